Context: an optimization exercise on an open-source flow, tuned for small area, a short achievable clock period and few clock cycles per item. The choices shown serve that exercise and are no tape-out recipe.
Where RTL was checked, it was by simulation tests only, not by an equivalence proof against the original.
Runs are listed by start time; runs that overlapped did not see each other's results, and the first one shown may already differ from the original design.
Some runs may be left out. An edit can pass the tests and still lose a function that they never use.
The RTL of run 3 was laid out without a check of its function.
Power and IR drop assume default switching activity.

**design.v**
```verilog
module ALU(
    input [2:0] op,
    input [31:0] a,
    input [31:0] b,
    output reg [31:0] x,  
    output reg zero  
);
parameter ALU_CODE_AND = 3'b000;
parameter ALU_CODE_OR = 3'b001;
parameter ALU_CODE_ADD = 3'b010;
parameter ALU_CODE_SUB = 3'b110;
parameter ALU_CODE_SUB_N = 3'b101;  
parameter ALU_CODE_SLT = 3'b111;
always @* begin
    case(op)
        ALU_CODE_AND: begin
            x = a & b;
            zero = 1'bx;
        end
        ALU_CODE_OR: begin
            x = a | b;
            zero = 1'bx;
        end
        ALU_CODE_ADD: begin
            x = a + b;
            zero = 1'bx;
        end
        ALU_CODE_SUB: begin
            x = a - b;
            zero = (a == b);
        end
        ALU_CODE_SUB_N: begin
            x = a - b;
            zero = !(a == b);
        end
        ALU_CODE_SLT: begin
            zero = 1'bx;
            if(a < b) begin
                x = 31'b1;
            end
            else begin
                x = 31'b0;
            end
        end
        default: begin
            x = 3'bx;
            zero = 1'bx;
        end
    endcase
end
endmodule
module ALUCTRL(
    input [2:0] alu_op,  
    input [5:0] func,  
    output reg [2:0] alu_code  
);
parameter ALU_OP_MEM = 3'b000;  
parameter ALU_OP_BEQ = 3'b001;  
parameter ALU_OP_ARITHMETIC = 3'b010;  
parameter ALU_OP_SLTI = 3'b011;  
parameter ALU_OP_BNE = 3'b100;  
parameter ALU_CODE_AND = 3'b000;
parameter ALU_CODE_OR = 3'b001;
parameter ALU_CODE_ADD = 3'b010;
parameter ALU_CODE_SUB = 3'b110;
parameter ALU_CODE_SUB_N = 3'b101;  
parameter ALU_CODE_SLT = 3'b111;
parameter FUNC_AND = 6'b100100;
parameter FUNC_OR =  6'b100101;
parameter FUNC_ADD = 6'b100000;
parameter FUNC_ADDU = 6'b100001;  
parameter FUNC_JR = 6'b001000;  
parameter FUNC_SUB = 6'b100010;
parameter FUNC_SLT = 6'b101010;
always @* begin
    case(alu_op)
        ALU_OP_MEM: alu_code = ALU_CODE_ADD;
        ALU_OP_BEQ: alu_code = ALU_CODE_SUB;
        ALU_OP_SLTI: alu_code = ALU_CODE_SLT;
        ALU_OP_BNE: alu_code = ALU_CODE_SUB_N;
        ALU_OP_ARITHMETIC: begin
            case(func)
                FUNC_AND: alu_code = ALU_CODE_AND;
                FUNC_OR:  alu_code = ALU_CODE_OR;
                FUNC_ADD: alu_code = ALU_CODE_ADD;
                FUNC_ADDU: alu_code = ALU_CODE_ADD;  
                FUNC_JR: alu_code = ALU_CODE_ADD;  
                FUNC_SUB: alu_code = ALU_CODE_SUB;
                FUNC_SLT: alu_code = ALU_CODE_SLT;
                default : alu_code = ALU_CODE_ADD;
            endcase
        end
        default: alu_code = 2'bx;
    endcase
end
endmodule
module DECODER(
    input [5:0] ins_op,
    input [5:0] func_code,
    output reg reg_write,
    output reg reg_dst,
    output reg alu_src,
    output reg [2:0] alu_op,
    output reg mem_read,
    output reg mem_write,
    output reg mem_to_reg,
    output reg branch,
    output reg jmp,
    output reg pc_to_reg,
    output reg pc_src_alu
);
always @* begin
    case(ins_op)
        0: begin  
        if(func_code == 6'b001000) begin
                reg_dst = 1'b1;
                alu_src = 1'b0;
                mem_to_reg = 1'b0;
                reg_write = 1'b0;
                mem_read = 1'b0;
                mem_write = 1'b0;
                branch = 1'b1;
                jmp = 1'b1;
                alu_op = 3'b001;
                pc_to_reg = 1'b0;
                pc_src_alu = 1'b1;
            end
            else begin
                reg_dst = 1'b1;
                alu_src = 1'b0;
                mem_to_reg = 1'b0;
                reg_write = 1'b1;
                mem_read = 1'b0;
                mem_write = 1'b0;
                branch = 1'b0;
                jmp = 1'b0;
                alu_op = 3'b010;
                pc_to_reg = 1'b0;
                pc_src_alu = 1'b0;
            end
        end
        2: begin  
            reg_dst = 1'b1;
            alu_src = 1'b0;
            mem_to_reg = 1'b0;
            reg_write = 1'b0;
            mem_read = 1'b0;
            mem_write = 1'b0;
            branch = 1'b1;
            jmp = 1'b1;
            alu_op = 3'b001;
            pc_to_reg = 1'b0;
            pc_src_alu = 1'b0;
        end
        3:begin  
            reg_dst = 1'b1;
            alu_src = 1'b0;
            mem_to_reg = 1'b0;
            reg_write = 1'b0;
            mem_read = 1'b0;
            mem_write = 1'b0;
            branch = 1'b1;
            jmp = 1'b1;
            alu_op = 3'b001;
            pc_to_reg = 1'b1;
            pc_src_alu = 1'b0;
        end
        4: begin  
            reg_dst = 1'bx;
            alu_src = 1'b0;
            mem_to_reg = 1'bx;
            reg_write = 1'b0;
            mem_read = 1'b0;
            mem_write = 1'b0;
            branch = 1'b1;
            jmp = 1'b0;
            alu_op = 3'b001;
            pc_to_reg = 1'b0;
            pc_src_alu = 1'b0;
        end
        5: begin  
            reg_dst = 1'bx;
            alu_src = 1'b0;
            mem_to_reg = 1'bx;
            reg_write = 1'b0;
            mem_read = 1'b0;
            mem_write = 1'b0;
            branch = 1'b1;
            jmp = 1'b0;
            alu_op = 3'b100;
            pc_to_reg = 1'b0;
            pc_src_alu = 1'b0;
        end
        8: begin  
            reg_dst = 1'b0;
            alu_src = 1'b1;
            mem_to_reg = 1'b0;
            reg_write = 1'b1;
            mem_read = 1'b0;
            mem_write = 1'b0;
            branch = 1'b0;
            jmp = 1'b0;
            alu_op = 3'b000;
            pc_to_reg = 1'b0;
            pc_src_alu = 1'b0;
        end
        9: begin  
            reg_dst = 1'b0;
            alu_src = 1'b1;
            mem_to_reg = 1'b0;
            reg_write = 1'b1;
            mem_read = 1'b0;
            mem_write = 1'b0;
            branch = 1'b0;
            jmp = 1'b0;
            alu_op = 3'b000;
            pc_to_reg = 1'b0;
            pc_src_alu = 1'b0;
        end
        10:begin  
            reg_dst = 1'b0;
            alu_src = 1'b1;
            mem_to_reg = 1'b0;
            reg_write = 1'b1;
            mem_read = 1'b0;
            mem_write = 1'b0;
            branch = 1'b0;
            jmp = 1'b0;
            alu_op = 3'b011;
            pc_to_reg = 1'b0;
            pc_src_alu = 1'b0;
        end
        35: begin  
            reg_dst = 1'b0;
            alu_src = 1'b1;
            mem_to_reg = 1'b1;
            reg_write = 1'b1;
            mem_read = 1'b1;
            mem_write = 1'b0;
            branch = 1'b0;
            jmp = 1'b0;
            alu_op = 3'b000;
            pc_to_reg = 1'b0;
            pc_src_alu = 1'b0;
        end
        43: begin  
            reg_dst = 1'bx;
            alu_src = 1'b1;
            mem_to_reg = 1'bx;
            reg_write = 1'b0;
            mem_read = 1'b0;
            mem_write = 1'b1;
            branch = 1'b0;
            jmp = 1'b0;
            alu_op = 3'b000;
            pc_to_reg = 1'b0;
            pc_src_alu = 1'b0;
        end
        default: begin
            reg_dst = 1'bx;
            alu_src = 1'bx;
            mem_to_reg = 1'bx;
            reg_write = 1'bx;
            mem_read = 1'bx;
            mem_write = 1'bx;
            branch = 1'bx;
            jmp = 1'bx;
            alu_op = 3'bxxx;
            pc_to_reg = 1'bx;
            pc_src_alu = 1'b0;
        end
    endcase
end
endmodule
module REGISTER_32(
    input reset_n,
    input clk,
    input write,
    input [31:0] in_data,
    output reg [31:0] data
);
always @(posedge clk) begin
    if(!reset_n) begin
        data <= 32'b0;
    end
    else begin
        if(write) begin
            data <= in_data;
        end
    end
end
endmodule
module REGFILE(
    input reset_n,
    input clk,
    input reg_write,  
    input reg_write_ra,
    input [4:0] r_reg0,  
    input [4:0] r_reg1,
    input [4:0] w_reg0,  
    input [31:0] w_data,  
    input [31:0] w_ra_data,
    output [31:0] reg0,  
    output [31:0] reg1
);
wire [31:0] _write_sel;
wire [31:0] _r_data[31:0];
wire [31:0] _r0_data;
wire [31:0] _r1_data;
wire [31:0] _r2_data;
wire [31:0] _r3_data;
wire [31:0] _r4_data;
wire [31:0] _r5_data;
wire [31:0] _r6_data;
wire [31:0] _r7_data;
wire [31:0] _r8_data;
wire [31:0] _r9_data;
wire [31:0] _r10_data;
wire [31:0] _r11_data;
wire [31:0] _r12_data;
wire [31:0] _r13_data;
wire [31:0] _r14_data;
wire [31:0] _r15_data;
wire [31:0] _r16_data;
wire [31:0] _r17_data;
wire [31:0] _r18_data;
wire [31:0] _r19_data;
wire [31:0] _r20_data;
wire [31:0] _r21_data;
wire [31:0] _r22_data;
wire [31:0] _r23_data;
wire [31:0] _r24_data;
wire [31:0] _r25_data;
wire [31:0] _r26_data;
wire [31:0] _r27_data;
wire [31:0] _r28_data;
wire [31:0] _r29_data;
wire [31:0] _r30_data;
wire [31:0] _r31_data;
wire [1023:0] regs;
wire [31:0] _r31_w_data;
assign regs = {
    _r31_data,
    _r30_data,
    _r29_data,
    _r28_data,
    _r27_data,
    _r26_data,
    _r25_data,
    _r24_data,
    _r23_data,
    _r22_data,
    _r21_data,
    _r20_data,
    _r19_data,
    _r18_data,
    _r17_data,
    _r16_data,
    _r15_data,
    _r14_data,
    _r13_data,
    _r12_data,
    _r11_data,
    _r10_data,
    _r9_data,
    _r8_data,
    _r7_data,
    _r6_data,
    _r5_data,
    _r4_data,
    _r3_data,
    _r2_data,
    _r1_data,
    _r0_data
};
assign _write_sel = (reg_write == 0) ? 32'b0 : (32'b1 << w_reg0);
assign reg0 = mux_reg(r_reg0, regs);
assign reg1 = mux_reg(r_reg1, regs);
REGISTER_32 r0(reset_n, clk, _write_sel[0], 32'h0, _r0_data);  
REGISTER_32 r1(reset_n, clk, _write_sel[1], w_data, _r1_data);  
REGISTER_32 r2(reset_n, clk, _write_sel[2], w_data, _r2_data);  
REGISTER_32 r3(reset_n, clk, _write_sel[3], w_data, _r3_data);  
REGISTER_32 r4(reset_n, clk, _write_sel[4], w_data, _r4_data);  
REGISTER_32 r5(reset_n, clk, _write_sel[5], w_data, _r5_data);  
REGISTER_32 r6(reset_n, clk, _write_sel[6], w_data, _r6_data);  
REGISTER_32 r7(reset_n, clk, _write_sel[7], w_data, _r7_data);  
REGISTER_32 r8(reset_n, clk, _write_sel[8], w_data, _r8_data);  
REGISTER_32 r9(reset_n, clk, _write_sel[9], w_data, _r9_data);  
REGISTER_32 r10(reset_n, clk, _write_sel[10], w_data, _r10_data);  
REGISTER_32 r11(reset_n, clk, _write_sel[11], w_data, _r11_data);  
REGISTER_32 r12(reset_n, clk, _write_sel[12], w_data, _r12_data);  
REGISTER_32 r13(reset_n, clk, _write_sel[13], w_data, _r13_data);  
REGISTER_32 r14(reset_n, clk, _write_sel[14], w_data, _r14_data);  
REGISTER_32 r15(reset_n, clk, _write_sel[15], w_data, _r15_data);  
REGISTER_32 r16(reset_n, clk, _write_sel[16], w_data, _r16_data);  
REGISTER_32 r17(reset_n, clk, _write_sel[17], w_data, _r17_data);  
REGISTER_32 r18(reset_n, clk, _write_sel[18], w_data, _r18_data);  
REGISTER_32 r19(reset_n, clk, _write_sel[19], w_data, _r19_data);  
REGISTER_32 r20(reset_n, clk, _write_sel[20], w_data, _r20_data);  
REGISTER_32 r21(reset_n, clk, _write_sel[21], w_data, _r21_data);  
REGISTER_32 r22(reset_n, clk, _write_sel[22], w_data, _r22_data);  
REGISTER_32 r23(reset_n, clk, _write_sel[23], w_data, _r23_data);  
REGISTER_32 r24(reset_n, clk, _write_sel[24], w_data, _r24_data);  
REGISTER_32 r25(reset_n, clk, _write_sel[25], w_data, _r25_data);  
REGISTER_32 r26(reset_n, clk, _write_sel[26], w_data, _r26_data);  
REGISTER_32 r27(reset_n, clk, _write_sel[27], w_data, _r27_data);  
REGISTER_32 r28(reset_n, clk, _write_sel[28], w_data, _r28_data);  
REGISTER_32 r29(reset_n, clk, _write_sel[29], w_data, _r29_data);  
REGISTER_32 r30(reset_n, clk, _write_sel[30], w_data, _r30_data);  
REGISTER_32 r31(reset_n, clk, (_write_sel[31] | reg_write_ra), _r31_w_data, _r31_data);  
assign _r31_w_data = (reg_write_ra == 0) ? (w_data) : (w_ra_data);
function [31:0] mux_reg;
    input [4:0] sel;
    input [1023:0] regs;
    begin
        case(sel)
            0: mux_reg = regs[(32*1)-1:32*0];
            1: mux_reg = regs[(32*2)-1:32*1];
            2: mux_reg = regs[(32*3)-1:32*2];
            3: mux_reg = regs[(32*4)-1:32*3];
            4: mux_reg = regs[(32*5)-1:32*4];
            5: mux_reg = regs[(32*6)-1:32*5];
            6: mux_reg = regs[(32*7)-1:32*6];
            7: mux_reg = regs[(32*8)-1:32*7];
            8: mux_reg = regs[(32*9)-1:32*8];
            9: mux_reg = regs[(32*10)-1:32*9];
            10: mux_reg = regs[(32*11)-1:32*10];
            11: mux_reg = regs[(32*12)-1:32*11];
            12: mux_reg = regs[(32*13)-1:32*12];
            13: mux_reg = regs[(32*14)-1:32*13];
            14: mux_reg = regs[(32*15)-1:32*14];
            15: mux_reg = regs[(32*16)-1:32*15];
            16: mux_reg = regs[(32*17)-1:32*16];
            17: mux_reg = regs[(32*18)-1:32*17];
            18: mux_reg = regs[(32*19)-1:32*18];
            19: mux_reg = regs[(32*20)-1:32*19];
            20: mux_reg = regs[(32*21)-1:32*20];
            21: mux_reg = regs[(32*22)-1:32*21];
            22: mux_reg = regs[(32*23)-1:32*22];
            23: mux_reg = regs[(32*24)-1:32*23];
            24: mux_reg = regs[(32*25)-1:32*24];
            25: mux_reg = regs[(32*26)-1:32*25];
            26: mux_reg = regs[(32*27)-1:32*26];
            27: mux_reg = regs[(32*28)-1:32*27];
            28: mux_reg = regs[(32*29)-1:32*28];
            29: mux_reg = regs[(32*30)-1:32*29];
            30: mux_reg = regs[(32*31)-1:32*30];
            31: mux_reg = regs[(32*32)-1:32*31];
        endcase
    end
endfunction
endmodule
module SIGNEXTEND_16_32(
    input [15:0] a,
    output [31:0] x
);
assign x = {
    {16{a[15]}},
    a
};
endmodule
module MIPS(
    input reset_n,
    input clk,
    output [31:0] imem_addr,
    input [31:0] imem_rdata,
    output [31:0] dmem_addr,
    output [31:0] dmem_wdata,
    output dmem_we,
    input [31:0] dmem_rdata
);
parameter ALU_CODE_ADD = 3'b010;
wire [2:0] alu_code;
wire [31:0] alu_result;
wire [4:0] reg_read_sel0;
wire [4:0] reg_read_sel1;
wire [4:0] reg_write_sel0;
wire [31:0] reg_write_data0;
wire [31:0] reg_data0;
wire [31:0] reg_data1;
wire [31:0] ins_data;
wire [31:0] ins_imm;
wire [31:0] alu_in_b;
wire [31:0] pc_data;
wire [31:0] pc_next;
wire [31:0] jmp_to;
wire [31:0] pc_branch_candidate0;
wire [31:0] pc_branch_candidate1;
wire [31:0] mem_data;
wire reg_write;
wire reg_dst;
wire alu_src;
wire [2:0] alu_op;
wire mem_read;
wire mem_write;
wire mem_to_reg;
wire branch;
wire jmp;
wire pc_to_reg;
wire pc_src_alu;
wire alu_zero;
DECODER dec(
    .ins_op(ins_data[31:26]),
    .func_code(ins_data[5:0]),
    .reg_write(reg_write),
    .reg_dst(reg_dst),
    .alu_src(alu_src),
    .alu_op(alu_op),
    .mem_read(mem_read),
    .mem_write(mem_write),
    .mem_to_reg(mem_to_reg),
    .branch(branch),
    .jmp(jmp),
    .pc_to_reg(pc_to_reg),
    .pc_src_alu(pc_src_alu)
);
assign dmem_addr = alu_result;
assign dmem_wdata = reg_data1;
assign dmem_we = mem_write;
assign mem_data = dmem_rdata;
assign reg_write_data0 = (mem_to_reg == 0) ? (alu_result) : (mem_data);
assign imem_addr = pc_data;
assign ins_data = imem_rdata;
assign reg_write_sel0 = (reg_dst == 0) ? (ins_data[20:16]) : (ins_data[15:11]);
assign alu_in_b = (alu_src == 0) ? (reg_data1) : (ins_imm);
SIGNEXTEND_16_32 signextend1(
    .a(ins_data[15:0]),
    .x(ins_imm)
);
REGFILE regfile(
    .reset_n(reset_n),
    .clk(clk),
    .reg_write(reg_write),
    .r_reg0(ins_data[25:21]),
    .r_reg1(ins_data[20:16]),
    .w_reg0(reg_write_sel0),
    .w_data(reg_write_data0),
    .reg0(reg_data0),
    .reg1(reg_data1),
    .w_ra_data(pc_branch_candidate0),
    .reg_write_ra(pc_to_reg)
);
ALUCTRL aluctrl(
    .alu_op(alu_op),
    .func(ins_data[5:0]),
    .alu_code(alu_code)
);
ALU alu(
    .op(alu_code),
    .a(reg_data0),
    .b(alu_in_b),
    .x(alu_result),
    .zero(alu_zero)
);
REGISTER_32 pc(
    .reset_n(reset_n),
    .clk(clk),
    .write(1'b1),
    .in_data((pc_src_alu == 0) ? (pc_next) : (alu_result)),
    .data(pc_data)
);
ALU pc_inc(
    .op(ALU_CODE_ADD),
    .a(pc_data),
    .b(32'h4),
    .x(pc_branch_candidate0)
);
ALU pc_branch(
    .op(ALU_CODE_ADD),
    .a(pc_branch_candidate0),
    .b({ins_imm[29:0], 2'b00}),
    .x(pc_branch_candidate1)
);
wire pc_src;
wire [31:0] branch_to;
assign pc_src = (branch & alu_zero);
assign branch_to = (pc_src == 0) ? (pc_branch_candidate0) : (pc_branch_candidate1);
assign jmp_to = {pc_branch_candidate0[31:28], {ins_imm[25:0], 2'b00}};
assign pc_next = (jmp == 0) ? (branch_to) : (jmp_to);
endmodule
```
**run.sh**
```bash
#!/bin/bash
# synth_recipe.tcl (not shown) runs the flow's synth.tcl, then flattens the netlist and writes it again
# the make line also repeats each setting of config.mk as NAME=value (left out here)
make -C /OpenROAD-flow-scripts/flow DESIGN_CONFIG=/design/flow/config.mk WORK_HOME=/design/flow/orfs CLKGATE_MAP_FILE= SYNTH_SCRIPT=/design/flow/synth_recipe.tcl finish
```
**config.mk**
```make
export PLATFORM = sky130hd
export DESIGN_NAME = MIPS
export DESIGN_NICKNAME = MIPS
export VERILOG_FILES = /design/flow/design.v
export SDC_FILE = /design/flow/constraint.sdc
export NUM_CORES = 4
export LEC_CHECK = 0
export CAP_MARGIN = 20
export CORE_MARGIN = 2
export CORE_UTILIZATION = 35
export PLACE_DENSITY = 0.55
export SLEW_MARGIN = 20
```
**constraint.sdc**
```tcl
create_clock -name core_clock -period 14.0 [get_ports {clk}]
set_input_delay 2.8000 -clock core_clock [delete_from_list [all_inputs] [get_ports {clk}]]
set_output_delay 2.8000 -clock core_clock [all_outputs]
set_load 0.01 [all_outputs]
```
==> results of run 1 <==
## stage by stage
| stage | setup slack [ns] | power (mW) |
|---|---|---|
| after global routing | 0.564 | 7.07 |
| final | 0.725 | 6.95 |
| after CTS | 1.05 | 6.91 |
| after detailed placement | 1.04 | 3.76 |
| after global placement | 1.05 | 3.76 |
| after floorplan | 3.69 | 3.39 |
## Yosys cell counts, types with 26 or more instances
library cell     n  share of area, %
nor3_1          41              0.38
nand4_1         96               1.1
nor2_1         654               4.5
buf_2           42              0.39
nor4_1          45              0.52
a211oi_1        36              0.50
or4_1           32              0.44
nand2_1        606               4.2
a22o_1         135               2.2
o221ai_1        83               1.3
xor2_1          26              0.42
inv_1          127              0.88
a22oi_1        645               8.9
xnor2_1         35              0.57
o21ai_0        600               5.5
a221oi_1       144               2.3
a21oi_1        518               4.8
and2_1          45              0.52
a21o_1          27              0.37
o21a_1          59              0.82
dfxtp_1       1024                38
ha_1           126               2.9
a222oi_1        64               1.2
nand3_1        760               7.0
clkbuf_1       604               4.2
## final cells by class
cell class / count / area (µm²) / share of cell area (%)
Antenna cell: 16 / 40.0 / 0.0639
Timing Repair Buffer: 417 / 3680 / 5.88
Clock buffer: 167 / 3240 / 5.18
Tap cell: 2044 / 2560 / 4.08
Sequential cell: 1024 / 20500 / 32.7
Inverter: 127 / 484 / 0.773
Multi-Input combinational cell: 5158 / 31500 / 50.2
Clock inverter: 51 / 674 / 1.08
## cell families after synthesis
group	count (synthesis)	synth area share, %
simple gates	2418	20.5
mux	39	0.753
compound gates	2511	31.0
flops	1024	37.9
fa+ha+maj	129	3.02
buf+inv	808	5.85
xor+xnor	61	0.987
## layer usage
layer / vias to the layer above / track usage (%)
met5: - / 0
met4: 24 / 24.5
met3: 1527 / 16.6
met2: 5219 / 59.7
met1: 29900 / 51.0
li1: 25800 / -
## final timing paths
path	start	to	cells past startpoint
max	imem_rdata[17]	dmem_addr[24]	20
min	regfile.r23.data[14]	regfile.r23.data[14]	2
max reg2reg	regfile.r5.data[0]	regfile.r31.data[10]	18
min reg2reg	regfile.r23.data[14]	regfile.r23.data[14]	2
## report_power, final
part | total (mW) | internal (mW) | switching (mW)
logic | 0.763 | 0.188 | 0.575
registers | 2.98 | 2.94 | 0.0380
clock network | 3.21 | 1.82 | 1.39
total | 6.95 | 4.95 | 2.00
## worst max-delay path: cells and delay by family
family | cells | cell delay, ns
buf+inv | 4 | 2.04
fa+ha+maj | 2 | 0.46
simple gates | 7 | 2.82
compound gates | 6 | 2.02
mux | 1 | 0.30
==> impl_metrics.ini, run 1 <==
[critical_path]
worstPathRequired_ns = 11.20
r2r_slack_ns = 7.41
worstSetupStartpointType = input port
max_stage_delay_ns = 1.02
cp_cell_sequence = clkdlybuf4s50_1 -> inv_1 -> or3_1 -> nor2_4 -> buf_4 -> a222oi_1 -> nand4_1 -> or3_1 -> mux2_2 -> ha_1 -> fa_1 -> or2_2 -> a221oi_1 -> o311a_1 -> o311ai_1 -> nand3_1 -> nand3_1 -> a221oi_1 -> o221ai_1 -> clkdlybuf4s50_1
critPathKind = in2out
cp_max_fo = 19
crit_path_top_delay_cell = nor2_4
cp-end-kind = output pin
cp.arrival_ns = 10.48

[placed_design]
portBuffers = 162
place_inst = 8769
gp_congestion = 1.01
hpwl_um = 225000
dpl_cell_area_mm2 = 0.0586

[global_routing]
grt_pass1_wl_um = 462000
antenna_found_initial = 29
grt_util_all_layers_pct = 41.2
grt_pass1_vias = 57600
grt_start_max_net_pins = 159
grt_overflow_total = 0

[routing]
wl_per_cell_um = 37.8
drcViolationCount = 0
first_pass_iters = 12
via_per_inst = 6.93
dr_total_vias = 62400
drt_iter0_drc = 11900
wl_um = 340000
wl_met1_um = 128000
ant_nets = 0
wl_met3_um = 48700
top_layer = met5
dr_wl_met2_um = 138000

[synthesis]
synth_flop_cell = dfxtp_1
synth_area_mm2 = 0.0542
synth_seq_area_share_pct = 37.9
ys_ff_latch = 1024
syn_inst = 6990
async_flop_share_pct = 0
synth_enable_flop_cells = 0
yosys_warnings = 5
synth_cell_type_count = 84
syn-mean-instance-area_um2 = 7.75

[clocking]
post-cts-setup-buffers = 0
cts-root-buf = clkbuf_16
clk_latency_ns = 0.79
holdBufCountCts = 0
clock_sinks = 1024
cts_tree = done
cts.clk_slew.worst_paths_ns = 0.06
cts_resized = 0
htree_num_levels = 3
cts_buffers = 115
cts_max_path_buffers = 3

[timing]
maxSlewHeadroom_pct = 11.1
whs_ns = 0.472
timing.setup.tns_ns = 0
post-route-period-util_pct = 94.8
max_freq_mhz = 75.3
fin_crit_ns = 13.28
finalMaxSlewViolations = 0
worst_pin_slew_ns = 1.33
hold_viol = 0
finalClockSkew_ns = 0.0417
finalSetupViolCount = 0
rsz0062_at_grt = false

[finish]
fin_area_mm2 = 0.0627
final_common_cell = dfxtp_1
fillerInstances = 15700
fin_util_pct = 40.7
nets = 7038
fin_cells = 9004
area.growth.synth_to_final_pct = 15.7
layout-drive-gt1-share_pct = 9.19
mostFrequentLayoutCells = dfxtp_1, nand3_1, a22oi_1

[floorplanning]
io_pins = 163
dieArea_mm2 = 0.158
start_util_pct = 35.2
rows = 144
die_h_um = 397
coreArea_mm2 = 0.154
fp.dieW_um = 397

[worst_hold_path]
hold_path.class = reg2reg

[power_and_ir_drop]
power_density_mw_per_mm2 = 111
power_leakage_nw = 21.9
peakVddDrop_v = 0.000100

[run_status]
outcome = timing/DRC/antenna clean

[flow_run]
maxCapViolCount = 0
Testbench counts, summed over its fixed seeds: cycles 32,772, insns 32,772.
==> run 2: changes to the inputs <==
==> design.v (replaced) <==
module MIPS(
    input reset_n,
    input clk,
    output [31:0] imem_addr,
    input [31:0] imem_rdata,
    output [31:0] dmem_addr,
    output [31:0] dmem_wdata,
    output dmem_we,
    input [31:0] dmem_rdata
);
reg [29:0] pc;           
reg [31:0] ir;           
reg        xv;           
reg [29:0] xpc1;         
reg [31:0] m_res;        
reg [31:0] m_wd;         
reg        m_we;         
reg        m_ld;         
reg [4:0]  m_rd;         
reg [31:0] rf [1:31];
wire [29:0] pc1 = pc + 30'd1;
assign imem_addr = {pc, 2'b00};
wire f_jmp = (imem_rdata[31:27] == 5'b00001);       
wire [5:0] op = ir[31:26];
wire [5:0] fn = ir[5:0];
wire [4:0] rs = ir[25:21];
wire [4:0] rt = ir[20:16];
wire [4:0] rd = ir[15:11];
wire is_mem  = op[5];                                    
wire is_sw   = op[5] & op[3];
wire is_lw   = op[5] & ~op[3];
wire is_imm  = ~op[5] & op[3];                           
wire is_slti = is_imm & op[1];
wire is_br   = ~op[5] & ~op[3] & op[2];                  
wire is_jj   = ~op[5] & ~op[3] & ~op[2] & op[1];         
wire is_jal  = is_jj & op[0];
wire is_r    = ~op[5] & ~op[3] & ~op[2] & ~op[1];
wire is_jr   = is_r & (fn == 6'b001000);
wire r_log   = fn[2];                                    
wire r_slt   = fn[3];
wire r_sub   = fn[1] & ~fn[3];
wire uses_rt = is_r | is_br | is_sw;
wire uses_rs = ~is_jj;
reg [31:0] rfa, rfb;
integer i;
always @* begin
    rfa = 32'd0;
    rfb = 32'd0;
    for (i = 1; i < 32; i = i + 1) begin
        rfa = rfa | ({32{rs == i}} & rf[i]);
        rfb = rfb | ({32{rt == i}} & rf[i]);
    end
end
wire fwd_a = (m_rd == rs) & (m_rd != 5'd0);
wire fwd_b = (m_rd == rt) & (m_rd != 5'd0);
wire [31:0] a = fwd_a ? m_res : rfa;
wire [31:0] b = fwd_b ? m_res : rfb;
wire [31:0] imm = {{16{ir[15]}}, ir[15:0]};
wire [31:0] opb = (is_imm | is_mem) ? imm : b;
wire sub = is_slti | (is_r & (r_slt | r_sub | is_jr));
wire [32:0] sum = {1'b0, a} + {1'b0, sub ? ~opb : opb} + {32'd0, sub};
wire lt = ~sum[32];
reg [31:0] res;
always @* begin
    if (is_jal)
        res = {xpc1, 2'b00};
    else if (is_slti | (is_r & r_slt))
        res = {31'd0, lt};
    else if (is_r & r_log)
        res = fn[0] ? (a | b) : (a & b);
    else
        res = sum[31:0];
end
reg [4:0] dst;
always @* begin
    if (is_r & ~is_jr) dst = rd;
    else if (is_imm | is_lw) dst = rt;
    else if (is_jal) dst = 5'd31;
    else dst = 5'd0;
end
wire eq = (a == b);
wire taken = xv & ((is_br & (eq ^ op[0])) | is_jr);
wire [29:0] btarget = xpc1 + imm[29:0];
wire [29:0] target = is_jr ? sum[31:2] : btarget;
wire ld_hz = xv & m_ld & (m_rd != 5'd0) &
             ((uses_rs & (rs == m_rd)) | (uses_rt & (rt == m_rd)));
assign dmem_addr  = m_res;
assign dmem_wdata = m_wd;
assign dmem_we    = m_we;
wire [31:0] wb = m_ld ? dmem_rdata : m_res;
always @(posedge clk) begin
    if (!reset_n) begin
        pc   <= 30'd0;
        xv   <= 1'b0;
        m_we <= 1'b0;
        m_ld <= 1'b0;
        m_rd <= 5'd0;
    end else if (ld_hz) begin
        m_we <= 1'b0;
        m_ld <= 1'b0;
        m_rd <= 5'd0;
    end else begin
        m_we <= xv & is_sw;
        m_ld <= xv & is_lw;
        m_rd <= xv ? dst : 5'd0;
        xv   <= ~taken;
        pc   <= taken ? target : (f_jmp ? {pc1[29:26], imem_rdata[25:0]} : pc1);
    end
end
always @(posedge clk) begin
    if (!ld_hz) begin
        ir    <= imem_rdata;
        xpc1  <= pc1;
        m_res <= res;
        m_wd  <= b;
    end
end
genvar g;
generate
    for (g = 1; g < 32; g = g + 1) begin : regs
        always @(posedge clk) begin
            if (!reset_n || (m_rd == g))
                rf[g] <= reset_n ? wb : 32'd0;
        end
    end
endgenerate
endmodule
--- a/config.mk
+++ b/config.mk
@@ -6,4 +6,5 @@
 export NUM_CORES = 4
 export LEC_CHECK = 0
+export ABC_CLOCK_PERIOD_IN_PS = 4000
 export CAP_MARGIN = 20
 export CORE_MARGIN = 2
==> run 2 against run 1 <==
Still clean on timing, DRC and antenna. Worst setup slack improved by 5.4 ns. Combinational power increased to 2.5 times the previous value. Final cell count decreased by 28%. Total power increased by 51%. Synthesized cell count decreased by 40%. Clock power increased by 5%. Global-route usage decreased by 8.5 points.
==> impl_metrics.ini, run 2 <==
[run_status]
outcome = timing/DRC/antenna clean

[critical_path]
r2r_slack_ns = 6.09
worstSetupStartpointType = flip-flop
rr_endpoint = pc[29]
startpoint = ir[22]
cp-endpoint = pc[29]
critPathKind = reg2reg
r2r_cells = 21
cp.arrival_ns = 8.60
worstReg2RegStart = ir[22]
cp-end-kind = flip-flop
cp_max_fo = 32
worstPathRequired_ns = 14.69

[timing]
finalMaxSlewViolations = 0
whs_ns = 0.511
rsz0062_at_grt = false
finalSetupViolCount = 0
max_freq_mhz = 126
finalClockSkew_ns = 0.0649
timing.setup.tns_ns = 0
maxSlewHeadroom_pct = 13.1
hold_viol = 0
post-route-period-util_pct = 56.5
worst_pin_slew_ns = 1.30
fin_crit_ns = 7.91

[global_routing]
grt_overflow_total = 0
grt_pass1_wl_um = 359000
grt_start_max_net_pins = 83
antenna_found_initial = 10
grt_util_all_layers_pct = 32.7
grt_pass1_vias = 43300

[placed_design]
portBuffers = 160
gp_congestion = 0.981
hpwl_um = 157000

[floorplanning]
die_h_um = 400
coreArea_mm2 = 0.156
start_util_pct = 35.1
rows = 145
io_pins = 163
fp.dieW_um = 400
dieArea_mm2 = 0.160

[power_and_ir_drop]
p_comb_share_pct = 18.1
cell_internal_pwr_mw = 7.21
clkPwrFrac_pct = 32.2
power_leakage_nw = 22.3
p_seq_share_pct = 49.7
sw_frac_of_total_pct = 31.4
peakVddDrop_v = 0.000125
power.switching_mw = 3.30
power_density_mw_per_mm2 = 164

[routing]
dr_total_vias = 46300
wl_um = 269000
drt_iter0_drc = 10900
via_per_inst = 7.14
top_layer = met5
wl_per_cell_um = 41.4
ant_nets = 0
dr_wl_met2_um = 109000
wl_met1_um = 98700
drcViolationCount = 0
wl_met3_um = 42100
first_pass_iters = 11

[clocking]
cts-root-buf = clkbuf_16
cts_resized = 0
cts_buffers = 118
post-cts-setup-buffers = 0
holdBufCountCts = 0
cts_tree = done
clk_latency_ns = 0.80
clock_sinks = 1155
htree_num_levels = 3
cts.clk_slew.worst_paths_ns = 0.07
cts_max_path_buffers = 3

[flow_run]
maxCapViolCount = 0

[worst_hold_path]
hold_path.class = reg2reg

[finish]
area.growth.synth_to_final_pct = 16.9
largestRegisters = rf (992), m_res (32), m_wd (32)
nets = 4526
mostFrequentLayoutCells = edfxtp_1, a22oi_1, a221oi_1
largest_reg_flops = 992
top_register = rf
layout-drive-gt1-share_pct = 11.3
final_common_cell = edfxtp_1
fillerInstances = 14400

[synthesis]
synth_enable_flop_cells = 1117
synth_cell_type_count = 91
ys_ff_latch = 1155
synth_most_common_cell = edfxtp_1
synth_top_area_share_pct = 61.3
yosys_warnings = 2
ys_top_cells_by_area = edfxtp_1, a22oi_1, a221oi_1
yosysTopAreaCell = edfxtp_1
synth_seq_area_share_pct = 62.7
synth_flop_cell = edfxtp_1
synth_area_mm2 = 0.0548
synth_common_cells = edfxtp_1, a22oi_1, nor2_1, a221oi_1, a22o_1
syn_inst = 4183
syn-mean-instance-area_um2 = 13.1
async_flop_share_pct = 0
run 2: cell count changes in the layout (fill, tap and decap cells not counted), moves of 108 or more:
cell | before | now
edfxtp_1 | 0 | 1117
a21oi_1 | 516 | 173
nand3_1 | 756 | 111
a221oi_1 | 144 | 252
o21ai_0 | 597 | 93
nor2_1 | 591 | 184
a22oi_1 | 644 | 381
a22o_1 | 135 | 251
nand2_1 | 579 | 125
dfxtp_1 | 1024 | 37
run 2: power groups by stage:
stage | Clock, mW | Sequential (mW) | Combinational [mW]
5_1_grt | 3.52 | 5.23 | 2.00
4_1_cts | 3.39 | 5.18 | 1.83
3_5_place_dp | 0 | 5.24 | 1.82
3_3_place_gp | 0 | 5.26 | 1.83
2_1_floorplan | 0 | 5.00 | 0.937
6_report | 3.38 | 5.22 | 1.91
run 2: routing by layer:
| metal | global-route usage [%] | vias to the layer above |
|---|---|---|
| met1 | 43.7 | 22900 |
| met4 | 17.4 | 6 |
| met5 | 0 | - |
| met3 | 11.8 | 1152 |
| li1 | - | 17500 |
| met2 | 46.0 | 4747 |
run 2: worst min path at each step:
stage | slack, ns | endpoint | from | cells past startpoint
floorplan | 0.49 | pc[28] | pc[28] | 2
global placement | 0.50 | pc[4] | pc[4] | 2
detailed placement | 0.50 | pc[28] | pc[28] | 2
CTS | 0.51 | pc[28] | pc[28] | 2
global route | 0.52 | pc[28] | pc[28] | 2
finish | 0.51 | pc[1] | pc[1] | 2
run 2: worst max-delay path, stage by stage (launching register included):
cell and delay (ns):
edfxtp_1 0.80, nand2b_1 0.85, nor2_4 0.28, buf_4 0.43, a22o_1 0.31, a221oi_1 0.22
nand4_1 0.16, nor3_1 0.99, nand2_1 0.14, o21a_1 0.19, ha_1 0.34, nor4_1 0.29
nand4_1 0.32, nor2_1 0.28, xnor2_1 0.11, nor3_1 0.20, o21ai_2 0.08, buf_4 0.27
nor2_1 0.66, nand2_1 0.34, o41a_1 0.46, o31ai_1 0.06
run 2: stage by stage:
stage          area, µm²  setup WS (ns)  cells  utilization [%]  power (mW)
2_1_floorplan      54800           8.06   4184                -        5.93
3_3_place_gp       59800           6.64   6265             38.4        7.09
3_5_place_dp       59800           6.58   6266             38.4        7.06
4_1_cts            64000           6.60   6490             41.0        10.4
5_1_grt            64000           5.95   6491             41.1        10.7
6_report           64000           6.09   6494             41.1        10.5
run 2: area by class of cell:
type | count | area [µm²] | share of cell area [%]
Clock buffer | 143 | 3090 | 4.82
Tap cell | 2058 | 2570 | 4.02
Sequential cell | 1155 | 34300 | 53.6
Timing Repair Buffer | 314 | 2780 | 4.34
Inverter | 96 | 365 | 0.571
Clock inverter | 81 | 1030 | 1.62
Multi-Input combinational cell | 2644 | 19900 | 31.0
Antenna cell | 3 | 7.51 | 0.0117
run 2: cell families (layout without fill, tap and decap cells):
family | after synthesis | after routing | synth area share [%]
multiplexers | 72 | 72 | 1.35
AND/OR/NAND/NOR | 862 | 862 | 7.91
AO/OA/AOI/OAI | 1456 | 1456 | 20.4
flip-flops | 1155 | 1155 | 62.7
XOR/XNOR | 121 | 121 | 1.94
other | 1 | 5 | 0.00685
buffers and inverters | 385 | 634 | 2.74
adder cells (fa/ha/maj) | 131 | 131 | 3.02
Testbench counts for the RTL of run 2, summed over its fixed seeds: cycles 36,985, insns 32,772.
==> run 3: changes to the inputs <==
--- a/design.v
+++ b/design.v
@@ -112,7 +112,9 @@
         ir    <= imem_rdata;
         xpc1  <= pc1;
-        m_res <= res;
-        m_wd  <= b;
     end
+end
+always @(posedge clk) begin
+    m_res <= res;
+    m_wd  <= b;
 end
 genvar g;
==> flow/run.sh (new file) <==
#!/bin/bash
set -o pipefail
bash standard.sh SETUP_SLACK_MARGIN=9.5 TNS_END_PERCENT=100 finish > make_finish.log 2>&1
==> standard.sh (new file) <==
#!/bin/bash
# synth_recipe.tcl (not shown) runs the flow's synth.tcl, then flattens the netlist and writes it again
# the make line also repeats each setting of config.mk as NAME=value (left out here)
make -C /OpenROAD-flow-scripts/flow DESIGN_CONFIG=/design/flow/config.mk WORK_HOME=/design/flow/orfs CLKGATE_MAP_FILE= SYNTH_SCRIPT=/design/flow/synth_recipe.tcl "${@:-finish}"
--- a/config.mk
+++ b/config.mk
@@ -6,5 +6,4 @@
 export NUM_CORES = 4
 export LEC_CHECK = 0
-export ABC_CLOCK_PERIOD_IN_PS = 4000
 export CAP_MARGIN = 20
 export CORE_MARGIN = 2
removed: run.sh
==> run 3 against run 2 <==
Wire length grew 5.3%. Worst setup slack gained 2.1 ns. Final cell count is 5.3% higher. Critical path type unchanged. Clock skew grew 0.012 ns. Worst hold slack lost 0.018 ns. Still clean.
==> impl_metrics.ini, run 3 <==
[clocking]
clk_latency_ns = 0.79
cts.clk_slew.worst_paths_ns = 0.07
cts_tree = done
htree_num_levels = 3
clock_sinks = 1155
cts-root-buf = clkbuf_16
cts_max_path_buffers = 3
cts_buffers = 114

[timing]
fin_crit_ns = 5.82
worst_slack_ns = 8.18
rsz0062_at_grt = true
worst_pin_slew_ns = 1.17
max_freq_mhz = 172
finalSetupViolCount = 0
maxSlewHeadroom_pct = 20.1
finalMaxSlewViolations = 0
post-route-period-util_pct = 41.5
finalClockSkew_ns = 0.0772
hold_viol = 0
timing.setup.tns_ns = 0
whs_ns = 0.494

[critical_path]
cp.arrival_ns = 6.45
worstPathRequired_ns = 14.64
cp_max_fo = 31
critPathKind = reg2reg
cp-end-kind = flip-flop
worstSetupStartpointType = flip-flop

[run_status]
outcome = timing/DRC/antenna clean

[finish]
final_common_cell = edfxtp_1
top_register = rf
fin_area_mm2 = 0.0682
largestRegisters = rf (992), m_res (32), m_wd (32)
area.growth.synth_to_final_pct = 25.9
nets = 4893
fin_cells = 6841
fillerInstances = 14000
fin_util_pct = 44.3
largest_reg_flops = 992
mostFrequentLayoutCells = edfxtp_1, a22oi_1, buf_4
layout-drive-gt1-share_pct = 21.7

[global_routing]
busiest_layer = met2
grtUsageMet2_pct = 47.3
met1_usage_pct = 44.7
grt_pass1_wl_um = 372000
grt_overflow_total = 0
grt_pass1_vias = 44100
grt_util_all_layers_pct = 34.1
grt_start_max_net_pins = 89
antenna_found_initial = 9
use_met3_pct = 12.3

[synthesis]
async_flop_share_pct = 0
synth_area_mm2 = 0.0542
synth_top_area_share_pct = 58.4
synth_enable_flop_cells = 1053
yosys_warnings = 2
ys_top_cells_by_area = edfxtp_1, a22oi_1, dfxtp_1
synth_most_common_cell = edfxtp_1
syn_inst = 4288
synth_flop_cell = edfxtp_1
synth_cell_type_count = 88
synth_common_cells = edfxtp_1, a22oi_1, nor2_1, clkbuf_1, nand2_1
yosysTopAreaCell = edfxtp_1
syn-mean-instance-area_um2 = 12.6
ys_ff_latch = 1155
synth_seq_area_share_pct = 62.1

[floorplanning]
io_pins = 163
start_util_pct = 35.2
die_h_um = 397
fp.dieW_um = 397
coreArea_mm2 = 0.154
rows = 144
dieArea_mm2 = 0.158

[routing]
drcViolationCount = 0
ant_nets = 0
first_pass_iters = 12
drt_iter0_drc = 11200
via_per_inst = 7.09
wl_um = 283000
dr_total_vias = 48500
wl_per_cell_um = 41.4

[power_and_ir_drop]
power_density_mw_per_mm2 = 156
peakVddDrop_v = 0.000114
power_leakage_nw = 24.9
total_power_mw = 10.7

[placed_design]
hpwl_um = 155000
post-place-ws_ns = 6.33
portBuffers = 160
place_inst = 6369
gp_congestion = 0.961
dpl_cell_area_mm2 = 0.0594

[flow_run]
maxCapViolCount = 0

[worst_hold_path]
hold_path.class = reg2reg
==> run 3: per-layer routing <==
| layer | wire [µm] | part of all wire (%) |
|---|---|---|
| met1 | 100000 | 35 |
| met2 | 112000 | 39 |
| met3 | 46100 | 16 |
| met4 | 24700 | 8.7 |
| met5 | 480 | 0.17 |
==> run 3: worst max-delay path, stage by stage, from the launching register on <==
cell and delay, ns:
edfxtp_1 0.42, buf_6 0.16, buf_4 0.14, nand2b_4 0.15, buf_4 0.16, nor2_4 0.04, buf_8 0.23, a22o_1 0.32
a221oi_2 0.22, nand3_1 0.17, nor3_4 0.66, a21oi_4 0.15, a21oi_2 0.19, xnor2_1 0.13, ha_2 0.33, a21o_1 0.18
a21oi_2 0.15, o21ai_1 0.11, a21o_1 0.22, a221o_1 0.42, a31oi_2 0.25, a21oi_2 0.10, a31o_4 0.26, xor2_2 0.15
buf_4 0.14, nor2_4 0.03, a211oi_2 0.18
==> run 3: worst paths after layout <==
| path | end | start | slack, ns | cells after the start |
|---|---|---|---|---|
| worst min register to register | m_res[2] | xpc1[0] | 0.49 | 2 |
| worst min-delay path | m_res[2] | xpc1[0] | 0.49 | 2 |
| worst max-delay path | pc[28] | ir[17] | 8.18 | 26 |
| worst max register to register | pc[28] | ir[17] | 8.18 | 26 |
==> run 3: layout make-up <==
type	count	area [µm²]	share of cell area (%)
antenna	8	20.0	0.0294
sequential	1155	33800	49.5
clock buffer	139	2970	4.35
timing repair buffer	574	5930	8.69
multi-input combinational	2731	21600	31.6
clock inverter	70	913	1.34
tap	2044	2560	3.75
inverter	120	450	0.661
==> run 3: what timing repair did <==
action | 4_1_cts | 5_1_grt
pin swaps | 107 | 117
gates cloned | 3 | 7
buffers inserted | 172 | 72
hold buffers | 0 | 0
setup endpoints to repair | 144 | 61
gates resized for setup | 507 | 211
==> run 3: cell families after synthesis <==
logic type,count (synthesis),synth area share [%]
compound gates,1416,19.3
other cells,1,0.00692
buf+inv,403,2.94
xor+xnor,114,1.84
simple gates,957,8.61
mux,111,2.08
flops,1155,62.1
fa+ha+maj,131,3.05
==> run 3: where the power goes <==
| group | internal (mW) | total [mW] | switching (mW) |
|---|---|---|---|
| Sequential | 4.63 | 5.16 | 0.532 |
| Clock | 1.85 | 3.25 | 1.41 |
| Combinational | 0.792 | 2.25 | 1.46 |
| Total | 7.27 | 10.7 | 3.40 |
==> run 4: changes to the inputs <==
--- a/design.v
+++ b/design.v
@@ -12,5 +12,7 @@
 reg [31:0] ir;           
 reg        xv;           
-reg [29:0] xpc1;         
+reg        xp;           
+reg [31:0] opa, opb_r;   
+reg        fa, fb;       
 reg [31:0] m_res;        
 reg [31:0] m_wd;         
@@ -19,10 +21,37 @@
 reg [4:0]  m_rd;         
 reg [31:0] rf [1:31];
+wire [4:0]  dst;         
+wire        taken;       
+wire [29:0] target;
+wire        ld_hz;       
+wire [31:0] wb;          
 wire [29:0] pc1 = pc + 30'd1;
 assign imem_addr = {pc, 2'b00};
+wire [4:0] f_rs = imem_rdata[25:21];
+wire [4:0] f_rt = imem_rdata[20:16];
 wire f_jmp = (imem_rdata[31:27] == 5'b00001);       
+wire f_jal = f_jmp & imem_rdata[26];
+wire [31:0] f_ir = f_jal ? {imem_rdata[31:26], pc1[25:0]} : imem_rdata;
+wire w31_busy = (xv & (dst == 5'd31)) | (m_rd == 5'd31);
+wire f_jr31 = (imem_rdata[31:26] == 6'd0) & (f_rs == 5'd31) & (f_rt == 5'd0) &
+              (imem_rdata[5:0] == 6'b001000) & ~w31_busy;
+reg [31:0] rfa, rfb;
+integer i;
+always @* begin
+    rfa = 32'd0;
+    rfb = 32'd0;
+    for (i = 1; i < 32; i = i + 1) begin
+        rfa = rfa | ({32{f_rs == i}} & rf[i]);
+        rfb = rfb | ({32{f_rt == i}} & rf[i]);
+    end
+end
+wire fm_a = (m_rd != 5'd0) & (m_rd == f_rs);
+wire fm_b = (m_rd != 5'd0) & (m_rd == f_rt);
+wire fe_a = (dst != 5'd0) & (dst == f_rs);
+wire fe_b = (dst != 5'd0) & (dst == f_rt);
+wire [31:0] f_a = fm_a ? wb : rfa;
+wire [31:0] f_b = fm_b ? wb : rfb;
 wire [5:0] op = ir[31:26];
 wire [5:0] fn = ir[5:0];
-wire [4:0] rs = ir[25:21];
 wire [4:0] rt = ir[20:16];
 wire [4:0] rd = ir[15:11];
@@ -42,18 +71,6 @@
 wire uses_rt = is_r | is_br | is_sw;
 wire uses_rs = ~is_jj;
-reg [31:0] rfa, rfb;
-integer i;
-always @* begin
-    rfa = 32'd0;
-    rfb = 32'd0;
-    for (i = 1; i < 32; i = i + 1) begin
-        rfa = rfa | ({32{rs == i}} & rf[i]);
-        rfb = rfb | ({32{rt == i}} & rf[i]);
-    end
-end
-wire fwd_a = (m_rd == rs) & (m_rd != 5'd0);
-wire fwd_b = (m_rd == rt) & (m_rd != 5'd0);
-wire [31:0] a = fwd_a ? m_res : rfa;
-wire [31:0] b = fwd_b ? m_res : rfb;
+wire [31:0] a = fa ? m_res : opa;
+wire [31:0] b = fb ? m_res : opb_r;
 wire [31:0] imm = {{16{ir[15]}}, ir[15:0]};
 wire [31:0] opb = (is_imm | is_mem) ? imm : b;
@@ -64,5 +81,5 @@
 always @* begin
     if (is_jal)
-        res = {xpc1, 2'b00};
+        res = {pc[29:26], ir[25:0], 2'b00};
     else if (is_slti | (is_r & r_slt))
         res = {31'd0, lt};
@@ -72,21 +89,17 @@
         res = sum[31:0];
 end
-reg [4:0] dst;
-always @* begin
-    if (is_r & ~is_jr) dst = rd;
-    else if (is_imm | is_lw) dst = rt;
-    else if (is_jal) dst = 5'd31;
-    else dst = 5'd0;
-end
+assign dst = ~xv ? 5'd0 :
+             (is_r & ~is_jr) ? rd :
+             (is_imm | is_lw) ? rt :
+             is_jal ? 5'd31 : 5'd0;
 wire eq = (a == b);
-wire taken = xv & ((is_br & (eq ^ op[0])) | is_jr);
-wire [29:0] btarget = xpc1 + imm[29:0];
-wire [29:0] target = is_jr ? sum[31:2] : btarget;
-wire ld_hz = xv & m_ld & (m_rd != 5'd0) &
-             ((uses_rs & (rs == m_rd)) | (uses_rt & (rt == m_rd)));
+assign taken = xv & ((is_br & (eq ^ op[0])) | (is_jr & ~xp));
+wire [29:0] btarget = pc + imm[29:0];
+assign target = is_jr ? sum[31:2] : btarget;
+assign ld_hz = xv & m_ld & ((uses_rs & fa) | (uses_rt & fb));
 assign dmem_addr  = m_res;
 assign dmem_wdata = m_wd;
 assign dmem_we    = m_we;
-wire [31:0] wb = m_ld ? dmem_rdata : m_res;
+assign wb = m_ld ? dmem_rdata : m_res;
 always @(posedge clk) begin
     if (!reset_n) begin
@@ -103,13 +116,24 @@
         m_we <= xv & is_sw;
         m_ld <= xv & is_lw;
-        m_rd <= xv ? dst : 5'd0;
+        m_rd <= dst;
         xv   <= ~taken;
-        pc   <= taken ? target : (f_jmp ? {pc1[29:26], imem_rdata[25:0]} : pc1);
+        pc   <= taken ? target :
+                f_jmp ? {pc1[29:26], imem_rdata[25:0]} :
+                f_jr31 ? rf[31][31:2] : pc1;
     end
 end
 always @(posedge clk) begin
-    if (!ld_hz) begin
-        ir    <= imem_rdata;
-        xpc1  <= pc1;
+    if (ld_hz) begin
+        if (fa) opa <= wb;
+        if (fb) opb_r <= wb;
+        fa <= 1'b0;
+        fb <= 1'b0;
+    end else begin
+        ir    <= f_ir;
+        xp    <= f_jr31;
+        opa   <= f_a;
+        opb_r <= f_b;
+        fa    <= fe_a;
+        fb    <= fe_b;
     end
 end
==> flow/run.sh (replaced) <==
#!/bin/bash
# Standard ORFS layout (standard.sh, standard synthesis unchanged), with:
#  - sizing free to pick any footprint of a cell's function;
#  - port buffers made with buf_2 instead of a delay-buffer cell.
set -o pipefail
bash standard.sh SETUP_SLACK_MARGIN=9.6 TNS_END_PERCENT=100 MATCH_CELL_FOOTPRINT=0 \
    "BUFFER_PORTS_ARGS=-buffer_cell sky130_fd_sc_hd__buf_2" finish > make_finish.log 2>&1
--- a/config.mk
+++ b/config.mk
@@ -8,5 +8,6 @@
 export CAP_MARGIN = 20
 export CORE_MARGIN = 2
-export CORE_UTILIZATION = 35
-export PLACE_DENSITY = 0.55
+export CORE_UTILIZATION = 50
+export CTS_BUF_LIST = sky130_fd_sc_hd__clkbuf_4 sky130_fd_sc_hd__clkbuf_8
+export PLACE_DENSITY = 0.65
 export SLEW_MARGIN = 20
==> run 4 against run 3 <==
Still clean. Clock power hardly changed. Sequential cell count is 37 higher. Synthesized area is 4.0% higher. Critical endpoint is now opa[27].
==> impl_metrics.ini, run 4 <==
[global_routing]
grt_pass1_vias = 47000
antenna_found_initial = 31
grt_start_max_net_pins = 65
grt_util_all_layers_pct = 48.1
grt_overflow_total = 0
grt_pass1_wl_um = 382000

[timing]
timing.setup.tns_ns = 0
fin_crit_ns = 4.58
post-route-period-util_pct = 32.7
max_freq_mhz = 218
finalSetupViolCount = 0
maxSlewHeadroom_pct = 12.8
worst_slack_ns = 9.42
hold_viol = 0
worst_pin_slew_ns = 1.30
rsz0062_at_grt = true
finalClockSkew_ns = 0.0556
finalMaxSlewViolations = 0

[clocking]
holdBufCountCts = 0
clock_sinks = 1192
cts_buffers = 194
cts.clk_slew.worst_paths_ns = 0.07
htree_num_levels = 4
cts_tree = done
cts-root-buf = clkbuf_8
cts_max_path_buffers = 3
clk_latency_ns = 0.94

[synthesis]
synth_seq_area_share_pct = 61.7
yosys_warnings = 2
yosysTopAreaCell = edfxtp_1
synth_area_mm2 = 0.0563
synth_common_cells = edfxtp_1, a22oi_1, clkbuf_1, nor2_1, a22o_1
synth_most_common_cell = edfxtp_1
async_flop_share_pct = 0
ys_ff_latch = 1192
synth_top_area_share_pct = 58.0
synth_enable_flop_cells = 1088
synth_cell_type_count = 86
syn_inst = 4428
syn-mean-instance-area_um2 = 12.7
ys_top_cells_by_area = edfxtp_1, a22oi_1, dfxtp_1
synth_flop_cell = edfxtp_1

[critical_path]
cp_cell_sequence = buf_4 -> nand3b_1 -> buf_12 -> nor2_4 -> buf_4 -> a22oi_1 -> nand4_1 -> nor4_2 -> a21oi_1
cp.arrival_ns = 5.30
cp-end-kind = flip-flop
worstSetupStartpointType = input port
cp_max_fo = 20
crit_path_top_delay_cell = buf_4
cpMostUsedCell = buf_4
max_stage_delay_ns = 0.56
r2r_slack_ns = 9.65
critPathKind = in2reg
worstPathRequired_ns = 14.72

[floorplanning]
rows = 123
coreArea_mm2 = 0.112
dieArea_mm2 = 0.115
die_h_um = 340
fp.dieW_um = 340
start_util_pct = 50.2
io_pins = 163

[worst_hold_path]
hold_path.class = reg2reg

[power_and_ir_drop]
power.switching_mw = 3.77
power_density_mw_per_mm2 = 166
cell_internal_pwr_mw = 7.25
p_seq_share_pct = 49.3
sw_frac_of_total_pct = 34.2
peakVddDrop_v = 0.000109
clkPwrFrac_pct = 29.7
p_comb_share_pct = 21.0
power_leakage_nw = 24.0

[routing]
dr_total_vias = 51300
via_per_inst = 8.02
wl_um = 286000
wl_per_cell_um = 44.7
first_pass_iters = 17
drt_iter0_drc = 12900
drcViolationCount = 0
ant_nets = 0

[placed_design]
gp_congestion = 1.03
portBuffers = 160
hpwl_um = 162000
post-place-ws_ns = 7.80

[run_status]
outcome = timing/DRC/antenna clean

[finish]
mostFrequentLayoutCells = edfxtp_1, a22oi_1, a22o_1
final_common_cell = edfxtp_1
area.growth.synth_to_final_pct = 18.1
multi_input_area_mm2 = 0.0222
layout-drive-gt1-share_pct = 22.2
top_register = rf
fillerInstances = 8857
final-seq-area_mm2 = 0.0348
largest_reg_flops = 992
nets = 4912

[flow_run]
maxCapViolCount = 0
## run 4: metal layers
layer | share of wire (%) | track usage, %
met1 | 31 | 56.1
met2 | 39 | 66.5
met3 | 18 | 24.4
met4 | 11 | 38.0
met5 | 0.078 | 2.45
## run 4: power by group through the flow
stage | Sequential (mW) | Clock, mW | Combinational [mW]
2_1_floorplan | 5.14 | 0 | 1.04
6_report | 5.44 | 3.27 | 2.32
3_3_place_gp | 5.43 | 0 | 1.94
3_5_place_dp | 5.41 | 0 | 1.95
5_1_grt | 5.43 | 3.40 | 2.38
4_1_cts | 5.36 | 3.25 | 2.10
## run 4: logic make-up (layout without fill, tap and decap cells)
kind of cell / Yosys count / count (layout) / share of synthesized area [%]
flops: 1192 / 1192 / 61.7
other cells: 1 / 29 / 0.00666
xor+xnor: 117 / 117 / 1.82
compound gates: 1540 / 1540 / 20.5
fa+ha+maj: 131 / 131 / 2.94
mux: 125 / 125 / 2.31
buf+inv: 405 / 846 / 2.74
simple gates: 917 / 917 / 8.04
## run 4: critical path, delay by kind of cell
family	cells	cell delay, ns
AOI/OAI and AO/OA	2	0.46
and+or+nand+nor	4	0.98
buffers and inverters	3	0.98
## run 4: final timing paths
check	to	cells past startpoint	startpoint
worst max-delay path	opa[27]	9	imem_rdata[24]
worst min-delay path	m_res[23]	2	ir[21]
worst min register to register	m_res[23]	2	ir[21]
worst max register to register	m_res[25]	17	ir[29]
## run 4: metrics by stage
step | cell area, µm² | hold slack, ns | cells | util [%] | power [mW]
6_report | 66500 | 0.490 | 6397 | 59.3 | 11.0
5_1_grt | 66500 | 0.513 | 6374 | 59.3 | 11.2
4_1_cts | 65500 | 0.488 | 6327 | 58.4 | 10.7
3_5_place_dp | 59900 | 0.460 | 5908 | 53.4 | 7.36
3_3_place_gp | 59800 | 0.459 | 5907 | 53.3 | 7.37
2_1_floorplan | 57000 | 0.415 | 4429 | - | 6.18
## run 4: area by class of cell
cell class | instances | share of cell area, %
flip-flops and latches | 1192 | 52.3
multi-input cells | 2832 | 33.3
repair buffers | 401 | 4.79
clock buffers | 228 | 4.40
well taps | 1500 | 2.82
clock inverters | 123 | 1.73
inverters | 94 | 0.530
diodes | 27 | 0.102
## run 4: repair_timing
item / 4_1_cts / 5_1_grt
gates resized for setup: 221 / 147
buffers inserted: 66 / 40
setup endpoints to repair: 536 / 121
cloned: 2 / 3
pin swaps: 31 / 47
Testbench counts for the RTL of run 4, summed over its fixed seeds: cycles 36,086, insns 32,772.
==> run 5: changes to the inputs <==
--- a/config.mk
+++ b/config.mk
@@ -8,6 +8,6 @@
 export CAP_MARGIN = 20
 export CORE_MARGIN = 2
-export CORE_UTILIZATION = 50
+export CORE_UTILIZATION = 35
 export CTS_BUF_LIST = sky130_fd_sc_hd__clkbuf_4 sky130_fd_sc_hd__clkbuf_8
-export PLACE_DENSITY = 0.65
+export PLACE_DENSITY = 0.55
 export SLEW_MARGIN = 20
==> run 5 against run 4 <==
Still clean on timing, DRC and antenna. Clock power is 3% lower. Worst hold slack worse by 0.0034 ns. Die area is 42% higher. Largest power group unchanged. Clock skew is 0.0090 ns higher.
==> impl_metrics.ini, run 5 <==
[synthesis]
syn-mean-instance-area_um2 = 12.7
synth_top_area_share_pct = 58.0
synth_area_mm2 = 0.0563
synth_common_cells = edfxtp_1, a22oi_1, clkbuf_1, nor2_1, a22o_1
synth_cell_type_count = 86
yosys_warnings = 2
yosysTopAreaCell = edfxtp_1
ys_top_cells_by_area = edfxtp_1, a22oi_1, dfxtp_1
syn_inst = 4428
async_flop_share_pct = 0
ys_ff_latch = 1192
synth_flop_cell = edfxtp_1
synth_enable_flop_cells = 1088
synth_most_common_cell = edfxtp_1
synth_seq_area_share_pct = 61.7

[placed_design]
gp_congestion = 0.964
portBuffers = 160
hpwl_um = 168000
dpl_cell_area_mm2 = 0.0607

[flow_run]
maxCapViolCount = 0

[global_routing]
grt_start_max_net_pins = 65
grt_util_all_layers_pct = 34.9
grt_pass1_wl_um = 393000
antenna_found_initial = 25
grt_overflow_total = 0
grt_pass1_vias = 46300

[routing]
ant_nets = 0
drt_iter0_drc = 11600
wl_per_cell_um = 42.5
dr_total_vias = 50300
via_per_inst = 7.16
wl_um = 299000
drcViolationCount = 0
first_pass_iters = 14

[finish]
area.growth.synth_to_final_pct = 19.2
layout-drive-gt1-share_pct = 22.2
final_common_cell = edfxtp_1
top_register = rf
nets = 4893
fillerInstances = 14800
fin_area_mm2 = 0.0672
largest_reg_flops = 992
mostFrequentLayoutCells = edfxtp_1, a22oi_1, a22o_1

[clocking]
clock_sinks = 1192
clk_latency_ns = 0.97
cts_max_path_buffers = 3
cts_buffers = 193
htree_num_levels = 4
cts.clk_slew.worst_paths_ns = 0.06
cts-root-buf = clkbuf_8
cts_tree = done

[critical_path]
r2r_slack_ns = 9.62
r2r_cells = 16
rr_endpoint = pc[29]
worstReg2RegStart = ir[31]
critPathKind = in2reg
worstSetupStartpointType = input port
worstPathRequired_ns = 14.65
cp.arrival_ns = 5.28
cp-endpoint = opa[18]
startpoint = imem_rdata[22]
cp-end-kind = flip-flop
cp_max_fo = 25

[timing]
timing.setup.tns_ns = 0
worst_pin_slew_ns = 1.23
rsz0062_at_grt = false
finalMaxSlewViolations = 0
fin_crit_ns = 4.63
hold_viol = 0
whs_ns = 0.487
max_freq_mhz = 216
maxSlewHeadroom_pct = 18.0
post-route-period-util_pct = 33.1
finalSetupViolCount = 0
finalClockSkew_ns = 0.0646

[floorplanning]
rows = 147
coreArea_mm2 = 0.160
dieArea_mm2 = 0.164
die_h_um = 405
start_util_pct = 35.2
io_pins = 163
fp.dieW_um = 405

[worst_hold_path]
hold_path.class = reg2reg

[power_and_ir_drop]
peakVddDrop_v = 0.000108
power_leakage_nw = 23.9
power_density_mw_per_mm2 = 163

[run_status]
outcome = timing/DRC/antenna clean
[run 5: worst min path at each step]
stage / startpoint / endpoint / slack, ns / cells past startpoint
CTS: ir[21] / m_res[23] / 0.50 / 2
global route: pc[4] / pc[4] / 0.52 / 2
detailed placement: ir[24] / m_res[26] / 0.49 / 2
finish: ir[21] / m_res[23] / 0.49 / 2
global placement: ir[24] / m_res[26] / 0.50 / 2
floorplan: ir[22] / m_res[24] / 0.42 / 2
[run 5: where the power goes]
group	leakage (nW)	internal, mW	total [mW]	switching (mW)
Sequential	12.1	4.81	5.42	0.611
Clock	2.07	1.65	3.16	1.51
Combinational	9.74	0.706	2.34	1.64
Total	23.9	7.16	10.9	3.76
[run 5: repair_timing]
action	4_1_cts	5_1_grt
pin swaps	42	41
setup endpoints to repair	951	110
resized for setup	255	145
gates cloned	0	5
buffers inserted	70	13
hold endpoints to repair	0	0
hold buffers	0	0
[run 5: metal layers]
metal  global-route usage, %  share of wire, %  routed length (µm)  up-vias
met5                    1.61              0.21                 632        -
met2                    50.0                41              121000     5355
met1                    42.7                34              102000    24500
li1                        -                 -                   -    18700
met4                    22.7               8.9               26600       42
met3                    15.0                16               48200     1681
[run 5: through the flow]
step | instances | total power, mW | utilization (%) | setup slack (ns)
finish | 7027 | 10.9 | 41.9 | 9.37
global route | 7012 | 11.2 | 41.9 | 9.60
CTS | 6992 | 10.7 | 41.3 | 9.51
detailed placement | 6572 | 7.42 | 37.9 | 7.78
global placement | 6572 | 7.44 | 37.9 | 7.82
floorplan | 4429 | 6.18 | - | 9.38
[run 5: critical path, cell delays in order]
cell      delay (ns)
buf_6           0.17
or2_4           0.21
buf_4           0.16
nor2_4          0.12
buf_12          0.20
a22o_1          0.27
a221oi_1        0.21
nand3_1         0.20
nor4_4          0.64
a21oi_2         0.15
[run 5: kinds of logic after synthesis]
kind of cell               count (synthesis)  synth area share, %
AOI/OAI and AO/OA                       1540                 20.5
DFF                                     1192                 61.7
xor gates and xnor gates                 117                 1.82
other                                      1              0.00666
buffers and inverters                    405                 2.74
muxes                                    125                 2.31
adders and majority gates                131                 2.94
and+or+nand+nor                          917                 8.04
[run 5: area by class of cell]
| cell class | instances | area (µm²) | share of cell area, % |
|---|---|---|---|
| clock buffers | 262 | 3220 | 4.79 |
| inverters | 94 | 353 | 0.525 |
| repair buffers | 383 | 3100 | 4.62 |
| well taps | 2160 | 2700 | 4.02 |
| clock inverters | 88 | 673 | 1.00 |
| flip-flops and latches | 1192 | 34800 | 51.9 |
| diodes | 16 | 40.0 | 0.0596 |
| multi-input cells | 2832 | 22200 | 33.1 |
==> run 6: changes to the inputs <==
--- a/design.v
+++ b/design.v
@@ -72,9 +72,10 @@
 wire uses_rs = ~is_jj;
 wire [31:0] a = fa ? m_res : opa;
+wire [31:0] alu_a = is_br ? {pc, 2'b00} : a;
 wire [31:0] b = fb ? m_res : opb_r;
 wire [31:0] imm = {{16{ir[15]}}, ir[15:0]};
-wire [31:0] opb = (is_imm | is_mem) ? imm : b;
+wire [31:0] opb = (is_imm | is_mem) ? imm : is_br ? {imm[29:0], 2'b00} : b;
 wire sub = is_slti | (is_r & (r_slt | r_sub | is_jr));
-wire [32:0] sum = {1'b0, a} + {1'b0, sub ? ~opb : opb} + {32'd0, sub};
+wire [32:0] sum = {1'b0, alu_a} + {1'b0, sub ? ~opb : opb} + {32'd0, sub};
 wire lt = ~sum[32];
 reg [31:0] res;
@@ -95,6 +96,5 @@
 wire eq = (a == b);
 assign taken = xv & ((is_br & (eq ^ op[0])) | (is_jr & ~xp));
-wire [29:0] btarget = pc + imm[29:0];
-assign target = is_jr ? sum[31:2] : btarget;
+assign target = sum[31:2];
 assign ld_hz = xv & m_ld & ((uses_rs & fa) | (uses_rt & fb));
 assign dmem_addr  = m_res;
--- a/config.mk
+++ b/config.mk
@@ -8,6 +8,6 @@
 export CAP_MARGIN = 20
 export CORE_MARGIN = 2
-export CORE_UTILIZATION = 35
+export CORE_UTILIZATION = 50
 export CTS_BUF_LIST = sky130_fd_sc_hd__clkbuf_4 sky130_fd_sc_hd__clkbuf_8
-export PLACE_DENSITY = 0.55
+export PLACE_DENSITY = 0.65
 export SLEW_MARGIN = 20
==> run 6 against run 5 <==
Still clean. Non-clock buffer count shrank 8. Highest routed layer unchanged. Synthesized area decreased by 2.9%. Count of clock-buffer cells in the layout fell by 11.
==> impl_metrics.ini, run 6 <==
[run_status]
outcome = timing/DRC/antenna clean

[synthesis]
async_flop_share_pct = 0
yosysTopAreaCell = edfxtp_1
synth_cell_type_count = 76
synth-compound-area-share_pct = 19.7
synth_enable_flop_cells = 1088
ys_ff_latch = 1192
synth_top_area_share_pct = 59.7
synth_top_family_by_area = compound AO/OA/AOI/OAI gates
synthMuxAreaShare_pct = 2.35
yosys_warnings = 2
synth_area_mm2 = 0.0547
synth_seq_area_share_pct = 63.5
synthXorXnorAreaFrac_pct = 1.73
syn_inst = 4217
synth_flop_cell = edfxtp_1
ys_top_cells_by_area = edfxtp_1, a22oi_1, dfxtp_1
syn-mean-instance-area_um2 = 13.0
synthAdderAreaFrac_pct = 2.32
synth_common_cells = edfxtp_1, a22oi_1, clkbuf_1, nor2_1, a221oi_1
synth_most_common_cell = edfxtp_1
synth-simple-area-share_pct = 7.64

[global_routing]
antenna_found_initial = 19
grt_util_all_layers_pct = 45.6
grt_pass1_vias = 44600
grt_overflow_total = 0
grt_pass1_wl_um = 353000
grt_start_max_net_pins = 54

[timing]
worst_pin_slew_ns = 1.16
rsz0062_at_grt = true
hold_viol = 0
max_freq_mhz = 216
finalClockSkew_ns = 0.0685
post-route-period-util_pct = 33.1
finalSetupViolCount = 0
timing.setup.tns_ns = 0
finalMaxSlewViolations = 0
fin_crit_ns = 4.64
maxSlewHeadroom_pct = 22.9

[routing]
drcViolationCount = 0
first_pass_iters = 21
via_per_inst = 8.04
wl_um = 263000
drt_iter0_drc = 13000
dr_total_vias = 48700
wl_per_cell_um = 43.5
ant_nets = 0

[critical_path]
cp.arrival_ns = 5.34
worstPathRequired_ns = 14.70
cp_cell_sequence = clkbuf_4 -> nand3b_1 -> buf_4 -> nor2_4 -> buf_6 -> a22oi_1 -> nand3_1 -> nor4_4 -> a21oi_1
cp-end-kind = flip-flop
r2r_slack_ns = 9.60
worstSetupStartpointType = input port
crit_path_top_delay_cell = nor2_4
cp_max_fo = 23
critPathKind = in2reg
max_stage_delay_ns = 0.55

[finish]
final-seq-area_mm2 = 0.0348
mostFrequentLayoutCells = edfxtp_1, a22oi_1, a22o_1
fillerInstances = 8558
fin_cells = 6055
top_register = rf
layout-drive-gt1-share_pct = 21.7
area.growth.synth_to_final_pct = 16.6
fin_area_mm2 = 0.0638
final_common_cell = edfxtp_1
largest_reg_flops = 992
multi_input_area_mm2 = 0.0202
nets = 4641

[floorplanning]
rows = 121
io_pins = 163
coreArea_mm2 = 0.109
dieArea_mm2 = 0.112
start_util_pct = 50.3
die_h_um = 335
fp.dieW_um = 335

[placed_design]
place_inst = 5608
portBuffers = 160
dpl_cell_area_mm2 = 0.0581
hpwl_um = 141000
gp_congestion = 1.01

[power_and_ir_drop]
peakVddDrop_v = 0.000108
power_leakage_nw = 22.7
power_density_mw_per_mm2 = 161
total_power_mw = 10.3

[clocking]
holdBufCountCts = 0
cts.clk_slew.worst_paths_ns = 0.07
clk_latency_ns = 0.95
cts_tree = done
cts-root-buf = clkbuf_8
cts_buffers = 184
htree_num_levels = 4
clock_sinks = 1192
cts_max_path_buffers = 3

[flow_run]
maxCapViolCount = 0

[worst_hold_path]
hold_path.class = reg2reg
-- run 6: changes by cell type after synthesis, sizes merged, moves of 15 or more --
cell	before	now
a211oi	39	24
a21oi	201	153
a221oi	230	200
a22o	232	196
a22oi	443	515
ha	129	100
mux2	38	54
mux2i	87	68
nand3	151	95
nand4	116	146
nor2	242	257
-- run 6: path summary, 6_finish.rpt --
kind | startpoint | end | cells after the start
worst max register to register | ir[29] | m_res[31] | 20
worst min-delay path | ir[25] | m_res[27] | 2
worst min register to register | ir[25] | m_res[27] | 2
worst max-delay path | imem_rdata[24] | opa[19] | 9
-- run 6: report_power, final --
group          switching [mW]  internal [mW]  total (mW)  leakage (nW)
Combinational            1.33          0.598        1.93          8.64
Clock                    1.45           1.55        3.00          1.93
Sequential              0.555           4.80        5.36          12.1
Total                    3.33           6.95        10.3          22.7
-- run 6: per-stage QoR --
step	worst slack, ns	hold slack (ns)	utilization, %
after global routing	9.51	0.496	58.7
after floorplan	9.20	0.418	-
final	9.36	0.475	58.7
after detailed placement	7.88	0.452	53.4
after CTS	9.56	0.465	57.9
after global placement	7.90	0.446	53.4
-- run 6: cell type report --
| type | instances | area share [%] |
|---|---|---|
| multi-input cells | 2633 | 31.7 |
| diodes | 19 | 0.0745 |
| flip-flops and latches | 1192 | 54.5 |
| clock inverters | 83 | 0.933 |
| repair buffers | 375 | 4.66 |
| inverters | 88 | 0.517 |
| well taps | 1414 | 2.77 |
| clock buffers | 251 | 4.80 |
-- run 6: repair_timing --
action	4_1_cts	5_1_grt
resized for setup	180	124
gates cloned	3	2
buffers inserted	49	40
pin swaps	33	32
endpoints found under the setup margin	1397	109
-- run 6: kinds of logic (layout without fill, tap and decap cells) --
kind of cell / count (synthesis) / after routing
xor gates and xnor gates: 108 / 108
muxes: 122 / 122
buffers and inverters: 395 / 797
and+or+nand+nor: 852 / 854
DFF: 1192 / 1192
adders and majority gates: 101 / 101
AOI/OAI and AO/OA: 1446 / 1446
other: 1 / 21
-- run 6: layer usage --
metal | share of wire [%] | GRT usage (%) | wire, µm | up-vias
li1 | - | - | - | 17800
met1 | 32 | 54.3 | 83500 | 22800
met2 | 39 | 61.6 | 102000 | 6080
met3 | 20 | 26.8 | 52500 | 2004
met4 | 9.5 | 30.1 | 25000 | 35
met5 | 0.29 | 3.30 | 766 | -
-- run 6: critical path: cells and delay by family --
kind / cells / cell delay, ns
AND/OR/NAND/NOR: 4 / 1.01
buffers and inverters: 3 / 0.87
AO/OA/AOI/OAI: 2 / 0.61
Testbench counts for the RTL of run 6, summed over its fixed seeds: cycles 36,086, insns 32,772.
==> run 7: changes to the inputs <==
--- a/config.mk
+++ b/config.mk
@@ -8,6 +8,6 @@
 export CAP_MARGIN = 20
 export CORE_MARGIN = 2
-export CORE_UTILIZATION = 50
+export CORE_UTILIZATION = 35
 export CTS_BUF_LIST = sky130_fd_sc_hd__clkbuf_4 sky130_fd_sc_hd__clkbuf_8
-export PLACE_DENSITY = 0.65
+export PLACE_DENSITY = 0.55
 export SLEW_MARGIN = 20
==> run 7 against run 6 <==
Non-clock buffer count up 19. Clock power is 5% higher. Register-to-register slack lost 0.06 ns. Maximum frequency rose by 2.7%. Sequential cell count is the same. Total power up 2.3%. Largest power group unchanged.
==> impl_metrics.ini, run 7 <==
[flow_run]
maxCapViolCount = 0

[synthesis]
ys_ff_latch = 1192
synth_most_common_cell = edfxtp_1
synth_seq_area_share_pct = 63.5
yosys_warnings = 2
synth_area_mm2 = 0.0547
synth_enable_flop_cells = 1088
syn_inst = 4217
synth_cell_type_count = 76
synth_flop_cell = edfxtp_1
syn-mean-instance-area_um2 = 13.0
ys_top_cells_by_area = edfxtp_1, a22oi_1, dfxtp_1
async_flop_share_pct = 0
yosysTopAreaCell = edfxtp_1
synth_top_area_share_pct = 59.7
synth_common_cells = edfxtp_1, a22oi_1, clkbuf_1, nor2_1, a221oi_1

[power_and_ir_drop]
peakVddDrop_v = 0.000114
power_density_mw_per_mm2 = 162
power_leakage_nw = 22.9

[global_routing]
grt_pass1_wl_um = 369000
grt_pass1_vias = 44400
grt_util_all_layers_pct = 33.7
grt_overflow_total = 0
antenna_found_initial = 15
grt_start_max_net_pins = 54

[routing]
drcViolationCount = 0
dr_total_vias = 48000
ant_nets = 0
first_pass_iters = 13
drt_iter0_drc = 11100
wl_per_cell_um = 41.3
via_per_inst = 7.13
wl_um = 278000

[critical_path]
cp_max_fo = 32
max_stage_delay_ns = 0.79
critPathKind = in2reg
cp_cell_sequence = buf_2 -> nand3_1 -> nor2_4 -> buf_4 -> a221oi_1 -> nand4_1 -> nor3_1 -> a31oi_1
cp.arrival_ns = 5.25
cp_num_buf_inv = 2
worstSetupStartpointType = input port
cp-end-kind = flip-flop
worstPathRequired_ns = 14.73
crit_path_top_delay_cell = buf_4
cp_top_family = buffers and inverters

[clocking]
cts-root-buf = clkbuf_8
clk_latency_ns = 0.98
cts_buffers = 192
htree_num_levels = 4
cts_max_path_buffers = 3
holdBufCountCts = 0
cts.clk_slew.worst_paths_ns = 0.07
cts_tree = done
clock_sinks = 1192

[floorplanning]
rows = 145
start_util_pct = 35.2
coreArea_mm2 = 0.156
dieArea_mm2 = 0.160
fp.dieW_um = 399
io_pins = 163
die_h_um = 399

[placed_design]
hpwl_um = 153000
place_inst = 6261
portBuffers = 160
gp_congestion = 0.961

[finish]
largest_reg_flops = 992
layout-drive-gt1-share_pct = 22.7
mostFrequentLayoutCells = edfxtp_1, a22oi_1, clkbuf_8
fin_cells = 6735
area.growth.synth_to_final_pct = 18.7
top_register = rf
final_common_cell = edfxtp_1
nets = 4666

[run_status]
outcome = timing/DRC/antenna clean

[timing]
worst_pin_slew_ns = 1.18
max_freq_mhz = 221
timing.setup.tns_ns = 0
fin_crit_ns = 4.52
maxSlewHeadroom_pct = 21.6
finalSetupViolCount = 0
finalClockSkew_ns = 0.0471
rsz0062_at_grt = true
finalMaxSlewViolations = 0
post-route-period-util_pct = 32.3
hold_viol = 0

[worst_hold_path]
hold_path.class = reg2reg
## run 7: cell counts after synthesis
Identical to the previous run, type by type.
## run 7: power breakdown
part           total, mW  switching, mW  internal [mW]
clock               3.16           1.51           1.65
sequential          5.41          0.599           4.81
combinational       1.95           1.33          0.622
total               10.5           3.44           7.08
## run 7: per-stage QoR
step	setup WS (ns)	hold slack [ns]	utilization [%]	cell area, µm²	power (mW)
finish	9.48	0.445	41.7	65000	10.5
global route	9.41	0.485	41.7	64900	10.8
CTS	9.59	0.439	41.1	63900	10.3
detailed placement	8.11	0.431	37.8	58900	7.10
global placement	8.12	0.438	37.8	58900	7.11
floorplan	9.20	0.418	-	55400	6.07
## run 7: cells by family (layout without fill, tap and decap cells)
family	after synthesis	count (layout)	share of synthesized area (%)
muxes	122	122	2.35
AOI/OAI and AO/OA	1446	1446	19.7
other	1	20	0.00685
and+or+nand+nor	852	852	7.64
buffers and inverters	395	836	2.76
xor gates and xnor gates	108	108	1.73
adders and majority gates	101	101	2.32
DFF	1192	1192	63.5
## run 7: routing by layer
layer	vias to the layer above	share of wire, %	global-route usage (%)
li1	17800	-	-
met2	5387	40	47.8
met3	1566	18	16.5
met1	23200	34	40.9
met4	20	8.0	20.1
met5	-	0.18	1.60
## run 7: path summary, 6_finish.rpt
kind | startpoint | to | slack [ns] | cells after the start
setup / recovery | imem_rdata[20] | opb_r[25] | 9.48 | 8
hold reg to reg | ir[25] | m_res[27] | 0.44 | 2
setup reg to reg | ir[31] | pc[29] | 9.54 | 19
hold / removal | ir[25] | m_res[27] | 0.44 | 2
## run 7: final cells by class
cell class	instances	area (µm²)
Timing Repair Buffer	394	3110
Clock buffer	251	3140
Sequential cell	1192	34900
Inverter	88	333
Clock inverter	103	774
Fill cell	14300	90700
Tap cell	2058	2570
Multi-Input combinational cell	2631	20100
Antenna cell	18	45.0
## run 7: timing repair
action | 4_1_cts | 5_1_grt
setup buffers | 50 | 49
pin swaps | 34 | 39
setup endpoints to repair | 1046 | 370
resized for setup | 185 | 138
cloned | 2 | 1
## run 7: worst reg2reg max path: stages, from the launching register on
cell and delay (ns):
edfxtp_1 0.42, inv_2 0.11, ha_4 0.16, buf_12 0.11, or3b_4 0.40, o21ai_4 0.21, buf_12 0.18, xnor2_2 0.11
ha_4 0.32, nand4_1 0.18, buf_4 0.19, or4_4 0.53, o32ai_4 0.30, o311ai_2 0.13, buf_4 0.18, a21oi_4 0.18
o41ai_4 0.13, o21ai_2 0.26, buf_4 0.15, o221ai_2 0.08

port drivers added, routing unchanged:
The flow's constraints put no driver on any port. The routed layouts listed below were extracted and timed again, unchanged, in two steps.
Step 1, drivers: a clkbuf_16 drives clk and a buf_2 each remaining input, both assumed.
Step 2 also shifts input and output timing later by t, the mid clock arrival at the registers, as if the neighbouring blocks saw the same clock.
Three values: ideal, step 1, step 2; two values: the first two.
run	t, ns	setup WS [ns]	clock arrival spread, ns	worst register clock-pin slew, ns
run 1	0.866	0.725 / 0.687 / 0.687	0.042 / 0.042	0.07 / 0.07
run 2	0.844	6.094 / 6.094 / 6.094	0.074 / 0.073	0.07 / 0.07
run 3	0.829	8.184 / 8.184 / 8.184	0.077 / 0.077	0.07 / 0.07
run 4	0.982	9.422 / 9.324 / 8.342	0.072 / 0.072	0.07 / 0.07
run 5	1.010	9.367 / 9.321 / 8.311	0.068 / 0.068	0.08 / 0.08
run 6	0.989	9.362 / 9.364 / 8.375	0.072 / 0.072	0.07 / 0.07
run 7	1.025	9.485 / 9.407 / 8.382	0.056 / 0.056	0.07 / 0.07
After both steps every run listed still meets setup and hold. For run 7, which loses most, drivers alone change the setup slack by -0.078 ns; drivers and shift together by -1.103 ns.
